What follows belongs to an exercise in optimizing a design on an open flow for small area; a production flow would make more cautious choices.
The RTL was checked by simulation tests, not by an equivalence proof against the original design.
Order is by start time. A run may have started before the one above it ended, and the first run may already hold edits.
Not every run is shown, and edits may drop behaviour that the tests do not exercise.
Power figures rest on the tool's default switching activity, not on a simulated workload.

==> flow/design.v <==
module XYCounter #(
	parameter width=4, height=10
	)(
	input clock,   
	input reset,
	input enable,  
	output reg [$clog2(width)-1:0] x,
	output reg [$clog2(height)-1:0] y
	);
always @(posedge clock) begin
	   if(~reset) begin
		x <= 0;
		y <= 0;
	   end
	   else if(enable)
	   begin
			if(x != width-1)
			x <= x + 1'b1;
			else
			if (y != height-1) begin
				y <= y + 1'b1;
				x <= {width{1'b0}};
			end
			else begin
				x <= {width{1'b0}};
				y <= {height{1'b0}};
			end
	   end		
	end
endmodule
`timescale 1ns / 1ps
module VGASyncTimer (
	input clock, 
	input reset,
	output hsync,
	output vsync,
	output activevideo,
	output [$clog2(800)-1:0] x,
	output [$clog2(525)-1:0] y
	);
	reg [1:0] clock_count;
	always @(posedge clock) begin : proc_clock_count
		if (~reset) clock_count <= 2'b00;
		else clock_count <= clock_count + 2'b01;
	end
	wire Every2ndTick;
	wire Every4thTick;
	assign Every2ndTick = (clock_count[0] == 1'b1);
	assign Every4thTick = (clock_count == 2'b11);
	XYCounter #(800, 525) xy (clock, reset, Every2ndTick, x, y);  
   assign activevideo 		= (x > (800  - 16 - 96 - 48)-1) || (y > (525 - 10 - 2 - 33)-1) ? 1'b0 : 1'b1;
   assign hsync 			= (x > (800 - 48 - 96) - 1) && (x < ((800 - 48 - 96) + 96 - 1) + 1)? 1'b0 : 1'b1;  
   assign vsync 			= (y > (525 - 33 - 2) - 1) && (y < ((525 - 33 - 2) + 2 - 1) + 1) ? 1'b0 : 1'b1;  
endmodule
`timescale 1ns / 1ps
module	delay_1s(
	output reg delay,
	input	CLOCK_50,
	input	reset
);
	reg	[25:0] count;
	always @(posedge CLOCK_50) begin
		if(~reset) begin
			count<=26'd0;
			delay<=0;
		end
		else if(count==26'd1_499) begin
			count<=26'd0;
			delay<=1;
		end
		else begin
			count<=count+1;
			delay<=0;
		end
	end
endmodule
`timescale 1ns / 1ps
module	delay_4s(
	output reg delay,
	input	CLOCK_50,
	input	reset
);
	reg	[25:0] count;
	always @(posedge CLOCK_50) begin
		if(~reset) begin
			count<=26'd0;
			delay<=0;
		end
		else if(count==26'd5_499) begin
			count<=26'd0;
			delay<=1;
		end
		else begin
			count<=count+1;
			delay<=0;
		end
	end
endmodule
`timescale 1ns / 1ps
module MOVBarra(
    input clock,
    input reset,
    input Up,
    input Down,
    output reg [9:0] y_S_Barra,
    output reg [9:0] y_I_Barra,
    input count2
    );
	reg count;
	delay_4s c1s
	(
		.CLOCK_50(clock),
		.reset(reset),
		.delay(return_barra)
	);
	always @(posedge clock) begin	
		if(~reset) begin
			y_S_Barra <= 220;
			y_I_Barra <= 260;
			count <= 0;
		end
		else if(count == 0 || count2 == 1) begin
			y_S_Barra <= 220;
			y_I_Barra <= 260;
			count <= count+1;
		end
		else if(Up == 0 && return_barra == 1) begin
			if(y_S_Barra > 28) begin
				y_S_Barra <= y_S_Barra - 10'b0000000011;
				y_I_Barra <= y_I_Barra - 10'b0000000011;
			end
			else begin
				y_S_Barra <= y_S_Barra;
				y_I_Barra <= y_I_Barra;
			end
		end
		else if(Down == 0 && return_barra == 1) begin
			if(y_I_Barra < 473) begin
				y_S_Barra <= y_S_Barra + 10'b0000000011;
				y_I_Barra <= y_I_Barra + 10'b0000000011;
			end
			else begin
				y_S_Barra <= y_S_Barra;
				y_I_Barra <= y_I_Barra;
			end
		end
		else begin
			y_S_Barra <= y_S_Barra;
			y_I_Barra <= y_I_Barra;
		end
	end
endmodule
module impact(
	input clock,
	input reset,
	input [9:0] Pos_barra_y_S,
	input [9:0] Pos_barra_y_I,
	input [9:0] Pos_bola_I_x,
	input [9:0] Pos_bola_F_x,
	input [9:0] Pos_bola_S_y,
	input [9:0] Pos_bola_I_y,
	output reg [1:0] sentido_x,
	output reg [1:0] ponto,
	output reg setor1,
	output reg setor2,
	output reg setor3,
	output reg setor4,
	output reg setor5,
	output reg setor6
);
	parameter INITIAL = 3'b001; 
	parameter DIREITA = 3'b010;
	parameter ESQUERDA = 3'b101;
	reg [2:0] state, next_state;
	reg [2:0] aux2;
	reg aux;
	always @(posedge clock)
		if (~reset) state <= INITIAL;
		else state <= next_state;
	always @(posedge clock) begin
		if (~reset) begin
			next_state <= INITIAL;
			sentido_x <= 2'b00;
			ponto <= 2'b00;
			setor1 <= 0;
			setor2 <= 0;
			setor3 <= 0;
			setor4 <= 0;
			setor5 <= 0;
			setor6 <= 0;
		end
		else
		case(state)
			INITIAL : begin
				if(Pos_bola_I_x == 33 && (Pos_barra_y_S <= ((Pos_bola_S_y + Pos_bola_I_y)/2)) && (Pos_barra_y_I >= ((Pos_bola_S_y + Pos_bola_I_y)/2))) begin
					ponto <= 2'b10;
					if((((Pos_bola_S_y + Pos_bola_I_y)/2) >= Pos_barra_y_S) && (((Pos_bola_S_y + Pos_bola_I_y)/2) <= Pos_barra_y_S+5))begin
						setor1 <= 1;
						setor2 <= 0;
						setor3 <= 0;
						setor4 <= 0;
						setor5 <= 0;
						setor6 <= 0;
					end
					else if((((Pos_bola_S_y + Pos_bola_I_y)/2) >= Pos_barra_y_S+6) && (((Pos_bola_S_y + Pos_bola_I_y)/2) <= Pos_barra_y_S+11))begin
						setor2 <= 1;
						setor1 <= 0;
						setor3 <= 0;
						setor4 <= 0;
						setor5 <= 0;
						setor6 <= 0;
					end
					else if((((Pos_bola_S_y + Pos_bola_I_y)/2) >= Pos_barra_y_S+12) && (((Pos_bola_S_y + Pos_bola_I_y)/2) <= Pos_barra_y_S+16))begin
						setor3 <= 1;
						setor1 <= 0;
						setor2 <= 0;
						setor4 <= 0;
						setor5 <= 0;
						setor6 <= 0;
					end
					else if((((Pos_bola_S_y + Pos_bola_I_y)/2) <= Pos_barra_y_I-12) && (((Pos_bola_S_y + Pos_bola_I_y)/2) >= Pos_barra_y_I-17))begin
						setor4 <= 1;
						setor1 <= 0;
						setor3 <= 0;
						setor2 <= 0;
						setor5 <= 0;
						setor6 <= 0;
					end
					else if((((Pos_bola_S_y + Pos_bola_I_y)/2) <= Pos_barra_y_I-6) && (((Pos_bola_S_y + Pos_bola_I_y)/2) >= Pos_barra_y_I-11))begin
						setor5 <= 1;
						setor1 <= 0;
						setor3 <= 0;
						setor4 <= 0;
						setor2 <= 0;
						setor6 <= 0;
					end
					else if((((Pos_bola_S_y + Pos_bola_I_y)/2) <= Pos_barra_y_I) && (((Pos_bola_S_y + Pos_bola_I_y)/2) >= Pos_barra_y_I-5))begin
						setor6 <= 1;
						setor1 <= 0;
						setor3 <= 0;
						setor4 <= 0;
						setor5 <= 0;
						setor2 <= 0;
					end
					else begin
						setor1 <= 0;
						setor2 <= 0;
						setor3 <= 0;
						setor4 <= 0;
						setor5 <= 0;
						setor6 <= 0;
					end
					next_state <= DIREITA;
				end
				else if(Pos_bola_I_x < 10 && ((((Pos_bola_S_y + Pos_bola_I_y)/2) > Pos_barra_y_I) || (((Pos_bola_S_y + Pos_bola_I_y)/2) < Pos_barra_y_S))) begin
					ponto <= 2'b01;
					next_state <= INITIAL;
				end
				else begin
					ponto <= 2'b10;
					sentido_x <= 2'b01;
					next_state <= INITIAL;
				end
			end
			DIREITA: begin
				if(Pos_bola_F_x == 634) begin
					next_state <= INITIAL;
				end
				else begin
					sentido_x <= 2'b10;
					next_state <= DIREITA;
				end
			end
		endcase
	end
endmodule
`timescale 1ns / 1ps
module MOVBola(
    input clock,
    input reset,
    input [1:0] sentido,
    output reg [9:0] x_F_Bola,
    output reg [9:0] x_I_Bola,
    output reg [9:0] y_S_Bola,
    output reg [9:0] y_I_Bola, 
    input [9:0] Pos_barra_y_I,
    input [9:0] Pos_barra_y_S,
    input [1:0] ponto,
    input setor1,
    input setor2,
    input setor3,
    input setor4,
    input setor5,
    input setor6,
    input count4
);
	reg ponto2;
	reg count;
	reg [3:0] random;
	reg [9:0] y_S_random;
    reg [9:0] y_I_random;
    reg sentido2;
    reg sentido3;
	delay_1s c1s
	(
		.CLOCK_50(clock), 
		.reset(reset),
		.delay(ret_bola)
	);
	always @(posedge clock) begin
		if (random == 4'b0001) begin
			y_S_random <= 100;
			y_I_random <= 106;
		end
		else if (random == 4'b0010) begin
			y_S_random <= 400;
			y_I_random <= 406;
		end
		else if (random == 4'b0011) begin
			y_S_random <= 270;
			y_I_random <= 276;
		end
		else if (random == 4'b0100) begin
			y_S_random <= 133;
			y_I_random <= 139;
		end
		else if (random == 4'b0101) begin
			y_S_random <= 450;
			y_I_random <= 456;
		end
		else if (random == 4'b0110) begin
			y_S_random <= 310;
			y_I_random <= 316;
		end
		else if (random == 4'b0111) begin
			y_S_random <= 210;
			y_I_random <= 216;
		end
		else if (random == 4'b1000) begin
			y_S_random <= 35;
			y_I_random <= 41;
		end
		else if (random == 4'b1001) begin
			y_S_random <= 335;
			y_I_random <= 341;
		end
		else if (random == 4'b1010) begin
			y_S_random <= 135;
			y_I_random <= 141;
		end
		else begin
			y_S_random <= 227;
			y_I_random <= 233;
		end
	end
	reg aux;
	reg aux2;
	reg aux11;
	reg aux22;
	always @(posedge clock) begin
		if(~reset) begin
			x_I_Bola <= 630;
			x_F_Bola <= 634;
			y_S_Bola <= 237;
			y_I_Bola <= 243;
			sentido2 <= 0;
			sentido3 <= 0;
			aux <= 0;
			aux2 <= 0;
			aux11 <= 0;
			aux22 <= 0;
			count <= 0;
			ponto2 <= 0;
			random <= 4'b0000;
		end
		else if(count == 0) begin
			x_I_Bola <= 630;
			x_F_Bola <= 634;
			y_S_Bola <= 237;
			y_I_Bola <= 243;
			count <= count + 1;
		end
		else if(ret_bola == 1) begin
			if (ponto == 2'b01 || ponto2 == 1 || count4 == 1) begin
				random <= random + 1'b1;
				x_I_Bola <= 630;
				x_F_Bola <= 634;
				y_S_Bola <= y_S_random;
				y_I_Bola <= y_I_random;
				sentido2 <= 0;
				sentido3 <= 0;
				ponto2 <= 0;
				aux <= 0;
				aux2 <= 0;
				aux11 <= 0;
				aux22 <= 0;
			end
			else if(y_S_Bola <= 29)begin
				aux <= 1;
				y_S_Bola <= y_S_Bola + 10'b0000000001;
				y_I_Bola <= y_I_Bola + 10'b0000000001;
				if (x_F_Bola == 636) begin
					aux2 <= 1;
				end
			end
			else if(aux == 1 &&  aux2 == 0)begin
				if (x_F_Bola == 636) begin
						aux2 <= 1;
						sentido2 <= 1;
				end
				else if(y_I_Bola >= 470) begin
						aux2 <= 1;
						sentido2 <= 0;
				end
					else begin
						if (sentido == 2'b01) begin
							if(x_I_Bola <= 10) begin
								ponto2 <= 1;
							end
							else begin
								x_I_Bola <= x_I_Bola - 10'b0000000001;
								x_F_Bola <= x_F_Bola - 10'b0000000001;
								y_S_Bola <= y_S_Bola + 10'b0000000001;
								y_I_Bola <= y_I_Bola + 10'b0000000001;
							end
						end
						else begin
							x_I_Bola <= x_I_Bola + 10'b0000000001;
							x_F_Bola <= x_F_Bola + 10'b0000000001;
							y_S_Bola <= y_S_Bola + 10'b0000000001;
							y_I_Bola <= y_I_Bola + 10'b0000000001;
						end
					end
			end
			else if(aux2 == 1)begin
				aux <= 0;
				aux2 <= 0;
			end
			else if(y_I_Bola >= 470)begin
					aux11 <= 1;
					x_I_Bola <= x_I_Bola + 10'b0000000001;
					x_F_Bola <= x_F_Bola + 10'b0000000001;
					y_S_Bola <= y_S_Bola - 10'b0000000001;
					y_I_Bola <= y_I_Bola - 10'b0000000001;
				if (x_F_Bola == 636) begin
					aux22 <= 1;
				end
			end
			else if(aux11 == 1 &&  aux22 == 0)begin
				if (x_F_Bola == 636 ) begin
					aux22 <= 1;
					sentido3 <= 1;
				end
				else if (y_S_Bola <= 29) begin
					aux22 <= 1;
					sentido3 <= 0;
				end
				else begin
					if (sentido == 2'b01) begin
							if(x_I_Bola <= 10) begin
								ponto2 <= 1;
							end
							else begin
								x_I_Bola <= x_I_Bola - 10'b0000000001;
								x_F_Bola <= x_F_Bola - 10'b0000000001;
								y_S_Bola <= y_S_Bola - 10'b0000000001;
								y_I_Bola <= y_I_Bola - 10'b0000000001;
							end
						end
						else begin
							x_I_Bola <= x_I_Bola + 10'b0000000001;
							x_F_Bola <= x_F_Bola + 10'b0000000001;
							y_S_Bola <= y_S_Bola - 10'b0000000001;
							y_I_Bola <= y_I_Bola - 10'b0000000001;
						end
				end
			end
			else if(aux22 == 1)begin
				aux11 <= 0;
				aux22 <= 0;
			end
			else if(sentido == 2'b01 && sentido2 == 1) begin
				x_I_Bola <= x_I_Bola - 10'b0000000001;
				x_F_Bola <= x_F_Bola - 10'b0000000001;
				y_S_Bola <= y_S_Bola + 10'b0000000001;
				y_I_Bola <= y_I_Bola + 10'b0000000001;
			end
			else if(sentido == 2'b01 && sentido3 == 1) begin
				x_I_Bola <= x_I_Bola - 10'b0000000001;
				x_F_Bola <= x_F_Bola - 10'b0000000001;
				y_S_Bola <= y_S_Bola - 10'b0000000001;
				y_I_Bola <= y_I_Bola - 10'b0000000001;
			end
			else if(sentido == 2'b01) begin
				x_I_Bola <= x_I_Bola - 10'b0000000001;
				x_F_Bola <= x_F_Bola - 10'b0000000001;
			end
			else begin
				if(setor1 == 1)begin
					x_I_Bola <= x_I_Bola + 10'b0000000001;
					x_F_Bola <= x_F_Bola + 10'b0000000001;
					y_S_Bola <= y_S_Bola - 10'b0000000011;
					y_I_Bola <= y_I_Bola - 10'b0000000011;
				end
				else if(setor2 == 1)begin
					x_I_Bola <= x_I_Bola + 10'b0000000001;
					x_F_Bola <= x_F_Bola + 10'b0000000001;
					y_S_Bola <= y_S_Bola - 10'b0000000010;
					y_I_Bola <= y_I_Bola - 10'b0000000010;
				end
				else if(setor3 == 1)begin
					x_I_Bola <= x_I_Bola + 10'b0000000001;
					x_F_Bola <= x_F_Bola + 10'b0000000001;
					y_S_Bola <= y_S_Bola - 10'b0000000001;
					y_I_Bola <= y_I_Bola - 10'b0000000001;
				end
				else if(setor4 == 1)begin
					x_I_Bola <= x_I_Bola + 10'b0000000001;
					x_F_Bola <= x_F_Bola + 10'b0000000001;
					y_S_Bola <= y_S_Bola + 10'b0000000001;
					y_I_Bola <= y_I_Bola + 10'b0000000001;
				end
				else if(setor5 == 1)begin
					x_I_Bola <= x_I_Bola + 10'b0000000001;
					x_F_Bola <= x_F_Bola + 10'b0000000001;
					y_S_Bola <= y_S_Bola + 10'b0000000010;
					y_I_Bola <= y_I_Bola + 10'b0000000010;
				end
				else if(setor6 == 1)begin
					x_I_Bola <= x_I_Bola + 10'b0000000001;
					x_F_Bola <= x_F_Bola + 10'b0000000001;
					y_S_Bola <= y_S_Bola + 10'b0000000011;
					y_I_Bola <= y_I_Bola + 10'b0000000011;
				end
				else begin
					x_I_Bola <= x_I_Bola + 10'b0000000001;
					x_F_Bola <= x_F_Bola + 10'b0000000001;
				end
			end
		end
		else begin
			x_I_Bola <= x_I_Bola;
			x_F_Bola <= x_F_Bola;
		end
	end
endmodule
`timescale 1ns / 1ps
module pong(
    input clock,
    output reg [3:0] red,
    output reg [3:0] green,
    output reg [3:0] blue,
    output hsync, vsync, avideo,
    input switch,
    input reset,
    input pushUp,
    input pushDown
  );
   wire [$clog2(800)-1:0] x;
   wire [$clog2(525)-1:0] y;
   wire [9:0] y_I_Barra;
   wire [9:0] y_S_Barra;
   wire [9:0] x_I_Bola;
   wire [9:0] x_F_Bola;
   wire [9:0] y_S_Bola;
   wire [9:0] y_I_Bola;
   wire activevideo;
   wire sentido;
   reg aux_reset;
   reg aux_reset1;
  assign avideo = activevideo;
  MOVBarra myMov
  (
    clock, 
    reset, 
    pushUp, 
    pushDown, 
    y_S_Barra, 
    y_I_Barra,
    aux_reset
  );
  impact impact
  (
    .clock(clock),
    .reset(reset),
    .Pos_barra_y_S(y_S_Barra),
    .Pos_barra_y_I(y_I_Barra),
    .Pos_bola_I_x(x_I_Bola),
    .Pos_bola_F_x(x_F_Bola),
    .Pos_bola_S_y(y_S_Bola),
    .Pos_bola_I_y(y_I_Bola),
    .sentido_x(sentido),
    .ponto(ponto),
    .setor1(setor1),
    .setor2(setor2),
    .setor3(setor3),
    .setor4(setor4),
    .setor5(setor5),
    .setor6(setor6)
  );
  MOVBola myMovBola
  (
    clock, 
    reset,
    sentido,
    x_F_Bola, 
    x_I_Bola,
    y_S_Bola,
    y_I_Bola,
    Pos_barra_y_S,
    Pos_barra_y_I,
    ponto, 
    setor1,
    setor2,
    setor3,
    setor4,
    setor5,
    setor6,
    aux_reset
  );
  VGASyncTimer myVGATimer
  (
    clock, 
    reset,
    hsync, 
    vsync, 
    activevideo, 
    x, 
    y
  );
  always @(posedge clock) begin
    if (switch == 0) begin
      aux_reset <= 0;
      aux_reset1 <= 0;
      red[3:0] <= (activevideo == 1) ? (  
                                        ((x>=200 && x<=204) && (y>=80 && y<=135)) || ((y>=80 && y<=84) && (x>=204 && x<=232)) || ((y>=80 && y<=109) && (x>=232 && x<=236)) || ((y>=105 && y<=109) && (x>=204 && x<=232)) ||
                                        ((x>=256 && x<=260) && (y>=80 && y<=135)) || ((y>=80 && y<=84) && (x>=260 && x<=288)) || ((y>=80 && y<=135) && (x>=288 && x<=292)) || ((y>=131 && y<=135) && (x>=260 && x<=288)) ||
                                        ((x>=308 && x<=312) && (y>=80 && y<=135)) || ((y>=80 && y<=135) && (x>=340 && x<=344))|| ((y>=80 && y<=84) && (x>=312 && x<=316)) || ((y>=84 && y<=88) && (x>=316 && x<=320))  || ((y>=88 && y<=92) && (x>=320 && x<=324)) || ((y>=92 && y<=96) && (x>=324 && x<=328)) || ((y>=96 && y<=100) && (x>=328 && x<=332)) || ((y>=100 && y<=104) && (x>=332 && x<=336)) || ((y>=104 && y<=108) && (x>=336 && x<=340)) ||
                                        ((x>=364 && x<=368) && (y>=80 && y<=135)) || ((y>=80 && y<=84) && (x>=368 && x<=394)) || ((y>=106 && y<=135) && (x>=392 && x<=396)) || ((y>=131 && y<=135) && (x>=368 && x<=394)) || ((y>=106 && y<=110) && (x>=380 && x<=394)) ||
                                        ((x>=30 && x<=33) && (y>=210 && y<=250)) || ((x>=100 && x<=104) && (y>=210 && y<=216)) || ((x>=200 && x<=204) && (y>=310 && y<=316)) || ((x>=300 && x<=304) && (y>=250 && y<=256)) ||
                                        ((x>=318 && x<=322) && (y>=420 && y<=450)) || ((y>=446 && y<=450) && (x>=322 && x<=342)) || ((x>=342 && x<=346) && (y>=420 && y<=450)) || ((y>=430 && y<=433) && (x>=327 && x<=337)) || ((x>=331 && x<=333) && (y>=410 && y<=433)) || ((x>=310 && x<=311) && (y>=410 && y<=423)) || ((x>=307 && x<=311) && (y>=444 && y<=450))
      ? 4'b1111 : 4'b0000) : (4'b0);
      blue[3:0] <= (activevideo == 1) ? (((x>=394 && x<=398) && (y>=150 && y<=180)) || ((y>=150 && y<=154) && (x>=398 && x<=413)) || ((y>=160 && y<=164) && (x>=398 && x<=413)) ||
                                        ((x>=423 && x<=427) && (y>=150 && y<=180)) || ((y>=150 && y<=154) && (x>=427 && x<=442)) ||  ((x>=438 && x<=442) && (y>=150 && y<=164)) || ((y>=165 && y<=169) && (x>=427 && x<=442)) ||                                               
                                        ((x>=452 && x<=456) && (y>=150 && y<=180)) || ((y>=150 && y<=154) && (x>=456 && x<=471)) ||  ((x>=467 && x<=471) && (y>=170 && y<=180)) || ((y>=166 && y<=170) && (x>=465 && x<=471)) || ((y>=176 && y<=180) && (x>=456 && x<=471)) ||
                                        ((x>=481 && x<=485) && (y>=150 && y<=180)) || ((y>=150 && y<=154) && (x>=485 && x<=500)) ||  ((x>=496 && x<=500) && (y>=150 && y<=180)) || ((y>=165 && y<=169) && (x>=485 && x<=500)) ||
                                        ((x>=30 && x<=33) && (y>=210 && y<=250)) || ((x>=100 && x<=104) && (y>=210 && y<=216)) || ((x>=200 && x<=204) && (y>=310 && y<=316)) || ((x>=300 && x<=304) && (y>=250 && y<=256)) ||
                                        ((x>=318 && x<=322) && (y>=420 && y<=450)) || ((y>=446 && y<=450) && (x>=322 && x<=342)) || ((x>=342 && x<=346) && (y>=420 && y<=450)) || ((y>=430 && y<=433) && (x>=327 && x<=337)) || ((x>=331 && x<=333) && (y>=410 && y<=433)) || ((x>=310 && x<=311) && (y>=410 && y<=423)) || ((x>=307 && x<=311) && (y>=444 && y<=450))
       ? 4'b1111 : 4'b0000) : (4'b0);
      green[3:0] <= (activevideo == 1) ?  (
                                          ((x>=30 && x<=33) && (y>=210 && y<=250)) || ((x>=100 && x<=104) && (y>=210 && y<=216)) || ((x>=200 && x<=204) && (y>=310 && y<=316)) || ((x>=300 && x<=304) && (y>=250 && y<=256)) ||
                                          ((x>=318 && x<=322) && (y>=420 && y<=450)) || ((y>=446 && y<=450) && (x>=322 && x<=342)) || ((x>=342 && x<=346) && (y>=420 && y<=450)) || ((y>=430 && y<=433) && (x>=327 && x<=337)) || ((x>=331 && x<=333) && (y>=410 && y<=433)) || ((x>=310 && x<=311) && (y>=410 && y<=423)) || ((x>=307 && x<=311) && (y>=444 && y<=450))
     ? 4'b1111 : 4'b0000) : (4'b0);
    end
    else begin
      if (aux_reset == 0 && aux_reset1 == 0)
        aux_reset <= 1;
      if(aux_reset == 1 && aux_reset1 == 0) begin
        aux_reset1 <= 1;
        aux_reset <= 0;
      end
      red[3:0] <= (activevideo == 1) ?  (
                                        ((y>=4 && y<=20) && (x>=15 && x<=16)) || ((y>=4 && y<=5) && (x>=17 && x<=21)) || ((y>=4 && y<=8) && (x>=21 && x<=22)) || ((y>=9 && y<=10) && (x>=17 && x<=22)) ||
                                        ((x>=318 && x<=322) && (y>=0 && y<=25)) ||
                                        ((y>=25 && y<=28) || y>=476 || (x>=636 && y>=25)) || ((x>=30 && x<=33) && (y>=y_S_Barra && y<=y_I_Barra)) || ( (x>=x_I_Bola && x<=x_F_Bola) && (y>=y_S_Bola && y<=y_I_Bola)) ? 4'b1111 : 4'b0000) : (4'b0);
      blue[3:0] <= (activevideo == 1) ? (
                                        ((x>=318 && x<=322) && (y>=0 && y<=25)) ||
                                        ((y>=25 && y<=28) || y>=476 || (x>=636 && y>=25)) || ((x>=30 && x<=33) && (y>=y_S_Barra && y<=y_I_Barra)) || ((x>=x_I_Bola && x<=x_F_Bola) && (y>=y_S_Bola && y<=y_I_Bola)) ? 4'b1111 : 4'b0000) : (4'b0);
      green[3:0] <= (activevideo == 1) ?  (
                                          ((x>=318 && x<=322) && (y>=0 && y<=25)) ||
                                          ((y>=4 && y<=20) && (x>=336 && x<=337)) || ((y>=4 && y<=5) && (x>=337 && x<=347)) || ((y>=19 && y<=20) && (x>=337 && x<=347)) ||
                                          ((y>=25 && y<=28) || y>=476 || (x>=636 && y>=25)) || ((x>=30 && x<=33) && (y>=y_S_Barra && y<=y_I_Barra)) || ((x>=x_I_Bola && x<=x_F_Bola) && (y>=y_S_Bola && y<=y_I_Bola)) ? 4'b1111 : 4'b0000) : (4'b0);
    end
    if (~reset) begin
      aux_reset <= 0;
      aux_reset1 <= 0;
    end
  end
endmodule
==> flow/run.sh <==
#!/bin/bash
# synth_recipe.tcl (not shown) runs the flow's synth.tcl, then flattens the netlist and writes it again
# the make line also repeats each setting of config.mk as NAME=value (left out here)
make -C /OpenROAD-flow-scripts/flow DESIGN_CONFIG=/design/flow/config.mk WORK_HOME=/design/flow/orfs CLKGATE_MAP_FILE= SYNTH_SCRIPT=/design/flow/synth_recipe.tcl finish
==> flow/config.mk <==
export PLATFORM = sky130hd
export DESIGN_NAME = pong
export DESIGN_NICKNAME = pong
export VERILOG_FILES = /design/flow/design.v
export SDC_FILE = /design/flow/constraint.sdc
export NUM_CORES = 4
export LEC_CHECK = 0
export CAP_MARGIN = 20
export CORE_MARGIN = 2
export CORE_UTILIZATION = 40
export SLEW_MARGIN = 20
==> flow/constraint.sdc <==
create_clock -name core_clock -period 10.0 [get_ports {clock}]
set_input_delay 2.0000 -clock core_clock [delete_from_list [all_inputs] [get_ports {clock}]]
set_output_delay 2.0000 -clock core_clock [all_outputs]
set_load 0.01 [all_outputs]
==> results by group, run 1 <==
Clock tree
  – CTS clk-pin slew, worst paths: about 0.08 ns
  – Worst-skew pair later-pin latency: 0.49 ns
  – Hold_buf cts: 0
  – Clock Path Buffers: 2
  – CTS buffer count: 17
  – Post-cts sizing count: 0
  – TritonCTS clock tree: done
  – Clock Tree Root: clkbuf_16
  – CTS sink cnt: 178
  – H-tree Lvls: 4
  – Post CTS Setup Buffer Count: 0

Synthesis
  – Synth unique cells: 94
  – Synth area leaders: dfxtp_1 (17%), ha_1 (16%), xnor2_1 (6.7%), nor2_1 (4.9%), a21oi_1 (4.7%)
  – Post-synth ARST share: 0%
  – Syn Std Cell Area: just over 0.02 mm2
  – Flops & latches, synth: 178
  – Cells after synthesis: 2793
  – Avg Cell Area, Syn: 7.33 um2
  – Post-synth top area cell: dfxtp_1
  – Sequential area share after synthesis: 17.4%
  – Main synth FF type: dfxtp_1
  – Syn_nets: 3060
  – Synth Warn #: 25
  – Share of the synthesized area in the top cell type: 17.4%
  – Post-synth EDFFs: 0

Timing
  – Final min period: about 5.3 ns
  – Worst Tran Pin Value: 1.03 ns
  – Max-slew violations: 0
  – Final worst setup slack: approximately 4.7 ns
  – Worst Skew: 0.0134 ns
  – Part of the cycle the worst path needs: 53.4%
  – Final Hold Vio Count: 0
  – RSZ-0062 raised after global routing: false
  – Setup violators final: 0
  – F_max: 187 MHz
  – Worst-case hold slack: 0.426 ns
  – Rel. slew slack: 31.0%
  – Setup TNS: 0 ns

Worst setup path
  – Critical Path RT: roughly 10 ns
  – CP Class: flip-flop to flip-flop
  – Crit Path Max Fanout: 13
  – Data arrival time of the critical path: 5.77 ns
  – Worst path slowest cell: dfxtp_1
  – Startpoint Class: flip-flop
  – Critical Path Sink Type: flip-flop
  – CP max stage delay: ~0.66 ns
  – Critical path, cell by cell: ha_1 -> a31o_2 -> a21oi_1 -> o21bai_1 -> a21oi_1 -> o21ba_2 -> nor2_1 -> o41ai_1 -> xnor2_1 -> buf_4 -> ha_1 -> and3_1 -> a221oi_1 -> o211ai_1 -> a22oi_1 -> nand4_1 -> nor3_1 -> and3b_1 -> a32o_1
  – R2R cell count: 19

Job
  – Max cap viols: 0

Finish
  – Most frequent cells in the layout: nor2_1 (267), ha_1 (259), nand2_1 (230)
  – Nets@finish: 2977
  – Post-layout util: 43.3%
  – Layout cells sized above 1: between 4 and 5%
  – Number of inserted diodes: 0
  – Synthesis-to-layout area growth: 6.58%
  – Commonest non-fill, non-tap cell in the layout: nor2_1
  – Final non-filler cell total: 3395

Global route
  – Total congestion overflow: 0
  – First-pass GRT wire length: 112 mm
  – Largest net degree at the start of global routing: 47
  – Vias in the first global route: 20.3k
  – Initial antenna violation count: 0
  – Total GRT Usage: 26.1%

Placed design
  – Port Buffer Count: 19
  – Pre-CTS setup slack: 4.60 ns
  – Post-Place Cells: about 3.4k
  – Detailed Place HPWL: 50.4 mm
  – Final Wtd Congestion: 0.983

Min path
  – Worst Hold Class: flip-flop to flip-flop
  – Hold path depth: 2

Die
  – Std cell rows: 82
  – Initial core utilization: 40.7%
  – IO Pins: 20
  – Die area: between 0.05 and 0.06 mm2
  – Die X: between 200 and 250 um
  – Die Ht: 230 um
  – Core Area: approximately 0.050 mm2

Route
  – WL final: 70.0 mm
  – Router iterations before antenna repair: 8
  – DRT iter0 DRCs: 2211
  – DR DRC count: 0
  – Vias: 21.4k
  – Drt wl/cell: 20.6 um
  – Via/cell ratio: between 6 and 7
  – Final ANT Viol Nets: 0

Outcome
  – Status: timing/DRC/antenna clean

Power
  – Pleak: 9.02 nW
  – PD cells: 71.8 mW/mm2
  – Worst vdd rail ir drop: 0.131 mV
Yosys cell counts, types with 13 or more instances:
cell	count
xnor2_1	157
nor2b_1	39
ha_1	259
inv_1	122
o31ai_1	20
nand2b_1	32
a2111oi_0	16
a211oi_1	29
a31oi_1	45
and2_1	29
xor2_1	57
o21bai_1	14
a32oi_1	14
and3_1	37
nand2_1	230
clkbuf_1	120
a21o_1	41
o22ai_1	24
or3_1	29
a211o_1	13
nor2_1	267
nor3_1	85
nand4_1	49
buf_2	31
o211ai_1	34
mux2i_1	16
dfxtp_1	178
o21ai_0	182
o2111ai_1	13
nor4_1	28
nand3_1	99
o21a_1	18
a21oi_1	193
a221oi_1	18
worst paths after layout:
kind | from | to | slack, ns
max | myMovBola.y_I_Bola[1] | impact.setor5 | 4.66
max reg2reg | myMovBola.y_I_Bola[1] | impact.setor5 | 4.66
min reg2reg | impact.next_state[0] | impact.state[0] | 0.43
min | impact.next_state[0] | impact.state[0] | 0.43
final cells by class:
class / count / area [um2]
Multi-Input combinational cell: 2311 / 15700
Fill cell: 5157 / 28500
Timing Repair Buffer: 70 / 568
Inverter: 132 / 495
Tap cell: 672 / 841
Clock buffer: 17 / 425
Clock inverter: 15 / 215
Sequential cell: 178 / 3560
state kept, by name (all words and copies together), names as in the netlist, 2 cells and up:
register	count
impact.next_state	2
impact.state	2
myMov.c1s.count	26
myMov.y_I_Barra	10
myMov.y_S_Barra	10
myMovBola.c1s.count	26
myMovBola.random	4
myMovBola.x_F_Bola	10
myMovBola.x_I_Bola	10
myMovBola.y_I_Bola	10
myMovBola.y_I_random	4
myMovBola.y_S_Bola	10
myMovBola.y_S_random	9
myVGATimer.xy.x	10
myVGATimer.xy.y	10
report_power, final:
| group | internal (mW) | switching [mW] | leakage (nW) | total (mW) |
|---|---|---|---|---|
| combinational | 0.0286 | 0.0613 | 7.28 | 0.0899 |
| clock | 0.405 | 0.352 | 0.305 | 0.757 |
| sequential | 0.713 | 0.00681 | 1.44 | 0.720 |
per-stage QoR:
step / instance area (um2) / total power [mW]
2_1_floorplan: 20500 / 0.793
3_3_place_gp: 21200 / 0.823
3_5_place_dp: 21200 / 0.824
4_1_cts: 21800 / 1.59
5_1_grt: 21800 / 1.62
6_report: 21800 / 1.57
routing by layer:
metal  vias to the layer above  track usage, %  part of all wire (%)
li1                      10100               -                     -
met1                     10100            34.7                    44
met2                      1017            41.4                    44
met3                       187            4.30                   7.9
met4                         0            11.3                   3.9
met5                         -               0                     0
critical path, delay by kind of cell (launching register included):
family                     cells  cell delay (ns)
AOI/OAI and AO/OA             10             2.33
xor gates and xnor gates       1             0.19
adders and majority gates      2             0.60
buffers and inverters          1             0.25
DFF                            1             0.66
and+or+nand+nor                5             1.24
logic make-up after synthesis:
kind of cell	after synthesis	synth area share, %
buffers and inverters	304	6.03
muxes	16	0.782
DFF	178	17.4
xor gates and xnor gates	214	9.15
and+or+nand+nor	1008	24.5
AOI/OAI and AO/OA	811	26.0
adders and majority gates	262	16.1
==> inputs of run 2 (changes only) <==
==> flow/design.v (replaced) <==
`timescale 1ns / 1ps
module pong(
    input clock,
    output [3:0] red,
    output [3:0] green,
    output [3:0] blue,
    output hsync, vsync, avideo,
    input switch,
    input reset,
    input pushUp,
    input pushDown
  );
  function ge;
    input [9:0] v;
    input [9:0] k;
    integer i;
    begin
      ge = 1'b1;
      for (i = 0; i < 10; i = i + 1)
        ge = k[i] ? (v[i] & ge) : (v[i] | ge);
    end
  endfunction
  function le;
    input [9:0] v;
    input [9:0] k;
    integer i;
    begin
      le = 1'b1;
      for (i = 0; i < 10; i = i + 1)
        le = k[i] ? (~v[i] | le) : (~v[i] & le);
    end
  endfunction
  reg [8:0] cnt;
  reg [1:0] m3;
  reg [3:0] m11;
  wire wrap  = &cnt[8:4] & ~cnt[2] & cnt[1] & cnt[0];    
  wire btick = wrap & m3[1];                             
  wire ptick = wrap & m11[3] & m11[1];                   
  wire en    = ~cnt[0];
  always @(posedge clock) begin
    if (~reset) begin
      cnt <= 9'h1ff;
      m3  <= 2'd0;
      m11 <= 4'd0;
    end else begin
      cnt <= wrap ? 9'd0 : cnt + 9'd1;
      if (wrap) begin
        m3  <= m3[1] ? 2'd0 : m3 + 2'd1;
        m11 <= (m11[3] & m11[1]) ? 4'd0 : m11 + 4'd1;
      end
    end
  end
  reg [9:0] x, y;
  always @(posedge clock) begin
    if (~reset) begin
      x <= 10'd0;
      y <= 10'd0;
    end else if (en) begin
      if (x != 10'd799) x <= x + 10'd1;
      else begin
        x <= 10'd0;
        y <= (y != 10'd524) ? y + 10'd1 : 10'd0;
      end
    end
  end
  wire act = (~ge(x,640)) & (~ge(y,480));
  assign avideo = act;
  assign hsync  = ~((ge(x,656)) & (le(x,751)));
  assign vsync  = ~((ge(y,490)) & (le(y,491)));
  reg ar, ar1;
  always @(posedge clock) begin
    if (~reset | ~switch) begin
      ar  <= 1'b0;
      ar1 <= 1'b0;
    end else begin
      if (~ar & ~ar1) ar <= 1'b1;
      if (ar & ~ar1) begin
        ar1 <= 1'b1;
        ar  <= 1'b0;
      end
    end
  end
  reg [9:0] pad;
  wire pad_top = ~(|pad[9:5] | pad[0]);                 
  wire pad_bot = pad[8] & pad[7] & pad[5] & pad[4];      
  always @(posedge clock) begin
    if (~reset | ar)
      pad <= 10'd220;
    else if (ptick & ((~pushUp & ~pad_top) | (pushUp & ~pushDown & ~pad_bot)))
      pad <= pad + (pushUp ? 10'd3 : 10'h3fd);
  end
  reg [9:0] bx, by;
  reg st, nst, sent, pt;
  reg [2:0] sec;    
  wire [10:0] d = {1'b0, by} + 11'd3 - {1'b0, pad};   
  wire onpad = ~d[10] & (d[9:0] <= 10'd40);
  reg [2:0] sec_code;
  always @(*) begin
    if (d[5:0] <= 6'd5)       sec_code = 3'b101;   
    else if (d[5:0] <= 6'd11) sec_code = 3'b110;   
    else if (d[5:0] <= 6'd16) sec_code = 3'b111;   
    else if (d[5:0] <= 6'd22) sec_code = 3'b000;
    else if (d[5:0] <= 6'd28) sec_code = 3'b001;   
    else if (d[5:0] <= 6'd34) sec_code = 3'b010;   
    else                      sec_code = 3'b011;   
  end
  wire bx33   = (bx == 10'd33);
  wire bxlt10 = (bx < 10'd10);
  wire bx630  = (bx == 10'd630);
  wire bx632  = (bx == 10'd632);
  always @(posedge clock) begin
    if (~reset) begin
      st <= 1'b0;
      nst <= 1'b0;
      sent <= 1'b0;
      pt <= 1'b0;
      sec <= 3'b000;
    end else begin
      st <= nst;
      if (~st) begin
        if (bx33 & onpad) begin
          pt <= 1'b0;
          sec <= sec_code;
          nst <= 1'b1;
        end else if (bxlt10 & ~onpad) begin
          pt <= 1'b1;
          nst <= 1'b0;
        end else begin
          pt <= 1'b0;
          sent <= 1'b1;
          nst <= 1'b0;
        end
      end else begin
        if (bx630) nst <= 1'b0;
        else begin
          sent <= 1'b0;
          nst <= 1'b1;
        end
      end
    end
  end
  reg [3:0] rnd;
  reg ponto2, s2, s3, a1, a2, a11, a22;
  wire [9:0] yr = (rnd == 4'd1)  ? 10'd100 :
                  (rnd == 4'd2)  ? 10'd400 :
                  (rnd == 4'd3)  ? 10'd270 :
                  (rnd == 4'd4)  ? 10'd133 :
                  (rnd == 4'd5)  ? 10'd450 :
                  (rnd == 4'd6)  ? 10'd310 :
                  (rnd == 4'd7)  ? 10'd210 :
                  (rnd == 4'd8)  ? 10'd35  :
                  (rnd == 4'd9)  ? 10'd335 :
                  (rnd == 4'd10) ? 10'd135 : 10'd227;
  wire top  = le(by, 29);
  wire bot  = ge(by, 464);
  wire xl10 = le(bx, 10);
  wire restart = pt | ponto2 | ar;
  reg [1:0] dx;      
  reg [2:0] dy;      
  reg n_ponto2, n_s2, n_s3, n_a1, n_a2, n_a11, n_a22;
  always @(*) begin
    dx = 2'b00;
    dy = 3'b000;
    {n_ponto2, n_s2, n_s3, n_a1, n_a2, n_a11, n_a22} = {ponto2, s2, s3, a1, a2, a11, a22};
    if (top) begin
      n_a1 = 1'b1;
      dy = 3'b001;
      if (bx632) n_a2 = 1'b1;
    end else if (a1 & ~a2) begin
      if (bx632) begin
        n_a2 = 1'b1;
        n_s2 = 1'b1;
      end else if (bot) begin
        n_a2 = 1'b1;
        n_s2 = 1'b0;
      end else if (sent & xl10) begin
        n_ponto2 = 1'b1;
      end else begin
        dx = sent ? 2'b11 : 2'b01;
        dy = 3'b001;
      end
    end else if (a2) begin
      n_a1 = 1'b0;
      n_a2 = 1'b0;
    end else if (bot) begin
      n_a11 = 1'b1;
      dx = 2'b01;
      dy = 3'b111;
      if (bx632) n_a22 = 1'b1;
    end else if (a11 & ~a22) begin
      if (bx632) begin
        n_a22 = 1'b1;
        n_s3 = 1'b1;
      end else if (sent & xl10) begin
        n_ponto2 = 1'b1;
      end else begin
        dx = sent ? 2'b11 : 2'b01;
        dy = 3'b111;
      end
    end else if (a22) begin
      n_a11 = 1'b0;
      n_a22 = 1'b0;
    end else if (sent) begin
      dx = 2'b11;
      dy = s2 ? 3'b001 : s3 ? 3'b111 : 3'b000;
    end else begin
      dx = 2'b01;
      dy = sec;
    end
  end
  wire [9:0] bx_step = bx + {{8{dx[1]}}, dx};
  wire [9:0] by_step = by + {{7{dy[2]}}, dy};
  always @(posedge clock) begin
    if (~reset) begin
      bx <= 10'd630;
      by <= 10'd237;
      rnd <= 4'd0;
      {ponto2, s2, s3, a1, a2, a11, a22} <= 7'd0;
    end else if (btick) begin
      if (restart) begin
        rnd <= rnd + 4'd1;
        bx <= 10'd630;
        by <= yr;
        {ponto2, s2, s3, a1, a2, a11, a22} <= 7'd0;
      end else begin
        bx <= bx_step;
        by <= by_step;
        {ponto2, s2, s3, a1, a2, a11, a22} <= {n_ponto2, n_s2, n_s3, n_a1, n_a2, n_a11, n_a22};
      end
    end
  end
  wire [10:0] py = {1'b0, y} - {1'b0, pad};
  wire [10:0] qy = {1'b0, y} - {1'b0, by};
  wire [10:0] qx = {1'b0, x} - {1'b0, bx};
  wire paddle = (ge(x,30)) & (le(x,33)) & ~py[10] & (py[9:0] <= 10'd40);
  wire ball   = ~qx[10] & (qx[9:0] <= 10'd4) & ~qy[10] & (qy[9:0] <= 10'd6);
  wire gc = ((ge(x,318) && le(x,322)) && (ge(y,0) && le(y,25))) ||
            ((ge(y,25) && le(y,28)) || ge(y,476) || (ge(x,636) && ge(y,25))) || paddle || ball;
  wire gr = ((ge(y,4) && le(y,20)) && (ge(x,15) && le(x,16))) || ((ge(y,4) && le(y,5)) && (ge(x,17) && le(x,21))) ||
            ((ge(y,4) && le(y,8)) && (ge(x,21) && le(x,22))) || ((ge(y,9) && le(y,10)) && (ge(x,17) && le(x,22)));
  wire gg = ((ge(y,4) && le(y,20)) && (ge(x,336) && le(x,337))) || ((ge(y,4) && le(y,5)) && (ge(x,337) && le(x,347))) ||
            ((ge(y,19) && le(y,20)) && (ge(x,337) && le(x,347)));
  wire mc = ((ge(x,30) && le(x,33)) && (ge(y,210) && le(y,250))) || ((ge(x,100) && le(x,104)) && (ge(y,210) && le(y,216))) ||
            ((ge(x,200) && le(x,204)) && (ge(y,310) && le(y,316))) || ((ge(x,300) && le(x,304)) && (ge(y,250) && le(y,256))) ||
            ((ge(x,318) && le(x,322)) && (ge(y,420) && le(y,450))) || ((ge(y,446) && le(y,450)) && (ge(x,322) && le(x,342))) ||
            ((ge(x,342) && le(x,346)) && (ge(y,420) && le(y,450))) || ((ge(y,430) && le(y,433)) && (ge(x,327) && le(x,337))) ||
            ((ge(x,331) && le(x,333)) && (ge(y,410) && le(y,433))) || ((ge(x,310) && le(x,311)) && (ge(y,410) && le(y,423))) ||
            ((ge(x,307) && le(x,311)) && (ge(y,444) && le(y,450)));
  wire mr = ((ge(x,200) && le(x,204)) && (ge(y,80) && le(y,135))) || ((ge(y,80) && le(y,84)) && (ge(x,204) && le(x,232))) ||
            ((ge(y,80) && le(y,109)) && (ge(x,232) && le(x,236))) || ((ge(y,105) && le(y,109)) && (ge(x,204) && le(x,232))) ||
            ((ge(x,256) && le(x,260)) && (ge(y,80) && le(y,135))) || ((ge(y,80) && le(y,84)) && (ge(x,260) && le(x,288))) ||
            ((ge(y,80) && le(y,135)) && (ge(x,288) && le(x,292))) || ((ge(y,131) && le(y,135)) && (ge(x,260) && le(x,288))) ||
            ((ge(x,308) && le(x,312)) && (ge(y,80) && le(y,135))) || ((ge(y,80) && le(y,135)) && (ge(x,340) && le(x,344))) ||
            ((ge(y,80) && le(y,84)) && (ge(x,312) && le(x,316))) || ((ge(y,84) && le(y,88)) && (ge(x,316) && le(x,320))) ||
            ((ge(y,88) && le(y,92)) && (ge(x,320) && le(x,324))) || ((ge(y,92) && le(y,96)) && (ge(x,324) && le(x,328))) ||
            ((ge(y,96) && le(y,100)) && (ge(x,328) && le(x,332))) || ((ge(y,100) && le(y,104)) && (ge(x,332) && le(x,336))) ||
            ((ge(y,104) && le(y,108)) && (ge(x,336) && le(x,340))) ||
            ((ge(x,364) && le(x,368)) && (ge(y,80) && le(y,135))) || ((ge(y,80) && le(y,84)) && (ge(x,368) && le(x,394))) ||
            ((ge(y,106) && le(y,135)) && (ge(x,392) && le(x,396))) || ((ge(y,131) && le(y,135)) && (ge(x,368) && le(x,394))) ||
            ((ge(y,106) && le(y,110)) && (ge(x,380) && le(x,394)));
  wire mb = ((ge(x,394) && le(x,398)) && (ge(y,150) && le(y,180))) || ((ge(y,150) && le(y,154)) && (ge(x,398) && le(x,413))) ||
            ((ge(y,160) && le(y,164)) && (ge(x,398) && le(x,413))) ||
            ((ge(x,423) && le(x,427)) && (ge(y,150) && le(y,180))) || ((ge(y,150) && le(y,154)) && (ge(x,427) && le(x,442))) ||
            ((ge(x,438) && le(x,442)) && (ge(y,150) && le(y,164))) || ((ge(y,165) && le(y,169)) && (ge(x,427) && le(x,442))) ||
            ((ge(x,452) && le(x,456)) && (ge(y,150) && le(y,180))) || ((ge(y,150) && le(y,154)) && (ge(x,456) && le(x,471))) ||
            ((ge(x,467) && le(x,471)) && (ge(y,170) && le(y,180))) || ((ge(y,166) && le(y,170)) && (ge(x,465) && le(x,471))) ||
            ((ge(y,176) && le(y,180)) && (ge(x,456) && le(x,471))) ||
            ((ge(x,481) && le(x,485)) && (ge(y,150) && le(y,180))) || ((ge(y,150) && le(y,154)) && (ge(x,485) && le(x,500))) ||
            ((ge(x,496) && le(x,500)) && (ge(y,150) && le(y,180))) || ((ge(y,165) && le(y,169)) && (ge(x,485) && le(x,500)));
  reg r, g, b;
  always @(posedge clock) begin
    if (~switch) begin
      r <= act & (mc | mr);
      b <= act & (mc | mb);
      g <= act & mc;
    end else begin
      r <= act & (gc | gr);
      b <= act & gc;
      g <= act & (gc | gg);
    end
  end
  assign red   = {4{r}};
  assign green = {4{g}};
  assign blue  = {4{b}};
endmodule
==> run 2 against run 1 <==
Compared with the run above: sequential power fell by 47%; power fell by 43%; via count down 57%; worst setup slack better by 0.91 ns; clock skew is 0.00097 ns lower; register-to-register slack improved by 1.4 ns; largest cell class unchanged; highest routed layer unchanged; die area decreased by 54%.
==> results by group, run 2 <==
Outcome
  – Status: timing/DRC/antenna clean

Worst setup path
  – CP delay by family, top: flip-flops
  – Critical Path Sink Type: output pin
  – Critical Path RT: 8.00 ns (-2.43 ns)
  – Buf/Inv on CP: 1 (unchanged)
  – Worst path slowest cell: dfxtp_1
  – Data arrival time of the critical path: 2.43 ns (-3.34 ns)
  – CP max stage delay: 0.99 ns (+0.33 ns)
  – CP Class: flip-flop to output pin
  – Critical path, cell by cell: nand3_1 -> nor2b_1 -> nand4_1 -> clkdlybuf4s50_1
  – Crit Path Max Fanout: 26 (+13)
  – Startpoint Class: flip-flop

Global route
  – Total congestion overflow: 0 (unchanged)
  – Initial antenna violation count: 0 (unchanged)
  – Total GRT Usage: 22.5% (-3.5 points)
  – First-pass GRT wire length: 44.6 mm (-60%)
  – Largest net degree at the start of global routing: 36 (-23%)
  – Vias in the first global route: 8553 (-58%)

Timing
  – F_max: 226 MHz (+20%)
  – Worst-case hold slack: 0.438 ns (+0.0118 ns)
  – Worst Tran Pin Value: 1.04 ns (+0.00724 ns)
  – Final min period: 4.43 ns (-0.908 ns)
  – Part of the cycle the worst path needs: 44.3% (-9.1 points)
  – Worst Skew: 0.0124 ns (-0.000972 ns)
  – Rel. slew slack: 30.6% (-0.35 points)
  – Max-slew violations: 0 (unchanged)
  – Final Hold Vio Count: 0 (unchanged)
  – Final worst setup slack: 5.57 ns (+0.908 ns)
  – RSZ-0062 raised after global routing: false
  – Setup TNS: 0 ns (unchanged)
  – Setup violators final: 0 (unchanged)

Route
  – Drt wl/cell: 17.8 um (-14%)
  – DR DRC count: 0 (unchanged)
  – Via/cell ratio: 6.01 (-4.4%)
  – Final ANT Viol Nets: 0 (unchanged)
  – WL final: 27.1 mm (-61%)
  – DRT iter0 DRCs: 604 (-73%)
  – Vias: 9149 (-57%)
  – Router iterations before antenna repair: 6 (-2)

Power
  – Design Power: 0.890 mW (-43%)
  – Sequential share of power: 43.1% (-2.9 points)
  – Logic gate share of total power: 15.3% (+9.6 points)
  – Worst vdd rail ir drop: 0.0963 mV (-26%)
  – PD cells: 90.5 mW/mm2 (+26%)
  – Sw frac: 27.4% (+0.59 points)
  – Psw: 0.244 mW (-42%)
  – Internal power: 0.646 mW (-44%)
  – Clock Power Share: 41.6% (-6.7 points)
  – Pleak: 3.78 nW (-58%)

Synthesis
  – Share of the synthesized area in the top cell type: 19.2% (+1.8 points)
  – Synth top cells by count: nor2_1 (118), nand2_1 (110), a21oi_1 (92), ha_1 (90), dfxtp_1 (88)
  – Syn_nets: 1364 (-55%)
  – Synth area leaders: dfxtp_1 (19%), ha_1 (12%), a21oi_1 (5.0%), nor2_1 (4.8%), o21ai_0 (4.6%)
  – Cells after synthesis: 1262 (-55%)
  – Post-synth EDFFs: 0 (unchanged)
  – Syn Std Cell Area: 0.00918 mm2 (-55%)
  – Avg Cell Area, Syn: 7.27 um2 (-0.87%)
  – Synth unique cells: 83 (-12%)
  – Main synth FF type: dfxtp_1
  – Flops & latches, synth: 88 (-51%)
  – Most frequent cell after synthesis: nor2_1
  – Post-synth ARST share: 0% (unchanged)
  – Post-synth top area cell: dfxtp_1
  – Sequential area share after synthesis: 19.2% (+1.8 points)
  – Synth Warn #: 1 (-96%)

Die
  – Die area: 0.0242 mm2 (-54%)
  – Core Area: 0.0226 mm2 (-55%)
  – Std cell rows: 55 (-33%)
  – Initial core utilization: 40.6% (about the same)
  – IO Pins: 20 (unchanged)
  – Die X: 155 um (-33%)
  – Die Ht: 155 um (-33%)

Finish
  – Area of the multi-input gates: 0.00679 mm2 (-57%)
  – Sequential cell area: 0.00176 mm2 (-51%)
  – Number of inserted diodes: 0 (unchanged)
  – Nets@finish: 1335 (-55%)
  – Commonest non-fill, non-tap cell in the layout: nor2_1
  – Most frequent cells in the layout: nor2_1 (118), nand2_1 (110), a21oi_1 (92)
  – Synthesis-to-layout area growth: 7.10%
  – Layout cells sized above 1: 4.77% (+0.33 points)
  – FILL cells: 2327 (-55%)
  – Post-route cell area: 0.00983 mm2 (-55%)

Placed design
  – Final Wtd Congestion: 0.968 (-1.5%)
  – Pre-CTS setup slack: 5.32 ns (+0.723 ns)
  – Detailed Place HPWL: 20.1 mm (-60%)
  – Port Buffer Count: 19 (unchanged)
  – Placement Cell Area: 0.00951 mm2 (-55%)

Clock tree
  – CTS sink cnt: 88 (-51%)
  – Post-cts sizing count: 0 (unchanged)
  – Clock Path Buffers: 2 (unchanged)
  – H-tree Lvls: 3 (-1)
  – Hold_buf cts: 0 (unchanged)
  – CTS buffer count: 9 (-8)
  – CTS clk-pin slew, worst paths: 0.07 ns (about the same)
  – Post CTS Setup Buffer Count: 0 (unchanged)
  – TritonCTS clock tree: done
  – Clock Tree Root: clkbuf_16
  – Worst-skew pair later-pin latency: 0.35 ns (-0.14 ns)

Job
  – Max cap viols: 0 (unchanged)

Min path
  – Worst Hold Class: flip-flop to flip-flop
-- run 2: cell count changes after synthesis, moves of 45 or more --
| cell | delta |
|---|---|
| ha_1 | -169 |
| nor2_1 | -149 |
| xnor2_1 | -131 |
| nand2_1 | -120 |
| a21oi_1 | -101 |
| o21ai_0 | -97 |
| dfxtp_1 | -90 |
| clkbuf_1 | -69 |
| nand3_1 | -57 |
| nor3_1 | -45 |
-- run 2: path summary, 6_finish.rpt --
| path | slack (ns) | cells after the start | startpoint | to |
|---|---|---|---|---|
| hold / removal | 0.44 | 1 | nst | st |
| hold reg to reg | 0.44 | 1 | nst | st |
| setup reg to reg | 6.02 | 15 | bx[4] | by[9] |
| setup / recovery | 5.57 | 4 | x[5] | hsync |
-- run 2: cell type report --
| class | instances | share of cell area (%) |
|---|---|---|
| multi-input cells | 1021 | 69.1 |
| well taps | 285 | 3.63 |
| clock inverters | 6 | 0.942 |
| inverters | 79 | 3.02 |
| repair buffers | 34 | 3.08 |
| flip-flops and latches | 88 | 17.9 |
| clock buffers | 9 | 2.29 |
-- run 2: power groups by stage --
stage / clock network (mW) / registers, mW / logic [mW]
4_1_cts: 0.380 / 0.383 / 0.136
3_5_place_dp: 0 / 0.391 / 0.135
6_report: 0.370 / 0.384 / 0.136
3_3_place_gp: 0 / 0.391 / 0.133
5_1_grt: 0.393 / 0.386 / 0.156
2_1_floorplan: 0 / 0.386 / 0.108
-- run 2: worst register-to-register path, cell delays in order (launching register included) --
cell,delay [ns]
dfxtp_1,0.34
or3_1,0.41
or4_1,0.52
o211a_1,0.26
nor2_1,0.14
a21o_1,0.17
inv_1,0.14
ha_1,0.36
nand3_1,0.10
o2111ai_1,0.17
a21o_1,0.22
a21oi_1,0.22
o21ai_0,0.15
xor2_1,0.18
or3_1,0.35
a31oi_1,0.16
-- run 2: logic make-up (layout without fill, tap and decap cells) --
| logic type | count (synthesis) | after routing | share of synthesized area (%) |
|---|---|---|---|
| mux | 13 | 13 | 1.42 |
| fa+ha+maj | 97 | 97 | 13.8 |
| flops | 88 | 88 | 19.2 |
| compound gates | 357 | 357 | 25.7 |
| buf+inv | 153 | 128 | 6.83 |
| simple gates | 503 | 503 | 28.2 |
| xor+xnor | 51 | 51 | 4.87 |
-- run 2: per-stage QoR --
stage / instances / util [%]
2_1_floorplan: 1262 / -
3_3_place_gp: 1507 / 42.1
3_5_place_dp: 1507 / 42.1
4_1_cts: 1522 / 43.5
5_1_grt: 1522 / 43.5
6_report: 1522 / 43.5
-- run 2: per-layer routing --
layer  track usage [%]  share of wire (%)  routed length [um]  vias up
met5                 0                  0                   0        -
met4              6.77                2.4                 641        0
met3              3.48                5.3                1450       52
met2              36.4                 46               12400      271
met1              31.0                 46               12600     4270
li1                  -                  -                   -     4556
==> inputs of run 3 (changes only) <==
--- a/flow/design.v
+++ b/flow/design.v
@@ -1,73 +1,210 @@
+function ge;
+  input [9:0] v;
+  input [9:0] k;
+  integer i;
+  begin
+    ge = 1'b1;
+    for (i = 0; i < 10; i = i + 1)
+      ge = k[i] ? (v[i] & ge) : (v[i] | ge);
+  end
+endfunction
+function le;
+  input [9:0] v;
+  input [9:0] k;
+  integer i;
+  begin
+    le = 1'b1;
+    for (i = 0; i < 10; i = i + 1)
+      le = k[i] ? (~v[i] | le) : (~v[i] & le);
+  end
+endfunction
+function [10:0] sub10;
+  input [9:0] a;
+  input [9:0] b;
+  integer i;
+  reg c;
+  begin
+    c = 1'b0;
+    for (i = 0; i < 10; i = i + 1) begin
+      sub10[i] = a[i] ^ b[i] ^ c;
+      c = (~a[i] & b[i]) | (~(a[i] ^ b[i]) & c);
+    end
+    sub10[10] = c;
+  end
+endfunction
+function [9:0] add10;
+  input [9:0] a;
+  input [9:0] b;
+  integer i;
+  reg c;
+  begin
+    c = 1'b0;
+    for (i = 0; i < 10; i = i + 1) begin
+      add10[i] = a[i] ^ b[i] ^ c;
+      c = (a[i] & b[i]) | ((a[i] ^ b[i]) & c);
+    end
+  end
+endfunction
+function [9:0] inc10;
+  input [9:0] v;
+  input en;
+  integer i;
+  reg c;
+  begin
+    c = en;
+    for (i = 0; i < 10; i = i + 1) begin
+      inc10[i] = v[i] ^ c;
+      c = c & v[i];
+    end
+  end
+endfunction
+function [9:0] step10;
+  input [9:0] v;
+  input en;
+  input dn;
+  integer i;
+  reg c;
+  begin
+    c = en;
+    for (i = 0; i < 10; i = i + 1) begin
+      step10[i] = v[i] ^ c;
+      c = c & (v[i] ^ dn);
+    end
+  end
+endfunction
 `timescale 1ns / 1ps
-module pong(
+module pong_timer(
     input clock,
-    output [3:0] red,
-    output [3:0] green,
-    output [3:0] blue,
-    output hsync, vsync, avideo,
-    input switch,
     input reset,
-    input pushUp,
-    input pushDown
+    output btick,
+    output ptick,
+    output reg [9:0] x,
+    output reg [9:0] y,
+    output act,
+    output hsync,
+    output vsync
   );
-  function ge;
-    input [9:0] v;
-    input [9:0] k;
-    integer i;
-    begin
-      ge = 1'b1;
-      for (i = 0; i < 10; i = i + 1)
-        ge = k[i] ? (v[i] & ge) : (v[i] | ge);
-    end
-  endfunction
-  function le;
-    input [9:0] v;
-    input [9:0] k;
-    integer i;
-    begin
-      le = 1'b1;
-      for (i = 0; i < 10; i = i + 1)
-        le = k[i] ? (~v[i] | le) : (~v[i] & le);
+function ge;
+  input [9:0] v;
+  input [9:0] k;
+  integer i;
+  begin
+    ge = 1'b1;
+    for (i = 0; i < 10; i = i + 1)
+      ge = k[i] ? (v[i] & ge) : (v[i] | ge);
+  end
+endfunction
+function le;
+  input [9:0] v;
+  input [9:0] k;
+  integer i;
+  begin
+    le = 1'b1;
+    for (i = 0; i < 10; i = i + 1)
+      le = k[i] ? (~v[i] | le) : (~v[i] & le);
+  end
+endfunction
+function [10:0] sub10;
+  input [9:0] a;
+  input [9:0] b;
+  integer i;
+  reg c;
+  begin
+    c = 1'b0;
+    for (i = 0; i < 10; i = i + 1) begin
+      sub10[i] = a[i] ^ b[i] ^ c;
+      c = (~a[i] & b[i]) | (~(a[i] ^ b[i]) & c);
+    end
+    sub10[10] = c;
+  end
+endfunction
+function [9:0] add10;
+  input [9:0] a;
+  input [9:0] b;
+  integer i;
+  reg c;
+  begin
+    c = 1'b0;
+    for (i = 0; i < 10; i = i + 1) begin
+      add10[i] = a[i] ^ b[i] ^ c;
+      c = (a[i] & b[i]) | ((a[i] ^ b[i]) & c);
+    end
+  end
+endfunction
+function [9:0] inc10;
+  input [9:0] v;
+  input en;
+  integer i;
+  reg c;
+  begin
+    c = en;
+    for (i = 0; i < 10; i = i + 1) begin
+      inc10[i] = v[i] ^ c;
+      c = c & v[i];
+    end
+  end
+endfunction
+function [9:0] step10;
+  input [9:0] v;
+  input en;
+  input dn;
+  integer i;
+  reg c;
+  begin
+    c = en;
+    for (i = 0; i < 10; i = i + 1) begin
+      step10[i] = v[i] ^ c;
+      c = c & (v[i] ^ dn);
     end
-  endfunction
+  end
+endfunction
   reg [8:0] cnt;
   reg [1:0] m3;
   reg [3:0] m11;
-  wire wrap  = &cnt[8:4] & ~cnt[2] & cnt[1] & cnt[0];    
-  wire btick = wrap & m3[1];                             
-  wire ptick = wrap & m11[3] & m11[1];                   
-  wire en    = ~cnt[0];
+  wire wrap = &cnt[8:4] & ~cnt[2] & cnt[1] & cnt[0];    
+  assign btick = wrap & m3[1];                          
+  assign ptick = wrap & m11[3] & m11[1];                
+  wire [9:0] cnt_inc = inc10({1'b0, cnt}, 1'b1);
   always @(posedge clock) begin
     if (~reset) begin
       cnt <= 9'h1ff;
       m3  <= 2'd0;
       m11 <= 4'd0;
     end else begin
-      cnt <= wrap ? 9'd0 : cnt + 9'd1;
+      cnt <= wrap ? 9'd0 : cnt_inc[8:0];
       if (wrap) begin
-        m3  <= m3[1] ? 2'd0 : m3 + 2'd1;
+        m3  <= {m3[0], ~m3[1] & ~m3[0]};
         m11 <= (m11[3] & m11[1]) ? 4'd0 : m11 + 4'd1;
       end
     end
   end
-  reg [9:0] x, y;
+  wire xend = x[9] & x[8] & (&x[4:0]);    
+  wire yend = y[9] & y[3] & y[2];         
+  wire [9:0] x_inc = inc10(x, 1'b1);
+  wire [9:0] y_inc = inc10(y, 1'b1);
   always @(posedge clock) begin
     if (~reset) begin
       x <= 10'd0;
       y <= 10'd0;
-    end else if (en) begin
-      if (x != 10'd799) x <= x + 10'd1;
+    end else if (~cnt[0]) begin
+      if (~xend) x <= x_inc;
       else begin
         x <= 10'd0;
-        y <= (y != 10'd524) ? y + 10'd1 : 10'd0;
+        y <= yend ? 10'd0 : y_inc;
       end
     end
   end
-  wire act = (~ge(x,640)) & (~ge(y,480));
-  assign avideo = act;
-  assign hsync  = ~((ge(x,656)) & (le(x,751)));
-  assign vsync  = ~((ge(y,490)) & (le(y,491)));
-  reg ar, ar1;
+  assign act   = ~(x[9] & (x[8] | x[7])) & ~(y[9] | (&y[8:5]));    
+  assign hsync = ~(ge(x, 656) & le(x, 751));
+  assign vsync = ~(y[9:1] == 9'd245);                             
+endmodule
+module pong_restart(
+    input clock,
+    input reset,
+    input switch,
+    output reg ar
+  );
+  reg ar1;
   always @(posedge clock) begin
     if (~reset | ~switch) begin
       ar  <= 1'b0;
@@ -80,34 +217,195 @@
       end
     end
   end
-  reg [9:0] pad;
+endmodule
+module pong_paddle(
+    input clock,
+    input reset,
+    input ar,
+    input ptick,
+    input pushUp,
+    input pushDown,
+    output reg [9:0] pad
+  );
+function ge;
+  input [9:0] v;
+  input [9:0] k;
+  integer i;
+  begin
+    ge = 1'b1;
+    for (i = 0; i < 10; i = i + 1)
+      ge = k[i] ? (v[i] & ge) : (v[i] | ge);
+  end
+endfunction
+function le;
+  input [9:0] v;
+  input [9:0] k;
+  integer i;
+  begin
+    le = 1'b1;
+    for (i = 0; i < 10; i = i + 1)
+      le = k[i] ? (~v[i] | le) : (~v[i] & le);
+  end
+endfunction
+function [10:0] sub10;
+  input [9:0] a;
+  input [9:0] b;
+  integer i;
+  reg c;
+  begin
+    c = 1'b0;
+    for (i = 0; i < 10; i = i + 1) begin
+      sub10[i] = a[i] ^ b[i] ^ c;
+      c = (~a[i] & b[i]) | (~(a[i] ^ b[i]) & c);
+    end
+    sub10[10] = c;
+  end
+endfunction
+function [9:0] add10;
+  input [9:0] a;
+  input [9:0] b;
+  integer i;
+  reg c;
+  begin
+    c = 1'b0;
+    for (i = 0; i < 10; i = i + 1) begin
+      add10[i] = a[i] ^ b[i] ^ c;
+      c = (a[i] & b[i]) | ((a[i] ^ b[i]) & c);
+    end
+  end
+endfunction
+function [9:0] inc10;
+  input [9:0] v;
+  input en;
+  integer i;
+  reg c;
+  begin
+    c = en;
+    for (i = 0; i < 10; i = i + 1) begin
+      inc10[i] = v[i] ^ c;
+      c = c & v[i];
+    end
+  end
+endfunction
+function [9:0] step10;
+  input [9:0] v;
+  input en;
+  input dn;
+  integer i;
+  reg c;
+  begin
+    c = en;
+    for (i = 0; i < 10; i = i + 1) begin
+      step10[i] = v[i] ^ c;
+      c = c & (v[i] ^ dn);
+    end
+  end
+endfunction
   wire pad_top = ~(|pad[9:5] | pad[0]);                 
   wire pad_bot = pad[8] & pad[7] & pad[5] & pad[4];      
+  wire [9:0] pad_mv = add10(pad, pushUp ? 10'd3 : 10'h3fd);
   always @(posedge clock) begin
     if (~reset | ar)
       pad <= 10'd220;
     else if (ptick & ((~pushUp & ~pad_top) | (pushUp & ~pushDown & ~pad_bot)))
-      pad <= pad + (pushUp ? 10'd3 : 10'h3fd);
+      pad <= pad_mv;
   end
-  reg [9:0] bx, by;
-  reg st, nst, sent, pt;
-  reg [2:0] sec;    
-  wire [10:0] d = {1'b0, by} + 11'd3 - {1'b0, pad};   
-  wire onpad = ~d[10] & (d[9:0] <= 10'd40);
-  reg [2:0] sec_code;
-  always @(*) begin
-    if (d[5:0] <= 6'd5)       sec_code = 3'b101;   
-    else if (d[5:0] <= 6'd11) sec_code = 3'b110;   
-    else if (d[5:0] <= 6'd16) sec_code = 3'b111;   
-    else if (d[5:0] <= 6'd22) sec_code = 3'b000;
-    else if (d[5:0] <= 6'd28) sec_code = 3'b001;   
-    else if (d[5:0] <= 6'd34) sec_code = 3'b010;   
-    else                      sec_code = 3'b011;   
-  end
-  wire bx33   = (bx == 10'd33);
-  wire bxlt10 = (bx < 10'd10);
-  wire bx630  = (bx == 10'd630);
-  wire bx632  = (bx == 10'd632);
+endmodule
+module pong_impact(
+    input clock,
+    input reset,
+    input [9:0] bx,
+    input [9:0] by,
+    input [9:0] pad,
+    output reg sent,        
+    output reg pt,          
+    output reg [2:0] sec    
+  );
+function ge;
+  input [9:0] v;
+  input [9:0] k;
+  integer i;
+  begin
+    ge = 1'b1;
+    for (i = 0; i < 10; i = i + 1)
+      ge = k[i] ? (v[i] & ge) : (v[i] | ge);
+  end
+endfunction
+function le;
+  input [9:0] v;
+  input [9:0] k;
+  integer i;
+  begin
+    le = 1'b1;
+    for (i = 0; i < 10; i = i + 1)
+      le = k[i] ? (~v[i] | le) : (~v[i] & le);
+  end
+endfunction
+function [10:0] sub10;
+  input [9:0] a;
+  input [9:0] b;
+  integer i;
+  reg c;
+  begin
+    c = 1'b0;
+    for (i = 0; i < 10; i = i + 1) begin
+      sub10[i] = a[i] ^ b[i] ^ c;
+      c = (~a[i] & b[i]) | (~(a[i] ^ b[i]) & c);
+    end
+    sub10[10] = c;
+  end
+endfunction
+function [9:0] add10;
+  input [9:0] a;
+  input [9:0] b;
+  integer i;
+  reg c;
+  begin
+    c = 1'b0;
+    for (i = 0; i < 10; i = i + 1) begin
+      add10[i] = a[i] ^ b[i] ^ c;
+      c = (a[i] & b[i]) | ((a[i] ^ b[i]) & c);
+    end
+  end
+endfunction
+function [9:0] inc10;
+  input [9:0] v;
+  input en;
+  integer i;
+  reg c;
+  begin
+    c = en;
+    for (i = 0; i < 10; i = i + 1) begin
+      inc10[i] = v[i] ^ c;
+      c = c & v[i];
+    end
+  end
+endfunction
+function [9:0] step10;
+  input [9:0] v;
+  input en;
+  input dn;
+  integer i;
+  reg c;
+  begin
+    c = en;
+    for (i = 0; i < 10; i = i + 1) begin
+      step10[i] = v[i] ^ c;
+      c = c & (v[i] ^ dn);
+    end
+  end
+endfunction
+  reg st, nst;
+  wire [10:0] d = sub10(add10(by, 10'd3), pad);
+  wire onpad = ~d[10] & le(d[9:0], 40);
+  wire [5:0] dl = d[5:0];
+  wire [2:0] sec_code = le(dl, 5)  ? 3'b101 :    
+                        le(dl, 11) ? 3'b110 :    
+                        le(dl, 16) ? 3'b111 :    
+                        le(dl, 22) ? 3'b000 :
+                        le(dl, 28) ? 3'b001 :    
+                        le(dl, 34) ? 3'b010 :    
+                                     3'b011;     
   always @(posedge clock) begin
     if (~reset) begin
       st <= 1'b0;
@@ -118,11 +416,11 @@
     end else begin
       st <= nst;
       if (~st) begin
-        if (bx33 & onpad) begin
+        if ((bx == 10'd33) & onpad) begin
           pt <= 1'b0;
           sec <= sec_code;
           nst <= 1'b1;
-        end else if (bxlt10 & ~onpad) begin
+        end else if (~ge(bx, 10) & ~onpad) begin
           pt <= 1'b1;
           nst <= 1'b0;
         end else begin
@@ -131,7 +429,7 @@
           nst <= 1'b0;
         end
       end else begin
-        if (bx630) nst <= 1'b0;
+        if (bx == 10'd630) nst <= 1'b0;
         else begin
           sent <= 1'b0;
           nst <= 1'b1;
@@ -139,6 +437,92 @@
       end
     end
   end
+endmodule
+module pong_ball(
+    input clock,
+    input reset,
+    input btick,
+    input ar,
+    input sent,
+    input pt,
+    input [2:0] sec,
+    output reg [9:0] bx,
+    output reg [9:0] by
+  );
+function ge;
+  input [9:0] v;
+  input [9:0] k;
+  integer i;
+  begin
+    ge = 1'b1;
+    for (i = 0; i < 10; i = i + 1)
+      ge = k[i] ? (v[i] & ge) : (v[i] | ge);
+  end
+endfunction
+function le;
+  input [9:0] v;
+  input [9:0] k;
+  integer i;
+  begin
+    le = 1'b1;
+    for (i = 0; i < 10; i = i + 1)
+      le = k[i] ? (~v[i] | le) : (~v[i] & le);
+  end
+endfunction
+function [10:0] sub10;
+  input [9:0] a;
+  input [9:0] b;
+  integer i;
+  reg c;
+  begin
+    c = 1'b0;
+    for (i = 0; i < 10; i = i + 1) begin
+      sub10[i] = a[i] ^ b[i] ^ c;
+      c = (~a[i] & b[i]) | (~(a[i] ^ b[i]) & c);
+    end
+    sub10[10] = c;
+  end
+endfunction
+function [9:0] add10;
+  input [9:0] a;
+  input [9:0] b;
+  integer i;
+  reg c;
+  begin
+    c = 1'b0;
+    for (i = 0; i < 10; i = i + 1) begin
+      add10[i] = a[i] ^ b[i] ^ c;
+      c = (a[i] & b[i]) | ((a[i] ^ b[i]) & c);
+    end
+  end
+endfunction
+function [9:0] inc10;
+  input [9:0] v;
+  input en;
+  integer i;
+  reg c;
+  begin
+    c = en;
+    for (i = 0; i < 10; i = i + 1) begin
+      inc10[i] = v[i] ^ c;
+      c = c & v[i];
+    end
+  end
+endfunction
+function [9:0] step10;
+  input [9:0] v;
+  input en;
+  input dn;
+  integer i;
+  reg c;
+  begin
+    c = en;
+    for (i = 0; i < 10; i = i + 1) begin
+      step10[i] = v[i] ^ c;
+      c = c & (v[i] ^ dn);
+    end
+  end
+endfunction
   reg [3:0] rnd;
   reg ponto2, s2, s3, a1, a2, a11, a22;
   wire [9:0] yr = (rnd == 4'd1)  ? 10'd100 :
@@ -151,6 +535,7 @@
                   (rnd == 4'd8)  ? 10'd35  :
                   (rnd == 4'd9)  ? 10'd335 :
                   (rnd == 4'd10) ? 10'd135 : 10'd227;
+  wire bx632 = (bx == 10'd632);
   wire top  = le(by, 29);
   wire bot  = ge(by, 464);
   wire xl10 = le(bx, 10);
@@ -208,32 +593,116 @@
       dy = sec;
     end
   end
-  wire [9:0] bx_step = bx + {{8{dx[1]}}, dx};
-  wire [9:0] by_step = by + {{7{dy[2]}}, dy};
+  wire ld = ~reset | (btick & restart);
+  wire mv = btick & ~restart;
+  wire [9:0] bx_step = step10(bx, mv & dx[0], dx[1]);
+  wire [9:0] by_step = add10(by, {{7{mv & dy[2]}}, mv & dy[2], mv & dy[1], mv & dy[0]});
+  wire [9:0] by_ld = reset ? yr : 10'd237;
   always @(posedge clock) begin
-    if (~reset) begin
-      bx <= 10'd630;
-      by <= 10'd237;
+    bx <= ld ? 10'd630 : bx_step;
+    by <= ld ? by_ld : by_step;
+    if (~reset)
       rnd <= 4'd0;
+    else if (btick & restart)
+      rnd <= rnd + 4'd1;
+    if (ld)
       {ponto2, s2, s3, a1, a2, a11, a22} <= 7'd0;
-    end else if (btick) begin
-      if (restart) begin
-        rnd <= rnd + 4'd1;
-        bx <= 10'd630;
-        by <= yr;
-        {ponto2, s2, s3, a1, a2, a11, a22} <= 7'd0;
-      end else begin
-        bx <= bx_step;
-        by <= by_step;
-        {ponto2, s2, s3, a1, a2, a11, a22} <= {n_ponto2, n_s2, n_s3, n_a1, n_a2, n_a11, n_a22};
-      end
+    else if (btick)
+      {ponto2, s2, s3, a1, a2, a11, a22} <= {n_ponto2, n_s2, n_s3, n_a1, n_a2, n_a11, n_a22};
+  end
+endmodule
+module pong_picture(
+    input clock,
+    input switch,
+    input [9:0] x,
+    input [9:0] y,
+    input act,
+    input [9:0] pad,
+    input [9:0] bx,
+    input [9:0] by,
+    output reg r,
+    output reg g,
+    output reg b
+  );
+function ge;
+  input [9:0] v;
+  input [9:0] k;
+  integer i;
+  begin
+    ge = 1'b1;
+    for (i = 0; i < 10; i = i + 1)
+      ge = k[i] ? (v[i] & ge) : (v[i] | ge);
+  end
+endfunction
+function le;
+  input [9:0] v;
+  input [9:0] k;
+  integer i;
+  begin
+    le = 1'b1;
+    for (i = 0; i < 10; i = i + 1)
+      le = k[i] ? (~v[i] | le) : (~v[i] & le);
+  end
+endfunction
+function [10:0] sub10;
+  input [9:0] a;
+  input [9:0] b;
+  integer i;
+  reg c;
+  begin
+    c = 1'b0;
+    for (i = 0; i < 10; i = i + 1) begin
+      sub10[i] = a[i] ^ b[i] ^ c;
+      c = (~a[i] & b[i]) | (~(a[i] ^ b[i]) & c);
+    end
+    sub10[10] = c;
+  end
+endfunction
+function [9:0] add10;
+  input [9:0] a;
+  input [9:0] b;
+  integer i;
+  reg c;
+  begin
+    c = 1'b0;
+    for (i = 0; i < 10; i = i + 1) begin
+      add10[i] = a[i] ^ b[i] ^ c;
+      c = (a[i] & b[i]) | ((a[i] ^ b[i]) & c);
+    end
+  end
+endfunction
+function [9:0] inc10;
+  input [9:0] v;
+  input en;
+  integer i;
+  reg c;
+  begin
+    c = en;
+    for (i = 0; i < 10; i = i + 1) begin
+      inc10[i] = v[i] ^ c;
+      c = c & v[i];
+    end
+  end
+endfunction
+function [9:0] step10;
+  input [9:0] v;
+  input en;
+  input dn;
+  integer i;
+  reg c;
+  begin
+    c = en;
+    for (i = 0; i < 10; i = i + 1) begin
+      step10[i] = v[i] ^ c;
+      c = c & (v[i] ^ dn);
     end
   end
-  wire [10:0] py = {1'b0, y} - {1'b0, pad};
-  wire [10:0] qy = {1'b0, y} - {1'b0, by};
-  wire [10:0] qx = {1'b0, x} - {1'b0, bx};
-  wire paddle = (ge(x,30)) & (le(x,33)) & ~py[10] & (py[9:0] <= 10'd40);
-  wire ball   = ~qx[10] & (qx[9:0] <= 10'd4) & ~qy[10] & (qy[9:0] <= 10'd6);
+endfunction
+  wire [10:0] py = sub10(y, pad);
+  wire [10:0] qy = sub10(y, by);
+  wire [10:0] qx = sub10(x, bx);
+  wire paddle = ge(x, 30) & le(x, 33) & ~py[10] & le(py[9:0], 40);
+  wire ball   = ~qx[10] & le(qx[9:0], 4) & ~qy[10] & le(qy[9:0], 6);
   wire gc = ((ge(x,318) && le(x,322)) && (ge(y,0) && le(y,25))) ||
             ((ge(y,25) && le(y,28)) || ge(y,476) || (ge(x,636) && ge(y,25))) || paddle || ball;
   wire gr = ((ge(y,4) && le(y,20)) && (ge(x,15) && le(x,16))) || ((ge(y,4) && le(y,5)) && (ge(x,17) && le(x,21))) ||
@@ -267,7 +736,6 @@
             ((ge(y,176) && le(y,180)) && (ge(x,456) && le(x,471))) ||
             ((ge(x,481) && le(x,485)) && (ge(y,150) && le(y,180))) || ((ge(y,150) && le(y,154)) && (ge(x,485) && le(x,500))) ||
             ((ge(x,496) && le(x,500)) && (ge(y,150) && le(y,180))) || ((ge(y,165) && le(y,169)) && (ge(x,485) && le(x,500)));
-  reg r, g, b;
   always @(posedge clock) begin
     if (~switch) begin
       r <= act & (mc | mr);
@@ -279,6 +747,33 @@
       g <= act & (gc | gg);
     end
   end
+endmodule
+module pong(
+    input clock,
+    output [3:0] red,
+    output [3:0] green,
+    output [3:0] blue,
+    output hsync, vsync, avideo,
+    input switch,
+    input reset,
+    input pushUp,
+    input pushDown
+  );
+  wire btick, ptick, act, ar, sent, pt, r, g, b;
+  wire [9:0] x, y, pad, bx, by;
+  wire [2:0] sec;
+  pong_timer   tmr (.clock(clock), .reset(reset), .btick(btick), .ptick(ptick), .x(x), .y(y),
+                    .act(act), .hsync(hsync), .vsync(vsync));
+  pong_restart rst (.clock(clock), .reset(reset), .switch(switch), .ar(ar));
+  pong_paddle  pdl (.clock(clock), .reset(reset), .ar(ar), .ptick(ptick), .pushUp(pushUp),
+                    .pushDown(pushDown), .pad(pad));
+  pong_impact  imp (.clock(clock), .reset(reset), .bx(bx), .by(by), .pad(pad), .sent(sent),
+                    .pt(pt), .sec(sec));
+  pong_ball    bal (.clock(clock), .reset(reset), .btick(btick), .ar(ar), .sent(sent), .pt(pt),
+                    .sec(sec), .bx(bx), .by(by));
+  pong_picture pic (.clock(clock), .switch(switch), .x(x), .y(y), .act(act), .pad(pad), .bx(bx),
+                    .by(by), .r(r), .g(g), .b(b));
+  assign avideo = act;
   assign red   = {4{r}};
   assign green = {4{g}};
   assign blue  = {4{b}};
==> run 3 against run 2 <==
Compared with the run above: sequential power down 2%; via count fell by 18%; non-clock buffer count is 6 lower; critical path depth is 9 higher; critical path type is now input pin to flip-flop; critical endpoint is now pdl.pad[9]; still clean on timing, DRC and antenna; clock skew increased by 0.0031 ns; largest power group unchanged.
==> results by group, run 3 <==
Clock tree
  – Clock Path Buffers: 2 (unchanged)
  – H-tree Lvls: 3 (unchanged)
  – Hold_buf cts: 0 (unchanged)
  – Post-cts sizing count: 0 (unchanged)
  – CTS clk-pin slew, worst paths: 0.07 ns (about the same)
  – CTS buffer count: 9 (unchanged)
  – Worst-skew pair later-pin latency: 0.36 ns (about the same)
  – TritonCTS clock tree: done
  – Post CTS Setup Buffer Count: 0 (unchanged)
  – Clock Tree Root: clkbuf_16
  – CTS sink cnt: 88 (unchanged)

Route
  – Vias: 7536 (-18%)
  – Router iterations before antenna repair: 6 (unchanged)
  – WL final: 23.4 mm (-14%)
  – Via/cell ratio: 6.00 (-0.11%)
  – DR DRC count: 0 (unchanged)
  – DRT iter0 DRCs: 659 (+9.1%)
  – Final ANT Viol Nets: 0 (unchanged)
  – Drt wl/cell: 18.6 um (+4.5%)

Power
  – PD cells: 91.7 mW/mm2 (+1.3%)
  – Worst vdd rail ir drop: 0.119 mV (+24%)
  – Pleak: 3.17 nW (-16%)

Timing
  – Worst Skew: 0.0155 ns (+0.00313 ns)
  – Setup violators final: 0 (unchanged)
  – RSZ-0062 raised after global routing: false
  – Part of the cycle the worst path needs: 65.1% (+21 points)
  – Final Hold Vio Count: 0 (unchanged)
  – Final min period: 6.51 ns (+2.08 ns)
  – Final worst setup slack: 3.49 ns (-2.08 ns)
  – F_max: 153 MHz (-32%)
  – Max-slew violations: 0 (unchanged)
  – Setup TNS: 0 ns (unchanged)
  – Worst Tran Pin Value: 0.992 ns (-0.0469 ns)
  – Rel. slew slack: 33.5% (+2.9 points)

Synthesis
  – Flops & latches, synth: 88 (unchanged)
  – Synth unique cells: 81 (-2.4%)
  – Most frequent cell after synthesis: nand2_1
  – Avg Cell Area, Syn: 8.06 um2 (+11%)
  – Syn Std Cell Area: 0.00822 mm2 (-10%)
  – Synth Warn #: 6 (+5)
  – Syn_nets: 1125 (-18%)
  – Main synth FF type: dfxtp_1
  – Share of the synthesized area in the top cell type: 21.4% (+2.2 points)
  – Post-synth EDFFs: 0 (unchanged)
  – Post-synth ARST share: 0% (unchanged)
  – Synth top cells by count: nand2_1 (100), nor2_1 (94), dfxtp_1 (88), inv_1 (60), fa_1 (52)
  – Post-synth top area cell: dfxtp_1
  – Sequential area share after synthesis: 21.4% (+2.2 points)
  – Synth area leaders: dfxtp_1 (21%), fa_1 (13%), ha_1 (7.5%), nand2_1 (4.6%), nor2_1 (4.3%)
  – Cells after synthesis: 1019 (-19%)

Die
  – Die X: 147 um (-5.2%)
  – Initial core utilization: 40.7% (+0.090 points)
  – IO Pins: 20 (unchanged)
  – Std cell rows: 52 (-5.5%)
  – Die Ht: 147 um (-5.2%)
  – Die area: 0.0217 mm2 (-10%)
  – Core Area: 0.0202 mm2 (-11%)

Global route
  – Initial antenna violation count: 0 (unchanged)
  – Total congestion overflow: 0 (unchanged)
  – Total GRT Usage: 21.9% (-0.66 points)
  – First-pass GRT wire length: 37.9 mm (-15%)
  – Vias in the first global route: 6839 (-20%)
  – Largest net degree at the start of global routing: 47 (+31%)

Placed design
  – Pre-CTS setup slack: 3.10 ns (-2.21 ns)
  – Detailed Place HPWL: 16.9 mm (-16%)
  – Final Wtd Congestion: 0.969 (+0.18%)
  – Port Buffer Count: 19 (unchanged)

Worst setup path
  – Critical Path RT: 10.28 ns (+2.28 ns)
  – Data arrival time of the critical path: 6.80 ns (+4.37 ns)
  – R2R cell count: 16 (+1)
  – Startpoint Class: input pin
  – Critical Path Sink Type: flip-flop
  – CP Class: input pin to flip-flop
  – Crit Path Max Fanout: 10 (-62%)
  – Most used cell along the critical path: fa_1
  – CP max stage delay: 0.87 ns (-0.12 ns)
  – Worst path slowest cell: clkdlybuf4s50_1
  – Critical path, cell by cell: clkdlybuf4s50_1 -> inv_1 -> fa_1 -> fa_1 -> fa_1 -> fa_1 -> fa_1 -> fa_1 -> fa_1 -> fa_1 -> xnor2_1 -> or3_1 -> a21oi_1

Finish
  – Nets@finish: 1086 (-19%)
  – Layout cells sized above 1: 4.87% (+0.10 points)
  – Number of inserted diodes: 0 (unchanged)
  – Most frequent cells in the layout: nand2_1 (100), nor2_1 (94), dfxtp_1 (88)
  – Commonest non-fill, non-tap cell in the layout: nand2_1
  – Synthesis-to-layout area growth: 6.41%

Min path
  – Worst Hold Class: flip-flop to flip-flop
  – Hold path depth: 1 (unchanged)

Job
  – Max cap viols: 0 (unchanged)

Outcome
  – Status: timing/DRC/antenna clean
-- run 3: worst paths after layout --
path,startpoint,slack (ns),endpoint
max,pushUp,3.49,pdl.pad[9]
max reg2reg,bal.bx[0],3.79,pic.r
min,imp.nst,0.43,imp.st
min reg2reg,imp.nst,0.43,imp.st
-- run 3: where the power goes --
part | internal (mW) | total, mW | switching [mW]
clock network | 0.179 | 0.343 | 0.164
registers | 0.366 | 0.377 | 0.0109
logic | 0.0362 | 0.0815 | 0.0452
-- run 3: routing by layer --
| layer | track usage (%) | vias up | part of all wire, % |
|---|---|---|---|
| li1 | - | 3580 | - |
| met1 | 30.9 | 3575 | 45 |
| met2 | 33.4 | 313 | 45 |
| met3 | 3.94 | 68 | 6.7 |
| met4 | 8.22 | 0 | 3.6 |
| met5 | 0 | - | 0 |
-- run 3: cell families after synthesis --
kind of cell | Yosys count | share of synthesized area (%)
flip-flops | 88 | 21.4
multiplexers | 19 | 2.33
XOR/XNOR | 13 | 1.39
AO/OA/AOI/OAI | 232 | 19.7
buffers and inverters | 141 | 7.29
adder cells (fa/ha/maj) | 101 | 20.1
AND/OR/NAND/NOR | 425 | 27.7
-- run 3: per-stage QoR --
stage / utilization [%] / total power [mW] / cells / instance area (um2) / hold WS [ns]
3_5_place_dp: 41.9 / 0.468 / 1239 / 8450 / 0.421
2_1_floorplan: - / 0.447 / 1019 / 8220 / 0.412
6_report: 43.3 / 0.801 / 1255 / 8740 / 0.434
4_1_cts: 43.3 / 0.812 / 1255 / 8740 / 0.434
5_1_grt: 43.3 / 0.841 / 1255 / 8740 / 0.473
3_3_place_gp: 41.9 / 0.467 / 1239 / 8450 / 0.414
-- run 3: critical path, delay by kind of cell --
| family | cells | cell delay, ns |
|---|---|---|
| compound gates | 1 | 0.13 |
| xor+xnor | 1 | 0.14 |
| fa+ha+maj | 8 | 3.18 |
| buf+inv | 2 | 1.04 |
| simple gates | 1 | 0.33 |
-- run 3: final cells by class --
cell class | count | area, um2
fill | 2058 | 11400
clock inverter | 6 | 50.0
inverter | 63 | 236
multi-input combinational | 790 | 5860
tap | 270 | 338
sequential | 88 | 1760
timing repair buffer | 28 | 258
clock buffer | 10 | 239
==> inputs of run 4 (changes only) <==
==> flow/flow/run.sh (new file) <==
#!/bin/bash
# Own layout flow: the standard synthesis, then the combinational logic is
# mapped again by ABC with an area-oriented script (the flip-flops, their
# names and cell types are kept as the standard synthesis made them), then
# the standard layout from floorplan to finish on that netlist.
set -euo pipefail
W=$(pwd)
PLAT=${FLOW_PLATFORM:-sky130hd}
R=$W/orfs/results/$PLAT/pong/base
L=$W/orfs/logs/$PLAT/pong/base

bash standard.sh synth > "$W/standard_synth.log" 2>&1

YOSYS=$(command -v yosys || true)
[ -n "$YOSYS" ] || YOSYS=$FLOW_HOME/../tools/install/yosys/bin/yosys
LIB=$FLOW_HOME/platforms/$PLAT/lib/sky130_fd_sc_hd__tt_025C_1v80.lib

cp "$R/1_2_yosys.v" "$W/standard_synth.v"
# the same don't-use cells as the standard synthesis gave ABC
DONT_USE=$(grep -m1 -o -- '^abc -script .*' "$L/1_2_yosys.log" | grep -o -- '-dont_use [^ ]*' | tr '\n' ' ')
# the sequential cells stay as they are
SEQ=$(grep -o 'sky130_fd_sc_hd__\(df\|edf\|sdf\|dl\|sdl\)[a-z0-9_]*' "$W/standard_synth.v" | sort -u | tr '\n' ' ')

cat > "$W/remap.ys" <<YS
read_liberty -ignore_miss_func $LIB
read_verilog $W/standard_synth.v
hierarchy -top $FLOW_TOP
setattr -mod -set blackbox 1 $SEQ
flatten
hierarchy -top $FLOW_TOP
opt_clean -purge
tee -o $W/remap_before.txt stat -liberty $LIB
abc -liberty $LIB $DONT_USE -script +strash;&get,-n;&deepsyn,-T,60;&put;dch,-f;amap
opt_clean -purge
setundef -zero
hilomap -singleton -hicell sky130_fd_sc_hd__conb_1 HI -locell sky130_fd_sc_hd__conb_1 LO
insbuf -buf sky130_fd_sc_hd__buf_4 A X
splitnets
opt_clean -purge
read_liberty -lib -ignore_redef $LIB
check -assert
tee -o $W/remap_after.txt stat -liberty $LIB
write_verilog -noattr -nohex -nodec $W/remap.v
YS
"$YOSYS" -s "$W/remap.ys" > "$W/remap.log" 2>&1

cp "$W/remap.v" "$R/1_2_yosys.v"
rm -f "$R/1_synth.odb" "$R/1_synth.sdc"
bash standard.sh > "$W/standard_layout.log" 2>&1
==> flow/standard.sh (new file) <==
#!/bin/bash
# synth_recipe.tcl (not shown) runs the flow's synth.tcl, then flattens the netlist and writes it again
# the make line also repeats each setting of config.mk as NAME=value (left out here)
make -C /OpenROAD-flow-scripts/flow DESIGN_CONFIG=/design/flow/config.mk WORK_HOME=/design/flow/orfs CLKGATE_MAP_FILE= SYNTH_SCRIPT=/design/flow/synth_recipe.tcl "${@:-finish}"
removed: flow/run.sh
==> run 4 against run 3 <==
Compared with the run above: die area decreased by 25%; largest power group is now the clock network; synthesized area decreased by 26%; critical endpoint is now bal.by[6]; cell count decreased by 7.2%; power increased by 3.3%; largest cell class unchanged; non-clock buffer count decreased by 8; routed wire length decreased by 13%.
==> results by group, run 4 <==
Route
  – DR DRC count: 0 (unchanged)
  – Router iterations before antenna repair: 7 (+1)
  – Drt wl/cell: 17.4 um (-6.3%)
  – DRT iter0 DRCs: 906 (+37%)
  – Vias: 7012 (-7.0%)
  – WL final: 20.3 mm (-13%)
  – Via/cell ratio: 6.02 (+0.23%)
  – Final ANT Viol Nets: 0 (unchanged)

Finish
  – Layout cells sized above 1: 1.74% (-3.1 points)
  – Synthesis-to-layout area growth: 11.2%
  – Most frequent cells in the layout: nor2_1 (233), clkinv_1 (132), dfxtp_1 (88)
  – Number of inserted diodes: 0 (unchanged)
  – Nets@finish: 977 (-10%)
  – FILL cells: 1625 (-21%)
  – Commonest non-fill, non-tap cell in the layout: nor2_1
  – Final non-filler cell total: 1165 (-7.2%)
  – Post-layout util: 45.0% (+1.7 points)

Timing
  – Worst Tran Pin Value: 0.894 ns (-0.0987 ns)
  – RSZ-0062 raised after global routing: false
  – Worst Skew: 0.0124 ns (-0.00318 ns)
  – Setup TNS: 0 ns (unchanged)
  – Setup violators final: 0 (unchanged)
  – Rel. slew slack: 40.3% (+6.8 points)
  – Final min period: 4.96 ns (-1.55 ns)
  – Max-slew violations: 0 (unchanged)
  – Worst-case hold slack: 0.443 ns (+0.00903 ns)
  – Part of the cycle the worst path needs: 49.6% (-16 points)
  – Final Hold Vio Count: 0 (unchanged)
  – F_max: 202 MHz (+31%)

Synthesis
  – Syn Std Cell Area: 0.00609 mm2 (-26%)
  – Avg Cell Area, Syn: 6.39 um2 (-21%)
  – Synth Warn #: 6 (unchanged)
  – Cells after synthesis: 953 (-6.5%)
  – Syn_nets: 958 (-15%)

Die
  – Core Area: 0.0150 mm2 (-25%)
  – Die Ht: 127 um (-14%)
  – IO Pins: 20 (unchanged)
  – Initial core utilization: 40.5% (-0.26 points)
  – Die X: 127 um (-14%)
  – Die area: 0.0162 mm2 (-25%)
  – Std cell rows: 45 (-13%)

Clock tree
  – CTS buffer count: 9 (unchanged)
  – Hold_buf cts: 0 (unchanged)
  – CTS clk-pin slew, worst paths: 0.07 ns (about the same)
  – TritonCTS clock tree: done
  – Post CTS Setup Buffer Count: 0 (unchanged)
  – Worst-skew pair later-pin latency: 0.36 ns (about the same)
  – Clock Path Buffers: 2 (unchanged)
  – H-tree Lvls: 3 (unchanged)
  – Clock Tree Root: clkbuf_16
  – Post-cts sizing count: 0 (unchanged)
  – CTS sink cnt: 88 (unchanged)

Worst setup path
  – CP Class: flip-flop to flip-flop
  – Crit Path Max Fanout: 10 (unchanged)
  – FF-to-FF End: bal.by[6]
  – Critical Path RT: 10.25 ns (-0.03 ns)
  – Critical R2R Launch: bal.by[7]
  – Startpoint Class: flip-flop
  – Critical Path Sink Type: flip-flop
  – R2r setup slk: 5.04 ns (+1.25 ns)
  – Data arrival time of the critical path: 5.21 ns (-1.59 ns)
  – CP max stage delay: 0.61 ns (-0.26 ns)
  – Crit path launch: bal.by[7]
  – Critical path, cell by cell: clkinv_1 -> nor2_1 -> nand2_1 -> o21ai_0 -> clkinv_1 -> o21ai_0 -> nor3b_1 -> o21ai_0 -> clkinv_1 -> o21ai_0 -> o21ai_0 -> o21ai_0 -> nand2_1 -> nor2_1 -> nor2_1 -> o21ai_0 -> o21ai_0 -> nor2b_1 -> o311a_1
  – Most used cell along the critical path: o21ai_0
  – Worst path slowest cell: o21ai_0
  – CP endpoint: bal.by[6]
  – R2R cell count: 19 (+3)

Power
  – Sw frac: 25.9% (-1.6 points)
  – Psw: 0.214 mW (-2.7%)
  – Logic gate share of total power: 7.5% (-2.7 points)
  – Clock Power Share: 46.9% (+4.1 points)
  – Worst vdd rail ir drop: 0.0800 mV (-33%)
  – Pleak: 2.19 nW (-31%)
  – Design Power: 0.828 mW (+3.3%)
  – Internal power: 0.614 mW (+5.5%)
  – Sequential share of power: 45.5% (-1.5 points)
  – PD cells: 122 mW/mm2 (+33%)

Placed design
  – Post-Place Cells: 1149 (-7.3%)
  – Final Wtd Congestion: 0.939 (-3.2%)
  – Detailed Place HPWL: 15.3 mm (-9.9%)
  – Port Buffer Count: 19 (unchanged)

Global route
  – First-pass GRT wire length: 33.0 mm (-13%)
  – Total GRT Usage: 25.5% (+3.6 points)
  – Total congestion overflow: 0 (unchanged)
  – Largest net degree at the start of global routing: 25 (-47%)
  – Vias in the first global route: 6372 (-6.8%)
  – Initial antenna violation count: 0 (unchanged)

Min path
  – Hold path depth: 1 (unchanged)
  – Worst Hold Class: flip-flop to flip-flop

Job
  – Max cap viols: 0 (unchanged)

Outcome
  – Status: timing/DRC/antenna clean
-- run 4: final cells by class --
cell class              count  area (um2)  area share (%)
multi-input cells         721        3740            55.3
flip-flops and latches     88        1760            26.0
inverters                 132         495            7.32
well taps                 188         235            3.48
clock buffers               9         225            3.33
repair buffers             20         198            2.92
clock inverters             7         110            1.63
-- run 4: worst min path at each step --
stage | to | slack, ns | startpoint
floorplan | tmr.cnt[0] | 0.40 | tmr.cnt[0]
global placement | imp.st | 0.43 | imp.nst
detailed placement | imp.st | 0.43 | imp.nst
CTS | imp.st | 0.44 | imp.nst
global route | imp.st | 0.47 | imp.nst
finish | imp.st | 0.44 | imp.nst
-- run 4: metrics by stage --
stage / area (um2) / setup WS, ns
after floorplan: 6090 / 6.11
after global placement: 6430 / 4.90
after detailed placement: 6430 / 4.68
after CTS: 6760 / 5.06
after global routing: 6770 / 4.46
final: 6770 / 5.04
-- run 4: critical path, delay by kind of cell (launching register included) --
kind,cells,cell delay (ns)
flops,1,0.39
simple gates,7,1.07
buf+inv,3,0.77
compound gates,9,2.63
-- run 4: power by group through the flow --
stage	clock network [mW]	logic, mW	registers [mW]
finish	0.389	0.0624	0.377
global route	0.404	0.0722	0.379
CTS	0.391	0.0624	0.377
detailed placement	0	0.0622	0.385
global placement	0	0.0617	0.384
floorplan	0	0.0468	0.382
-- run 4: metal layers --
metal	vias to the layer above	wire, um	track usage [%]
li1	3463	-	-
met1	3138	9290	35.7
met2	354	8690	38.6
met3	57	1770	5.19
met4	0	567	9.70
met5	-	0	0
==> inputs of run 5 (changes only) <==
--- a/flow/design.v
+++ b/flow/design.v
@@ -204,18 +204,10 @@
     input switch,
     output reg ar
   );
-  reg ar1;
+  reg p;
   always @(posedge clock) begin
-    if (~reset | ~switch) begin
-      ar  <= 1'b0;
-      ar1 <= 1'b0;
-    end else begin
-      if (~ar & ~ar1) ar <= 1'b1;
-      if (ar & ~ar1) begin
-        ar1 <= 1'b1;
-        ar  <= 1'b0;
-      end
-    end
+    p  <= reset & switch;
+    ar <= reset & switch & ~p;
   end
 endmodule
 module pong_paddle(
@@ -225,7 +217,7 @@
     input ptick,
     input pushUp,
     input pushDown,
-    output reg [9:0] pad
+    output reg [8:0] pad
   );
 function ge;
   input [9:0] v;
@@ -301,22 +293,22 @@
     end
   end
 endfunction
-  wire pad_top = ~(|pad[9:5] | pad[0]);                 
+  wire pad_top = ~(|pad[8:5] | pad[0]);                 
   wire pad_bot = pad[8] & pad[7] & pad[5] & pad[4];      
-  wire [9:0] pad_mv = add10(pad, pushUp ? 10'd3 : 10'h3fd);
+  wire [9:0] pad_mv = add10({1'b0, pad}, pushUp ? 10'd3 : 10'h3fd);
   always @(posedge clock) begin
     if (~reset | ar)
-      pad <= 10'd220;
+      pad <= 9'd220;
     else if (ptick & ((~pushUp & ~pad_top) | (pushUp & ~pushDown & ~pad_bot)))
-      pad <= pad_mv;
+      pad <= pad_mv[8:0];
   end
 endmodule
 module pong_impact(
     input clock,
     input reset,
     input [9:0] bx,
-    input [9:0] by,
-    input [9:0] pad,
+    input [8:0] by,
+    input [8:0] pad,
     output reg sent,        
     output reg pt,          
     output reg [2:0] sec    
@@ -396,25 +388,22 @@
   end
 endfunction
   reg st, nst;
-  wire [10:0] d = sub10(add10(by, 10'd3), pad);
-  wire onpad = ~d[10] & le(d[9:0], 40);
-  wire [5:0] dl = d[5:0];
-  wire [2:0] sec_code = le(dl, 5)  ? 3'b101 :    
-                        le(dl, 11) ? 3'b110 :    
-                        le(dl, 16) ? 3'b111 :    
-                        le(dl, 22) ? 3'b000 :
-                        le(dl, 28) ? 3'b001 :    
-                        le(dl, 34) ? 3'b010 :    
-                                     3'b011;     
+  wire [10:0] e = sub10({1'b0, by}, {1'b0, pad});
+  wire eneg = e[10] & (&e[9:2]) & (e[1] | e[0]);      
+  wire onpad = (~e[10] & le(e[9:0], 37)) | eneg;
+  wire [5:0] el = e[5:0];
+  wire [2:0] sec_code = (eneg | le(el, 2)) ? 3'b101 :    
+                        le(el, 8)  ? 3'b110 :            
+                        le(el, 13) ? 3'b111 :            
+                        le(el, 19) ? 3'b000 :
+                        le(el, 25) ? 3'b001 :            
+                        le(el, 31) ? 3'b010 :            
+                                     3'b011;             
   always @(posedge clock) begin
+    st <= nst;
     if (~reset) begin
-      st <= 1'b0;
       nst <= 1'b0;
-      sent <= 1'b0;
-      pt <= 1'b0;
-      sec <= 3'b000;
     end else begin
-      st <= nst;
       if (~st) begin
         if ((bx == 10'd33) & onpad) begin
           pt <= 1'b0;
@@ -447,7 +436,7 @@
     input pt,
     input [2:0] sec,
     output reg [9:0] bx,
-    output reg [9:0] by
+    output reg [8:0] by
   );
 function ge;
   input [9:0] v;
@@ -525,19 +514,19 @@
 endfunction
   reg [3:0] rnd;
   reg ponto2, s2, s3, a1, a2, a11, a22;
-  wire [9:0] yr = (rnd == 4'd1)  ? 10'd100 :
-                  (rnd == 4'd2)  ? 10'd400 :
-                  (rnd == 4'd3)  ? 10'd270 :
-                  (rnd == 4'd4)  ? 10'd133 :
-                  (rnd == 4'd5)  ? 10'd450 :
-                  (rnd == 4'd6)  ? 10'd310 :
-                  (rnd == 4'd7)  ? 10'd210 :
-                  (rnd == 4'd8)  ? 10'd35  :
-                  (rnd == 4'd9)  ? 10'd335 :
-                  (rnd == 4'd10) ? 10'd135 : 10'd227;
+  wire [8:0] yr = (rnd == 4'd1)  ? 9'd100 :
+                  (rnd == 4'd2)  ? 9'd400 :
+                  (rnd == 4'd3)  ? 9'd270 :
+                  (rnd == 4'd4)  ? 9'd133 :
+                  (rnd == 4'd5)  ? 9'd450 :
+                  (rnd == 4'd6)  ? 9'd310 :
+                  (rnd == 4'd7)  ? 9'd210 :
+                  (rnd == 4'd8)  ? 9'd35  :
+                  (rnd == 4'd9)  ? 9'd335 :
+                  (rnd == 4'd10) ? 9'd135 : 9'd227;
   wire bx632 = (bx == 10'd632);
-  wire top  = le(by, 29);
-  wire bot  = ge(by, 464);
+  wire top  = le({1'b0, by}, 29);
+  wire bot  = ge({1'b0, by}, 464);
   wire xl10 = le(bx, 10);
   wire restart = pt | ponto2 | ar;
   reg [1:0] dx;      
@@ -596,11 +585,11 @@
   wire ld = ~reset | (btick & restart);
   wire mv = btick & ~restart;
   wire [9:0] bx_step = step10(bx, mv & dx[0], dx[1]);
-  wire [9:0] by_step = add10(by, {{7{mv & dy[2]}}, mv & dy[2], mv & dy[1], mv & dy[0]});
-  wire [9:0] by_ld = reset ? yr : 10'd237;
+  wire [9:0] by_step = add10({1'b0, by}, {{7{mv & dy[2]}}, mv & dy[2], mv & dy[1], mv & dy[0]});
+  wire [8:0] by_ld = reset ? yr : 9'd237;
   always @(posedge clock) begin
     bx <= ld ? 10'd630 : bx_step;
-    by <= ld ? by_ld : by_step;
+    by <= ld ? by_ld : by_step[8:0];
     if (~reset)
       rnd <= 4'd0;
     else if (btick & restart)
@@ -615,11 +604,11 @@
     input clock,
     input switch,
     input [9:0] x,
-    input [9:0] y,
+    input [9:0] yin,
     input act,
-    input [9:0] pad,
+    input [8:0] pad,
     input [9:0] bx,
-    input [9:0] by,
+    input [8:0] by,
     output reg r,
     output reg g,
     output reg b
@@ -698,8 +687,9 @@
     end
   end
 endfunction
-  wire [10:0] py = sub10(y, pad);
-  wire [10:0] qy = sub10(y, by);
+  wire [9:0] y = {1'b0, yin[8:0]};
+  wire [10:0] py = sub10(y, {1'b0, pad});
+  wire [10:0] qy = sub10(y, {1'b0, by});
   wire [10:0] qx = sub10(x, bx);
   wire paddle = ge(x, 30) & le(x, 33) & ~py[10] & le(py[9:0], 40);
   wire ball   = ~qx[10] & le(qx[9:0], 4) & ~qy[10] & le(qy[9:0], 6);
@@ -760,7 +750,8 @@
     input pushDown
   );
   wire btick, ptick, act, ar, sent, pt, r, g, b;
-  wire [9:0] x, y, pad, bx, by;
+  wire [9:0] x, y, bx;
+  wire [8:0] pad, by;
   wire [2:0] sec;
   pong_timer   tmr (.clock(clock), .reset(reset), .btick(btick), .ptick(ptick), .x(x), .y(y),
                     .act(act), .hsync(hsync), .vsync(vsync));
@@ -771,7 +762,7 @@
                     .pt(pt), .sec(sec));
   pong_ball    bal (.clock(clock), .reset(reset), .btick(btick), .ar(ar), .sent(sent), .pt(pt),
                     .sec(sec), .bx(bx), .by(by));
-  pong_picture pic (.clock(clock), .switch(switch), .x(x), .y(y), .act(act), .pad(pad), .bx(bx),
+  pong_picture pic (.clock(clock), .switch(switch), .x(x), .yin(y), .act(act), .pad(pad), .bx(bx),
                     .by(by), .r(r), .g(g), .b(b));
   assign avideo = act;
   assign red   = {4{r}};
--- a/flow/flow/run.sh
+++ b/flow/flow/run.sh
@@ -1,8 +1,12 @@
 #!/bin/bash
-# Own layout flow: the standard synthesis, then the combinational logic is
-# mapped again by ABC with an area-oriented script (the flip-flops, their
-# names and cell types are kept as the standard synthesis made them), then
-# the standard layout from floorplan to finish on that netlist.
+# Own layout flow:
+#  1. the standard synthesis (bash standard.sh synth);
+#  2. the combinational logic mapped again by ABC with an area-oriented
+#     script; the flip-flops, their names and their cells stay as the
+#     standard synthesis made them;
+#  3. the standard layout from floorplan to finish on that netlist, with
+#     the smallest buffer on each port and a clock tree of small buffers.
+# Each tool's output goes to a log file of its own in this folder.
 set -euo pipefail
 W=$(pwd)
 PLAT=${FLOW_PLATFORM:-sky130hd}
@@ -30,11 +34,11 @@
 hierarchy -top $FLOW_TOP
 opt_clean -purge
 tee -o $W/remap_before.txt stat -liberty $LIB
-abc -liberty $LIB $DONT_USE -script +strash;&get,-n;&deepsyn,-T,60;&put;dch,-f;amap
+abc -liberty $LIB $DONT_USE -script +strash;&get,-n;&deepsyn,-T,${DEEPSYN_T:-120};&put;dch,-f;amap
 opt_clean -purge
 setundef -zero
 hilomap -singleton -hicell sky130_fd_sc_hd__conb_1 HI -locell sky130_fd_sc_hd__conb_1 LO
-insbuf -buf sky130_fd_sc_hd__buf_4 A X
+insbuf -buf sky130_fd_sc_hd__buf_1 A X
 splitnets
 opt_clean -purge
 read_liberty -lib -ignore_redef $LIB
@@ -46,4 +50,7 @@
 
 cp "$W/remap.v" "$R/1_2_yosys.v"
 rm -f "$R/1_synth.odb" "$R/1_synth.sdc"
+
+export BUFFER_PORTS_ARGS="-buffer_cell sky130_fd_sc_hd__buf_1"
+export CTS_ARGS="-sink_clustering_enable -repair_clock_nets -dont_use_dummy_load ${CTS_EXTRA:-}"
 bash standard.sh > "$W/standard_layout.log" 2>&1
==> run 5 against run 4 <==
Compared with the run above: largest cell class unchanged; worst hold slack got worse by 0.10 ns; clock power decreased by 26%; flip-flop and latch count shrank 2.
==> results by group, run 5 <==
Synthesis
  – Synth Warn #: 6 (unchanged)
  – Syn_nets: 888 (-7.3%)
  – Cells after synthesis: 883 (-7.3%)
  – Syn Std Cell Area: 0.00576 mm2 (-5.4%)
  – Avg Cell Area, Syn: 6.52 um2 (+2.1%)

Power
  – Pleak: 1.92 nW (-12%)
  – Worst vdd rail ir drop: 0.0924 mV (+16%)
  – PD cells: 111 mW/mm2 (-9.2%)

Timing
  – Setup violators final: 0 (unchanged)
  – Part of the cycle the worst path needs: 44.3% (-5.3 points)
  – Max-slew violations: 0 (unchanged)
  – Setup TNS: 0 ns (unchanged)
  – Rel. slew slack: 37.6% (-2.6 points)
  – RSZ-0062 raised after global routing: false
  – F_max: 226 MHz (+12%)
  – Final min period: 4.43 ns (-0.532 ns)
  – Worst Skew: 0.0198 ns (+0.00742 ns)
  – Final worst setup slack: 5.57 ns (+0.532 ns)
  – Final Hold Vio Count: 0 (unchanged)
  – Worst Tran Pin Value: 0.923 ns (+0.0297 ns)

Finish
  – Commonest non-fill, non-tap cell in the layout: nor2_1
  – Synthesis-to-layout area growth: 8.28%
  – Largest regs: bal.bx (10), tmr.x (10), tmr.y (10)
  – Most frequent cells in the layout: nor2_1 (212), clkinv_1 (129), dfxtp_1 (81)
  – Nets@finish: 906 (-7.3%)
  – Number of inserted diodes: 0 (unchanged)
  – Layout cells sized above 1: 1.00% (-0.74 points)

Die
  – Initial core utilization: 41.2% (+0.67 points)
  – Die X: 124 um (-2.7%)
  – Core Area: 0.0140 mm2 (-6.9%)
  – Std cell rows: 43 (-4.4%)
  – IO Pins: 20 (unchanged)
  – Die area: 0.0154 mm2 (-5.2%)
  – Die Ht: 124 um (-2.7%)

Worst setup path
  – CP max stage delay: 0.65 ns (+0.04 ns)
  – Critical Path RT: 10.00 ns (-0.25 ns)
  – Startpoint Class: flip-flop
  – FF-to-FF End: imp.sec[2]
  – R2r setup slk: 5.57 ns (+0.53 ns)
  – Worst path slowest cell: a2111oi_0
  – Most used cell along the critical path: o21ai_0
  – Critical Path Sink Type: flip-flop
  – Crit Path Max Fanout: 6 (-4)
  – CP Class: flip-flop to flip-flop
  – R2R cell count: 21 (+2)
  – Data arrival time of the critical path: 4.43 ns (-0.78 ns)
  – Critical path, cell by cell: clkinv_1 -> o22ai_1 -> clkinv_1 -> nand2_1 -> o21ai_0 -> nand2_1 -> o21ai_0 -> nand2_1 -> o21ai_0 -> nand2_1 -> o21ai_0 -> nand2_1 -> o21ai_0 -> o21ai_0 -> o22ai_1 -> nor2b_1 -> a2111oi_0 -> a31oi_1 -> nor3_1 -> clkinv_1 -> nor3_1
  – Critical R2R Launch: bal.by[1]

Clock tree
  – Clock Path Buffers: 2 (unchanged)
  – Worst-skew pair later-pin latency: 0.35 ns (about the same)
  – CTS sink cnt: 86 (-2.3%)
  – H-tree Lvls: 3 (unchanged)
  – CTS clk-pin slew, worst paths: 0.06 ns (about the same)
  – Hold_buf cts: 0 (unchanged)
  – TritonCTS clock tree: done
  – Post-cts sizing count: 0 (unchanged)
  – Post CTS Setup Buffer Count: 0 (unchanged)
  – Clock Tree Root: clkbuf_16
  – CTS buffer count: 9 (unchanged)

Global route
  – Total congestion overflow: 0 (unchanged)
  – Vias in the first global route: 5762 (-9.6%)
  – Total GRT Usage: 24.9% (-0.60 points)
  – Initial antenna violation count: 0 (unchanged)
  – First-pass GRT wire length: 29.5 mm (-11%)
  – Largest net degree at the start of global routing: 20 (-20%)

Route
  – Final ANT Viol Nets: 0 (unchanged)
  – Drt wl/cell: 17.4 um (-0.23%)
  – Vias: 6538 (-6.8%)
  – DRT iter0 DRCs: 917 (+1.2%)
  – WL final: 18.8 mm (-7.6%)
  – DR DRC count: 0 (unchanged)
  – Router iterations before antenna repair: 6 (-1)
  – Via/cell ratio: 6.06 (+0.67%)

Min path
  – Worst Hold Class: flip-flop to flip-flop
  – Hold path depth: 0 (-1)
  – Hold Path Origin: imp.nst
  – Hold endpoint: imp.st

Outcome
  – Status: timing/DRC/antenna clean

Placed design
  – Pre-CTS setup slack: 5.60 ns (+0.918 ns)
  – Final Wtd Congestion: 1.04 (+11%)
  – Port Buffer Count: 19 (unchanged)
  – Detailed Place HPWL: 14.3 mm (-6.2%)

Job
  – Max cap viols: 0 (unchanged)
## run 5: stage by stage
step                cell area [um2]  cells  power, mW  hold WS [ns]  util [%]
global route                   6230   1079      0.721         0.357      44.6
global placement               6010   1070      0.413         0.310      43.0
finish                         6230   1079      0.693         0.343      44.6
detailed placement             6010   1070      0.413         0.332      43.0
CTS                            6230   1079      0.700         0.352      44.6
floorplan                      5760    883      0.401         0.310         -
## run 5: layout make-up
cell class / instances / area (um2)
fillers: 1509 / 7750
inverters: 129 / 484
multi-input cells: 656 / 3460
well taps: 180 / 225
clock buffers: 9 / 225
repair buffers: 19 / 71.3
flip-flops and latches: 86 / 1770
## run 5: worst max-delay path by stage
stage,from,endpoint,slack [ns],cells past startpoint
final,bal.by[1],imp.sec[2],5.57,21
after CTS,bal.by[1],imp.sec[1],5.60,21
after global routing,bal.by[1],imp.sec[2],4.88,21
after detailed placement,bal.by[1],imp.sec[1],5.60,21
after global placement,reset,bal.by[6],5.74,7
after floorplan,pdl.pad[1],imp.sec[0],6.33,21
## run 5: power by group
group          internal (mW)  leakage (nW)  switching [mW]
sequential             0.356         0.702         0.00646
clock                  0.158         0.111           0.129
combinational         0.0141          1.11          0.0295
total                  0.528          1.92           0.164
## run 5: routing by layer
layer	vias to the layer above	wire length, um	share of wire, %	global-route usage [%]
met1	2925	8590	46	34.0
met3	62	1760	9.4	6.09
met2	335	7840	42	37.5
li1	3216	-	-	-
met4	0	595	3.2	10.5
met5	-	0	0	0
## run 5: critical path: cells and delay by family, from the launching register on
kind	cells	cell delay, ns
AO/OA/AOI/OAI	10	1.90
buffers and inverters	3	0.46
flip-flops	1	0.42
AND/OR/NAND/NOR	8	1.29
==> inputs of run 6 (changes only) <==
--- a/flow/design.v
+++ b/flow/design.v
@@ -728,9 +728,9 @@
             ((ge(x,496) && le(x,500)) && (ge(y,150) && le(y,180))) || ((ge(y,165) && le(y,169)) && (ge(x,485) && le(x,500)));
   always @(posedge clock) begin
     if (~switch) begin
-      r <= act & (mc | mr);
-      b <= act & (mc | mb);
-      g <= act & mc;
+      r <= mc | mr;
+      b <= mc | mb;
+      g <= mc;
     end else begin
       r <= act & (gc | gr);
       b <= act & gc;
--- a/flow/flow/run.sh
+++ b/flow/flow/run.sh
@@ -2,7 +2,7 @@
 # Own layout flow:
 #  1. the standard synthesis (bash standard.sh synth);
 #  2. the combinational logic mapped again by ABC with an area-oriented
-#     script; the flip-flops, their names and their cells stay as the
+#     script (deepsyn, best of four seeds); the flip-flops, their names and their cells stay as the
 #     standard synthesis made them;
 #  3. the standard layout from floorplan to finish on that netlist, with
 #     the smallest buffer on each port and a clock tree of small buffers.
@@ -25,7 +25,11 @@
 # the sequential cells stay as they are
 SEQ=$(grep -o 'sky130_fd_sc_hd__\(df\|edf\|sdf\|dl\|sdl\)[a-z0-9_]*' "$W/standard_synth.v" | sort -u | tr '\n' ' ')
 
-cat > "$W/remap.ys" <<YS
+# ABC's deepsyn is run with a few random seeds side by side; the smallest
+# mapped netlist is kept
+remap() {
+  local S=$1
+  cat > "$W/remap_s$S.ys" <<YS
 read_liberty -ignore_miss_func $LIB
 read_verilog $W/standard_synth.v
 hierarchy -top $FLOW_TOP
@@ -34,7 +38,7 @@
 hierarchy -top $FLOW_TOP
 opt_clean -purge
 tee -o $W/remap_before.txt stat -liberty $LIB
-abc -liberty $LIB $DONT_USE -script +strash;&get,-n;&deepsyn,-T,${DEEPSYN_T:-120};&put;dch,-f;amap
+abc -liberty $LIB $DONT_USE -script +strash;&get,-n;&deepsyn,-S,$S,-T,240;&put;dch,-f;amap
 opt_clean -purge
 setundef -zero
 hilomap -singleton -hicell sky130_fd_sc_hd__conb_1 HI -locell sky130_fd_sc_hd__conb_1 LO
@@ -43,14 +47,30 @@
 opt_clean -purge
 read_liberty -lib -ignore_redef $LIB
 check -assert
-tee -o $W/remap_after.txt stat -liberty $LIB
-write_verilog -noattr -nohex -nodec $W/remap.v
+tee -o $W/remap_s$S.txt stat -liberty $LIB
+write_verilog -noattr -nohex -nodec $W/remap_s$S.v
 YS
-"$YOSYS" -s "$W/remap.ys" > "$W/remap.log" 2>&1
+  "$YOSYS" -s "$W/remap_s$S.ys" > "$W/remap_s$S.log" 2>&1
+}
+for S in 0 1 2 3; do remap $S & done
+wait
+BEST=""
+BEST_AREA=""
+for S in 0 1 2 3; do
+  [ -f "$W/remap_s$S.v" ] || continue
+  A=$(grep -m1 'Chip area' "$W/remap_s$S.txt" | awk '{print $NF}')
+  if [ -z "$BEST" ] || awk -v a="$A" -v b="$BEST_AREA" 'BEGIN { exit !(a < b) }'; then
+    BEST=$S
+    BEST_AREA=$A
+  fi
+done
+[ -n "$BEST" ] || { echo "no remapped netlist" >&2; exit 1; }
+echo "remap: seed $BEST, area $BEST_AREA" > "$W/remap_choice.txt"
+cp "$W/remap_s$BEST.v" "$W/remap.v"
 
 cp "$W/remap.v" "$R/1_2_yosys.v"
 rm -f "$R/1_synth.odb" "$R/1_synth.sdc"
 
 export BUFFER_PORTS_ARGS="-buffer_cell sky130_fd_sc_hd__buf_1"
-export CTS_ARGS="-sink_clustering_enable -repair_clock_nets -dont_use_dummy_load ${CTS_EXTRA:-}"
+export CTS_ARGS="-sink_clustering_enable -repair_clock_nets -dont_use_dummy_load -buf_list sky130_fd_sc_hd__clkbuf_8"
 bash standard.sh > "$W/standard_layout.log" 2>&1
==> run 6 against run 5 <==
Compared with the run above: still clean; routed wire length down 2.7%; cell area down 2.7%; synthesized area down 1.3%; die area shrank 1.2%; critical path type unchanged.
==> results by group, run 6 <==
Finish
  – Number of inserted diodes: 0 (unchanged)
  – Most frequent cells in the layout: nor2_1 (220), clkinv_1 (117), dfxtp_1 (81)
  – Synthesis-to-layout area growth: 6.74%
  – Commonest non-fill, non-tap cell in the layout: nor2_1
  – Nets@finish: 908 (+0.22%)
  – Post-route cell area: 0.00607 mm2 (-2.7%)
  – Layout cells sized above 1: 1.11% (+0.11 points)
  – Largest regs: bal.bx (10), tmr.x (10), tmr.y (10)

Timing
  – Max-slew violations: 0 (unchanged)
  – Final worst setup slack: 5.17 ns (-0.401 ns)
  – Setup violators final: 0 (unchanged)
  – Worst Skew: 0.0317 ns (+0.0119 ns)
  – Worst Tran Pin Value: 0.986 ns (+0.0626 ns)
  – Rel. slew slack: 33.7% (-4.0 points)
  – Part of the cycle the worst path needs: 48.3% (+4.0 points)
  – Worst-case hold slack: 0.348 ns (+0.00458 ns)
  – F_max: 207 MHz (-8.3%)
  – Final min period: 4.83 ns (+0.401 ns)
  – Setup TNS: 0 ns (unchanged)
  – RSZ-0062 raised after global routing: false
  – Final Hold Vio Count: 0 (unchanged)

Placed design
  – Final Wtd Congestion: 1.04 (-0.29%)
  – Placement Cell Area: 0.00594 mm2 (-1.1%)
  – Port Buffer Count: 19 (unchanged)
  – Pre-CTS setup slack: 4.94 ns (-0.661 ns)
  – Detailed Place HPWL: 13.9 mm (-3.1%)

Worst setup path
  – Critical Path RT: 10.27 ns (+0.27 ns)
  – Worst path slowest cell: nor4_1
  – Buf/Inv on CP: 5 (+2)
  – Crit Path Max Fanout: 6 (unchanged)
  – Critical Path Sink Type: flip-flop
  – Startpoint Class: flip-flop
  – CP max stage delay: 0.88 ns (+0.23 ns)
  – CP delay by family, top: simple AND/OR/NAND/NOR gates
  – Critical R2R Launch: bal.by[6]
  – Critical path, cell by cell: clkinv_1 -> nor4_1 -> clkinv_1 -> o31ai_1 -> a21oi_1 -> or3_1 -> o21ai_0 -> o21ai_0 -> nor2_1 -> clkinv_1 -> nand2_1 -> o21ai_0 -> nor3_1 -> o22ai_1 -> nor2_1 -> clkinv_1 -> nor2_1 -> clkinv_1 -> nor3_1 -> nor2_1 -> o22a_1
  – CP Class: flip-flop to flip-flop
  – Most used cell along the critical path: clkinv_1
  – Data arrival time of the critical path: 5.11 ns (+0.68 ns)
  – Crit path launch: bal.by[6]
  – R2r setup slk: 5.17 ns (-0.40 ns)

Die
  – Core Area: 0.0139 mm2 (-0.77%)
  – Die Ht: 123 um (-0.62%)
  – Std cell rows: 43 (unchanged)
  – Die X: 123 um (-0.62%)
  – Die area: 0.0152 mm2 (-1.2%)
  – IO Pins: 20 (unchanged)
  – Initial core utilization: 40.9% (-0.21 points)

Route
  – Router iterations before antenna repair: 6 (unchanged)
  – Final ANT Viol Nets: 0 (unchanged)
  – Via/cell ratio: 5.89 (-2.8%)
  – Vias: 6366 (-2.6%)
  – DR DRC count: 0 (unchanged)
  – WL final: 18.3 mm (-2.7%)
  – DRT iter0 DRCs: 624 (-32%)
  – Drt wl/cell: 16.9 um (-2.9%)

Clock tree
  – Hold_buf cts: 0 (unchanged)
  – Post CTS Setup Buffer Count: 0 (unchanged)
  – CTS clk-pin slew, worst paths: 0.10 ns (+0.04 ns)
  – CTS sink cnt: 86 (unchanged)
  – Clock Tree Root: clkbuf_8
  – Clock Path Buffers: 2 (unchanged)
  – CTS buffer count: 9 (unchanged)
  – TritonCTS clock tree: done
  – Worst-skew pair later-pin latency: 0.39 ns (+0.04 ns)
  – H-tree Lvls: 3 (unchanged)
  – Post-cts sizing count: 0 (unchanged)

Min path
  – Worst Hold Class: flip-flop to flip-flop
  – Hold Path Origin: imp.nst

Power
  – PD cells: 98.9 mW/mm2 (-11%)
  – Sequential share of power: 60.2% (+7.9 points)
  – Internal power: 0.449 mW (-15%)
  – Clock Power Share: 33.0% (-8.4 points)
  – Design Power: 0.600 mW (-13%)
  – Psw: 0.151 mW (-8.4%)
  – Logic gate share of total power: 6.9% (+0.6 points)
  – Pleak: 1.89 nW (-1.8%)
  – Worst vdd rail ir drop: 0.0616 mV (-33%)
  – Sw frac: 25.1% (+1.4 points)

Synthesis
  – Syn Std Cell Area: 0.00568 mm2 (-1.3%)
  – Avg Cell Area, Syn: 6.43 um2 (-1.4%)
  – Syn_nets: 889 (+0.11%)
  – Synth Warn #: 6 (unchanged)
  – Cells after synthesis: 884 (+0.11%)

Global route
  – Largest net degree at the start of global routing: 21 (+5.0%)
  – Vias in the first global route: 5685 (-1.3%)
  – Total GRT Usage: 25.1% (+0.20 points)
  – Initial antenna violation count: 0 (unchanged)
  – Total congestion overflow: 0 (unchanged)
  – First-pass GRT wire length: 29.4 mm (about the same)

Job
  – Max cap viols: 0 (unchanged)

Outcome
  – Status: timing/DRC/antenna clean
run 6: metal layers:
metal  global-route usage, %  wire length (um)
met1                    34.0              8510
met2                    38.9              7960
met4                    12.4               637
met5                       0                 0
met3                    3.78              1170
run 6: cell type report:
class                      instances  area (um2)
clock buffer                       9         124
fill                            1487        7820
inverter                         117         439
multi-input combinational        669        3430
sequential                        86        1770
tap                              180         225
timing repair buffer              20        78.8
run 6: power groups by stage:
stage | Sequential (mW) | Clock [mW] | Combinational (mW)
after floorplan | 0.367 | 0 | 0.0309
after global routing | 0.362 | 0.217 | 0.0476
after detailed placement | 0.369 | 0 | 0.0413
final | 0.361 | 0.198 | 0.0413
after global placement | 0.369 | 0 | 0.0408
after CTS | 0.361 | 0.205 | 0.0414
run 6: final timing paths:
| path | end | cells after the start |
|---|---|---|
| max | bal.by[7] | 21 |
| min | imp.st | 0 |
| max reg2reg | bal.by[7] | 21 |
| min reg2reg | imp.st | 0 |
run 6: per-stage QoR:
stage               utilization, %  cells
floorplan                        -    884
global placement              42.8   1072
detailed placement            42.8   1072
CTS                           43.7   1081
global route                  43.7   1081
finish                        43.7   1081
==> inputs of run 7 (changes only) <==
--- a/flow/design.v
+++ b/flow/design.v
@@ -403,6 +403,9 @@
     st <= nst;
     if (~reset) begin
       nst <= 1'b0;
+      sent <= 1'b0;
+      pt <= 1'b0;
+      sec <= 3'b000;
     end else begin
       if (~st) begin
         if ((bx == 10'd33) & onpad) begin
==> run 7 against run 6 <==
Compared with the run above: still clean; clock skew shrank 0.0010 ns; clock-buffer cell count is the same; worst setup slack gained 0.24 ns; via count grew 2.5%; routed wire length grew 2.0%; power grew 0.94%; global-route usage grew 0.12 points; sequential power is essentially flat; sequential share of layout area shrank 0.98 points; non-clock buffer count grew 2; die area grew 0.30%; first-iteration DRC count grew 16%.
==> results by group, run 7 <==
Global route
  – Initial antenna violation count: 0 (unchanged)
  – Vias in the first global route: 5802 (+2.1%)
  – First-pass GRT wire length: 29.8 mm (+1.2%)
  – Total congestion overflow: 0 (unchanged)
  – Largest net degree at the start of global routing: 19 (-9.5%)
  – Total GRT Usage: 25.2% (+0.12 points)

Worst setup path
  – Critical Path RT: 10.25 ns (-0.02 ns)
  – CP max stage delay: 0.38 ns (-0.50 ns)
  – Startpoint Class: flip-flop
  – Data arrival time of the critical path: 4.84 ns (-0.27 ns)
  – R2R cell count: 26 (+24%)
  – CP Class: flip-flop to flip-flop
  – Critical R2R Launch: tmr.cnt[7]
  – Critical Path Sink Type: flip-flop
  – Worst path slowest cell: nor3_1
  – R2r setup slk: 5.40 ns (+0.24 ns)
  – Crit Path Max Fanout: 9 (+3)
  – FF-to-FF End: bal.by[8]
  – Most used cell along the critical path: clkinv_1

Finish
  – Final non-filler cell total: 1074 (-0.65%)
  – Most frequent cells in the layout: nor2_1 (212), clkinv_1 (116), dfxtp_1 (86)
  – Layout cells sized above 1: 1.34% (+0.23 points)
  – Commonest non-fill, non-tap cell in the layout: nor2_1
  – Largest regs: bal.bx (10), tmr.x (10), tmr.y (10)
  – Number of inserted diodes: 0 (unchanged)
  – Post-layout util: 43.9% (+0.23 points)
  – Post-route cell area: 0.00610 mm2 (+0.54%)
  – Nets@finish: 901 (-0.77%)
  – Synthesis-to-layout area growth: 6.98%

Power
  – Clock Power Share: 33.9% (+0.9 points)
  – Worst vdd rail ir drop: 0.103 mV (+66%)
  – Sw frac: 26.3% (+1.2 points)
  – Psw: 0.159 mW (+5.9%)
  – Pleak: 1.94 nW (+2.5%)
  – PD cells: 99.3 mW/mm2 (+0.40%)
  – Sequential share of power: 59.0% (-1.2 points)
  – Internal power: 0.446 mW (-0.70%)
  – Logic gate share of total power: 7.1% (+0.2 points)

Die
  – Die X: 123 um (+0.15%)
  – Std cell rows: 43 (unchanged)
  – Core Area: 0.0139 mm2 (unchanged)
  – Die area: 0.0152 mm2 (+0.30%)
  – Die Ht: 123 um (+0.15%)
  – IO Pins: 20 (unchanged)
  – Initial core utilization: 41.1% (+0.13 points)

Route
  – Router iterations before antenna repair: 5 (-1)
  – Vias: 6523 (+2.5%)
  – Final ANT Viol Nets: 0 (unchanged)
  – Drt wl/cell: 17.4 um (+2.7%)
  – DR DRC count: 0 (unchanged)
  – Via/cell ratio: 6.07 (+3.1%)
  – WL final: 18.7 mm (+2.0%)
  – DRT iter0 DRCs: 726 (+16%)

Placed design
  – Pre-CTS setup slack: 5.47 ns (+0.532 ns)
  – Port Buffer Count: 19 (unchanged)
  – Placement Cell Area: 0.00597 mm2 (+0.55%)
  – Detailed Place HPWL: 14.2 mm (+2.2%)
  – Final Wtd Congestion: 0.933 (-9.9%)
  – Post-Place Cells: 1065 (-0.65%)

Outcome
  – Status: timing/DRC/antenna clean

Clock tree
  – CTS sink cnt: 86 (unchanged)
  – Hold_buf cts: 0 (unchanged)
  – Worst-skew pair later-pin latency: 0.39 ns (about the same)
  – Clock Path Buffers: 2 (unchanged)
  – Clock Tree Root: clkbuf_8
  – CTS clk-pin slew, worst paths: 0.08 ns (-0.02 ns)
  – Post CTS Setup Buffer Count: 0 (unchanged)
  – H-tree Lvls: 3 (unchanged)
  – CTS buffer count: 9 (unchanged)
  – Post-cts sizing count: 0 (unchanged)
  – TritonCTS clock tree: done

Min path
  – Hold Path Origin: imp.nst
  – Worst Hold Class: flip-flop to flip-flop
  – Hold endpoint: imp.st
  – Hold path depth: 0 (unchanged)

Timing
  – Worst Skew: 0.0306 ns (-0.00102 ns)
  – F_max: 218 MHz (+5.1%)
  – Max-slew violations: 0 (unchanged)
  – Setup violators final: 0 (unchanged)
  – Final min period: 4.60 ns (-0.236 ns)
  – Final worst setup slack: 5.40 ns (+0.236 ns)
  – Part of the cycle the worst path needs: 46.0% (-2.4 points)
  – RSZ-0062 raised after global routing: false
  – Rel. slew slack: 44.8% (+11 points)
  – Setup TNS: 0 ns (unchanged)
  – Final Hold Vio Count: 0 (unchanged)
  – Worst Tran Pin Value: 0.819 ns (-0.167 ns)

Synthesis
  – Syn_nets: 880 (-1.0%)
  – Synth Warn #: 6 (unchanged)
  – Cells after synthesis: 875 (-1.0%)
  – Avg Cell Area, Syn: 6.51 um2 (+1.3%)
  – Syn Std Cell Area: 0.00570 mm2 (+0.31%)

Job
  – Max cap viols: 0 (unchanged)
run 7: area by class of cell:
cell class / count / area (um2)
inverter: 116 / 435
multi-input combinational: 661 / 3500
fill: 1481 / 7780
sequential: 86 / 1720
tap: 180 / 225
clock buffer: 9 / 124
timing repair buffer: 22 / 93.8
run 7: metal layers:
metal  wire [um]  track usage (%)  share of wire [%]
met3        1330             4.70                7.2
met2        8160             39.3                 44
met4         520             9.23                2.8
met5           0                0                  0
met1        8640             34.6                 46
run 7: per-stage QoR:
step | hold slack, ns | power [mW]
floorplan | 0.310 | 0.395
CTS | 0.330 | 0.608
global placement | 0.313 | 0.408
global route | 0.339 | 0.626
finish | 0.329 | 0.606
detailed placement | 0.312 | 0.408
run 7: critical path: cells and delay by family, from the launching register on:
kind	cells	cell delay (ns)
buffers and inverters	6	0.86
AND/OR/NAND/NOR	14	2.29
AO/OA/AOI/OAI	6	0.93
flip-flops	1	0.36
run 7: power by group through the flow:
stage | Clock (mW) | Sequential (mW) | Combinational, mW
floorplan | 0 | 0.364 | 0.0304
global placement | 0 | 0.366 | 0.0421
detailed placement | 0 | 0.366 | 0.0421
CTS | 0.209 | 0.357 | 0.0423
global route | 0.219 | 0.359 | 0.0487
finish | 0.205 | 0.358 | 0.0427
run 7: worst max-delay path by stage:
stage | startpoint | depth (start not counted) | end | slack, ns
after global placement | tmr.cnt[7] | 26 | bal.by[8] | 5.40
after detailed placement | tmr.cnt[7] | 26 | bal.by[8] | 5.47
after CTS | tmr.cnt[7] | 26 | bal.by[8] | 5.42
final | tmr.cnt[7] | 26 | bal.by[8] | 5.40
after global routing | tmr.cnt[7] | 26 | bal.by[8] | 4.73
after floorplan | pushDown | 9 | pdl.pad[7] | 6.32
==> inputs of run 8 (changes only) <==
--- a/flow/design.v
+++ b/flow/design.v
@@ -389,7 +389,7 @@
 endfunction
   reg st, nst;
   wire [10:0] e = sub10({1'b0, by}, {1'b0, pad});
-  wire eneg = e[10] & (&e[9:2]) & (e[1] | e[0]);      
+  wire eneg = e[10] & (&e[8:2]) & (e[1] | e[0]);      
   wire onpad = (~e[10] & le(e[9:0], 37)) | eneg;
   wire [5:0] el = e[5:0];
   wire [2:0] sec_code = (eneg | le(el, 2)) ? 3'b101 :    
@@ -528,8 +528,8 @@
                   (rnd == 4'd9)  ? 9'd335 :
                   (rnd == 4'd10) ? 9'd135 : 9'd227;
   wire bx632 = (bx == 10'd632);
-  wire top  = le({1'b0, by}, 29);
-  wire bot  = ge({1'b0, by}, 464);
+  wire top  = ~(|by[8:5]) & ~(by[2] & by[1]);           
+  wire bot  = by[8] & by[7] & by[6] & by[4];             
   wire xl10 = le(bx, 10);
   wire restart = pt | ponto2 | ar;
   reg [1:0] dx;      
==> run 8 against run 7 <==
Compared with the run above: cell area shrank 0.18%; routed wire length is 1.3% higher; worst setup slack worse by 1.3 ns; global-route usage rose by 0.74 points; flip-flop and latch count unchanged; sequential power about the same; first-iteration DRC count increased by 6.7%; die area decreased by 0.19%; combinational power increased by 1%; power is 0.73% lower; register-to-register slack got worse by 1.3 ns; clock skew down 0.0060 ns; critical endpoint is now bal.by[7]; largest power group unchanged.
==> results by group, run 8 <==
Outcome
  – Status: timing/DRC/antenna clean

Finish
  – Largest regs: bal.bx (10), tmr.x (10), tmr.y (10)
  – Layout cells sized above 1: 1.33% (-0.012 points)
  – Most frequent cells in the layout: nor2_1 (206), clkinv_1 (110), nand2_1 (86), dfxtp_1 (86), o21ai_0 (64)
  – Commonest non-fill, non-tap cell in the layout: nor2_1
  – Synthesis-to-layout area growth: 6.99% (about the same)
  – Post-route cell area: 0.00609 mm2 (-0.18%)
  – Number of inserted diodes: 0 (unchanged)
  – Nets@finish: 909 (+0.89%)

Synthesis
  – Cells after synthesis: 883 (+0.91%)
  – Avg Cell Area, Syn: 6.44 um2 (-1.1%)
  – Syn_nets: 888 (+0.91%)
  – Synth Warn #: 6 (unchanged)
  – Syn Std Cell Area: 0.00569 mm2 (-0.20%)

Route
  – DR DRC count: 0 (unchanged)
  – Via/cell ratio: 5.99 (-1.4%)
  – Drt wl/cell: 17.5 um (+0.52%)
  – DRT iter0 DRCs: 775 (+6.7%)
  – WL final: 18.9 mm (+1.3%)
  – Vias: 6482 (-0.63%)
  – Final ANT Viol Nets: 0 (unchanged)
  – Router iterations before antenna repair: 5 (unchanged)

Timing
  – Rel. slew slack: 36.2% (-8.6 points)
  – Worst Skew: 0.0247 ns (-0.00596 ns)
  – F_max: 171 MHz (-21%)
  – RSZ-0062 raised after global routing: false
  – Part of the cycle the worst path needs: 58.5% (+13 points)
  – Max-slew violations: 0 (unchanged)
  – Setup violators final: 0 (unchanged)
  – Final Hold Vio Count: 0 (unchanged)
  – Setup TNS: 0 ns (unchanged)
  – Worst-case hold slack: 0.333 ns (+0.00365 ns)
  – Final min period: 5.85 ns (+1.25 ns)
  – Worst Tran Pin Value: 0.957 ns (+0.138 ns)

Clock tree
  – Worst-skew pair later-pin latency: 0.39 ns (about the same)
  – Post-cts sizing count: 0 (unchanged)
  – CTS sink cnt: 86 (unchanged)
  – Hold_buf cts: 0 (unchanged)
  – Clock Tree Root: clkbuf_8
  – Post CTS Setup Buffer Count: 0 (unchanged)
  – Clock Path Buffers: 2 (unchanged)
  – H-tree Lvls: 3 (unchanged)
  – TritonCTS clock tree: done
  – CTS clk-pin slew, worst paths: 0.09 ns (about the same)
  – CTS buffer count: 9 (unchanged)

Worst setup path
  – Critical Path Sink Type: flip-flop
  – Startpoint Class: flip-flop
  – R2r setup slk: 4.15 ns (-1.25 ns)
  – R2R cell count: 25 (-3.8%)
  – Critical Path RT: 10.25 ns (about the same)
  – CP Class: flip-flop to flip-flop
  – Data arrival time of the critical path: 6.10 ns (+1.26 ns)
  – Crit Path Max Fanout: 12 (+3)

Die
  – Die area: 0.0152 mm2 (-0.19%)
  – Core Area: 0.0139 mm2 (unchanged)
  – Initial core utilization: 41.0% (-0.081 points)
  – Die X: 123 um (about the same)
  – IO Pins: 20 (unchanged)
  – Std cell rows: 43 (unchanged)
  – Die Ht: 123 um (about the same)

Global route
  – Vias in the first global route: 5733 (-1.2%)
  – Total GRT Usage: 26.0% (+0.74 points)
  – First-pass GRT wire length: 30.6 mm (+2.7%)
  – Initial antenna violation count: 0 (unchanged)
  – Total congestion overflow: 0 (unchanged)
  – Largest net degree at the start of global routing: 22 (+3)

Power
  – Pleak: 1.89 nW (-2.6%)
  – Worst vdd rail ir drop: 0.0574 mV (-44%)
  – PD cells: 98.8 mW/mm2 (-0.55%)

Placed design
  – Detailed Place HPWL: 14.2 mm (+0.48%)
  – Placement Cell Area: 0.00596 mm2 (-0.19%)
  – Port Buffer Count: 19 (unchanged)
  – Final Wtd Congestion: 1.00 (+7.4%)

Min path
  – Worst Hold Class: flip-flop to flip-flop
  – Hold path depth: 0 (unchanged)

Job
  – Max cap viols: 0 (unchanged)
-- run 8: worst paths after layout --
| path | startpoint | to |
|---|---|---|
| setup / recovery | tmr.cnt[6] | bal.by[7] |
| hold / removal | imp.nst | imp.st |
| setup reg to reg | tmr.cnt[6] | bal.by[7] |
| hold reg to reg | imp.nst | imp.st |
-- run 8: per-layer routing --
metal  GRT usage [%]  up-vias  share of wire, %
li1                -     3221                 -
met1            36.1     2907                46
met2            39.5      298                43
met3            4.06       56               7.1
met4            11.5        0               3.7
met5               0        -                 0
-- run 8: per-stage QoR --
stage	cells	setup WS (ns)	total power, mW	utilization (%)
global placement	1073	4.50	0.410	43.0
finish	1082	4.15	0.601	43.9
global route	1082	3.09	0.629	43.9
detailed placement	1073	4.29	0.410	43.0
floorplan	883	5.18	0.397	-
CTS	1082	4.19	0.607	43.9
-- run 8: cell type report --
class | count | area, um2
fill | 1498 | 7790
tap | 180 | 225
inverter | 110 | 413
sequential | 86 | 1720
clock buffer | 9 | 124
multi-input combinational | 675 | 3510
timing repair buffer | 22 | 93.8
-- run 8: report_power, final --
group	total, mW	leakage [nW]	internal [mW]	switching, mW
Sequential	0.359	0.697	0.352	0.00725
Combinational	0.0432	1.12	0.0143	0.0290
Clock	0.199	0.0647	0.0806	0.118
-- run 8: critical path, cell delays in order, from the launching register on --
cell      delay, ns
dfxtp_1        0.32
clkinv_1       0.08
nor3_1         0.20
nand3_1        0.12
nor3_1         0.65
clkinv_1       0.53
nor4_1         0.68
clkinv_1       0.22
nor2_1         0.21
o21ai_0        0.15
a21oi_1        0.13
a21oi_1        0.06
a31oi_1        0.24
nor2_1         0.07
a21oi_1        0.16
nand2_1        0.09
o21ai_0        0.14
clkinv_1       0.17
nor2_1         0.15
nand2_1        0.07
a22oi_1        0.20
o221ai_1       0.20
nor3_1         0.39
o22ai_1        0.16
a211oi_1       0.26
a31oi_1        0.06

-- static timing again, ports no longer ideal --
The flow's constraints put no driver on any port. The routed layouts listed below were extracted and timed again, unchanged, in two steps.
Step 1 assumes that a clkbuf_16 drives the clock port and a buf_2 every other input.
Step 2 adds t to the input delays and takes it off the output delays; t is the mean of the earliest and latest rising clock arrival at the registers after step 1. Input paths then give back, and output paths get back, about the clock's delay inside the block.
Three values: no drivers, after step 1, after step 2; two values: the first two.
| run | t (ns) | slack for setup (ns) | hold slack, ns | worst setup path after step 2 | slew at the worst register clock pin (ns) |
|---|---|---|---|---|---|
| run 1 | 0.546 | 4.660 / 4.660 / 4.540 | 0.426 / 0.426 / 0.426 | input to register | 0.08 / 0.08 |
| run 2 | 0.390 | 5.568 / 5.524 / 5.295 | 0.438 / 0.438 / 0.438 | input to register | 0.07 / 0.07 |
| run 3 | 0.394 | 3.485 / 3.503 / 3.109 | 0.434 / 0.434 / 0.434 | input to register | 0.08 / 0.08 |
| run 4 | 0.401 | 5.038 / 5.038 / 4.669 | 0.443 / 0.443 / 0.443 | input to register | 0.08 / 0.08 |
| run 5 | 0.383 | 5.570 / 5.570 / 5.570 | 0.343 / 0.343 / 0.343 | register to register | 0.07 / 0.07 |
| run 6 | 0.416 | 5.169 / 5.169 / 5.079 | 0.348 / 0.348 / 0.348 | input to register | 0.10 / 0.10 |
| run 7 | 0.410 | 5.405 / 5.405 / 5.405 | 0.329 / 0.329 / 0.329 | register to register | 0.10 / 0.10 |
| run 8 | 0.414 | 4.153 / 4.153 / 4.153 | 0.333 / 0.333 / 0.333 | register to register | 0.09 / 0.09 |
After both steps every run listed still meets setup and hold. For run 3, which loses most, drivers alone change the setup slack by +0.018 ns; drivers and shift together by -0.376 ns.
